Source: an optimization exercise on an open RTL-to-GDS flow (aim: a short achievable clock period and few clock cycles). Production flows keep margins and buffers that such runs may drop. Only simulation tests tie the RTL to the original design; equivalence was not proved. Order is by start time. A run may have started before the one above it ended, and the first run may already hold edits. Not every run is shown, and edits may drop behaviour that the tests do not exercise. Power and IR drop assume default switching activity.

<file path="design/flow/design.v">
`timescale 1ns/1ns
module alu(
    input wire [15:0] a, b,
    input wire [3:0] alu_op,
    output reg [15:0] alu_result,
    output  wire zero
);
    always @(*) begin
    case (alu_op)
        4'b0000: alu_result = a + b;
        4'b0001: alu_result = a - b;
        4'b0010: alu_result = a & b;
        4'b0011 : alu_result = a | b;
        4'b0100: alu_result = a ^ b;
        4'b0101: alu_result = ($signed(a) < $signed(b)) ? 16'd1 : 16'd0;
        default : alu_result = 16'd0;
    endcase
end
    assign zero = (alu_result == 16'd0);
endmodule
module control(
    input wire [3:0] opcode,
    input wire is_nop,
    output reg reg_write,
    output reg alu_src,
    output reg mem_read,
    output reg mem_write,
    output reg mem_to_reg,
    output reg branch,
    output reg branch_ne,
    output reg jump,
    output reg halt,
    output reg [3:0] alu_op
);
    always @(*) begin
        reg_write = 0; alu_src = 0;
        mem_read = 0; mem_write = 0; mem_to_reg = 0;
        branch = 0; branch_ne = 0; jump = 0;
        halt = 0;
        alu_op = 4'b0000;
        if (is_nop) begin
        end else case (opcode)
            4'h0  : begin reg_write=1; alu_op=4'b0000; end
            4'h1  : begin reg_write=1; alu_op=4'b0001; end
            4'h2  : begin reg_write=1; alu_op=4'b0010; end
            4'h3   : begin reg_write=1; alu_op=4'b0011; end
            4'h4  : begin reg_write=1; alu_op=4'b0100; end
            4'h5  : begin reg_write=1; alu_op=4'b0101; end
            4'h6 : begin reg_write=1; alu_src=1; end
            4'h7 : begin reg_write=1; alu_src=1; alu_op=4'b0010; end
            4'h8  : begin reg_write=1; alu_src=1; alu_op=4'b0011; end
            4'h9 : begin reg_write=1; alu_src=1; alu_op=4'b0100; end
            4'hA   : begin reg_write=1; alu_src=1; mem_read=1; mem_to_reg=1; end
            4'hB   : begin alu_src=1; mem_write=1; end
            4'hC  : begin branch=1; alu_op=4'b0001; end
            4'hD  : begin branch_ne=1; alu_op=4'b0001; end
            4'hE : begin jump=1; end
            4'hF : begin halt=1; end
        endcase
    end
endmodule
`timescale 1ns/1ns
module regfile(
    input wire clk,
    input wire rst,
    input wire reg_write,
    input wire [3:0] rs1,
    input wire [3:0] rs2,
    input wire [3:0] rd,
    input wire [15:0] rd_data,
    output wire [15:0] rs1_data,
    output wire [15:0] rs2_data
);
    reg [15:0] regs [0:15];
    integer i;
    always @(posedge clk or posedge rst) begin
        if (rst) begin
            for (i = 0; i < 16; i = i + 1)
                regs[i] <= 16'd0;
        end 
        else if (reg_write && rd != 4'd0) begin
            regs[rd] <= rd_data;
        end
    end
    wire [15:0] rs1_raw = (rs1 == 4'd0) ? 16'd0 : regs[rs1];
    wire [15:0] rs2_raw = (rs2 == 4'd0) ? 16'd0 : regs[rs2];
    assign rs1_data = (reg_write && (rd == rs1) && (rd != 4'd0)) ? rd_data : rs1_raw;
    assign rs2_data = (reg_write && (rd == rs2) && (rd != 4'd0)) ? rd_data : rs2_raw;
endmodule
`timescale 1ns/1ns
module hazard_unit (
    input wire [3:0] ifid_rs1,
    input wire [3:0] ifid_rs2,
    input wire [3:0] idex_rd,
    input wire idex_mem_read,
    output reg pc_write,       
    output reg ifid_write,     
    output reg idex_flush      
);
    always @(*) begin
        pc_write = 1'b1;
        ifid_write = 1'b1;
        idex_flush = 1'b0;
        if (idex_mem_read &&
            (idex_rd != 4'd0) &&
            ((idex_rd == ifid_rs1) || (idex_rd == ifid_rs2))) begin
            pc_write = 1'b0;       
            ifid_write = 1'b0;     
            idex_flush = 1'b1;     
        end
    end
endmodule
`timescale 1ns/1ns
module forwarding_unit (
    input wire [3:0] idex_rs1,
    input wire [3:0] idex_rs2,
    input wire exmem_reg_write,
    input wire exmem_mem_to_reg,
    input wire [3:0] exmem_rd,
    input wire memwb_reg_write,
    input wire [3:0] memwb_rd,
    input wire wb_reg_write,
    input wire [3:0] wb_rd,
    output reg [1:0] forward_a,     
    output reg [1:0] forward_b      
);
    always @(*) begin
        forward_a = 2'b00;
        forward_b = 2'b00;
        if (exmem_reg_write && !exmem_mem_to_reg &&
            exmem_rd != 4'd0 &&
            exmem_rd == idex_rs1) begin
            forward_a = 2'b10;
        end
        else if (memwb_reg_write && memwb_rd != 4'd0 &&
                 !(exmem_reg_write && !exmem_mem_to_reg && exmem_rd == idex_rs1) &&
                 memwb_rd == idex_rs1) begin
            forward_a = 2'b01;
        end
        else if (wb_reg_write && wb_rd != 4'd0 && wb_rd == idex_rs1) begin
            forward_a = 2'b11;
        end
        if (exmem_reg_write && !exmem_mem_to_reg &&
            exmem_rd != 4'd0 &&
            exmem_rd == idex_rs2) begin
            forward_b = 2'b10;
        end
        else if (memwb_reg_write && memwb_rd != 4'd0 &&
                 !(exmem_reg_write && !exmem_mem_to_reg && exmem_rd == idex_rs2) &&
                 memwb_rd == idex_rs2) begin
            forward_b = 2'b01;
        end
        else if (wb_reg_write && wb_rd != 4'd0 && wb_rd == idex_rs2) begin
            forward_b = 2'b11;
        end
    end
endmodule
`timescale 1ns/1ns
module pipe_if_id (
    input wire clk,
    input wire rst,
    input wire stall,            
    input wire flush,            
    input wire [15:0] if_pc,
    input wire [15:0] if_instr,
    output reg [15:0] id_pc,
    output reg [15:0] id_instr
);
    always @(posedge clk or posedge rst) begin
        if (rst) begin
            id_pc <= 16'd0;
            id_instr <= 16'h0000;
        end
        else if (flush) begin
            id_pc <= 16'd0;
            id_instr <= 16'h0000;   
        end 
        else if (!stall) begin
            id_pc <= if_pc;
            id_instr <= if_instr;
        end
    end
endmodule
`timescale 1ns/1ns
module pipe_id_ex (
    input wire clk,
    input wire rst,
    input wire flush,
    input wire [15:0] id_pc,
    input wire [15:0] id_rs1_data,
    input wire [15:0] id_rs2_data,
    input wire [15:0] id_imm,
    input wire [3:0] id_rs1,
    input wire [3:0] id_rs2,
    input wire [3:0] id_rd,
    input wire [3:0] id_alu_op,
    input wire id_reg_write,
    input wire id_alu_src,
    input wire id_mem_read,
    input wire id_mem_write,
    input wire id_mem_to_reg,
    input wire id_branch,
    input wire id_branch_ne,
    output reg [15:0] ex_pc,
    output reg [15:0] ex_rs1_data,
    output reg [15:0] ex_rs2_data,
    output reg [15:0] ex_imm,
    output reg [3:0] ex_rs1,
    output reg [3:0] ex_rs2,
    output reg [3:0] ex_rd,
    output reg [3:0] ex_alu_op,
    output reg ex_reg_write,
    output reg ex_alu_src,
    output reg ex_mem_read,
    output reg ex_mem_write,
    output reg ex_mem_to_reg,
    output reg ex_branch,
    output reg ex_branch_ne
);
    always @(posedge clk or posedge rst) begin
        if (rst) begin
            ex_pc <= 16'd0;
            ex_rs1_data <= 16'd0;
            ex_rs2_data <= 16'd0;
            ex_imm <= 16'd0;
            ex_rs1 <= 4'd0;
            ex_rs2 <= 4'd0;
            ex_rd <= 4'd0;
            ex_alu_op <= 4'd0;
            ex_reg_write <= 1'b0;
            ex_alu_src <= 1'b0;
            ex_mem_read <= 1'b0;
            ex_mem_write <= 1'b0;
            ex_mem_to_reg <= 1'b0;
            ex_branch <= 1'b0;
            ex_branch_ne <= 1'b0;
        end
        else if (flush) begin
            ex_pc <= 16'd0;
            ex_rs1_data <= 16'd0;
            ex_rs2_data <= 16'd0;
            ex_imm <= 16'd0;
            ex_rs1 <= 4'd0;
            ex_rs2 <= 4'd0;
            ex_rd <= 4'd0;
            ex_alu_op <= 4'd0;
            ex_reg_write <= 1'b0;
            ex_alu_src <= 1'b0;
            ex_mem_read <= 1'b0;
            ex_mem_write <= 1'b0;
            ex_mem_to_reg <= 1'b0;
            ex_branch <= 1'b0;
            ex_branch_ne <= 1'b0;
        end
        else begin
            ex_pc <= id_pc;
            ex_rs1_data <= id_rs1_data;
            ex_rs2_data <= id_rs2_data;
            ex_imm <= id_imm;
            ex_rs1 <= id_rs1;
            ex_rs2 <= id_rs2;
            ex_rd <= id_rd;
            ex_alu_op <= id_alu_op;
            ex_reg_write <= id_reg_write;
            ex_alu_src <= id_alu_src;
            ex_mem_read <= id_mem_read;
            ex_mem_write <= id_mem_write;
            ex_mem_to_reg <= id_mem_to_reg;
            ex_branch <= id_branch;
            ex_branch_ne <= id_branch_ne;
        end
    end
endmodule
`timescale 1ns/1ns
module pipe_ex1_ex2 (
    input wire clk,
    input wire rst,
    input wire flush,            
    input wire [15:0] ex1_alu_result,
    input wire [15:0] ex1_rs2_data,
    input wire [15:0] ex1_branch_target,
    input wire [3:0] ex1_rd,
    input wire ex1_zero,
    input wire ex1_reg_write,
    input wire ex1_mem_read,
    input wire ex1_mem_write,
    input wire ex1_mem_to_reg,
    input wire ex1_branch,
    input wire ex1_branch_ne,
    output reg [15:0] ex2_alu_result,
    output reg [15:0] ex2_rs2_data,
    output reg [15:0] ex2_branch_target,
    output reg [3:0] ex2_rd,
    output reg ex2_zero,
    output reg ex2_reg_write,
    output reg ex2_mem_read,
    output reg ex2_mem_write,
    output reg ex2_mem_to_reg,
    output reg ex2_branch,
    output reg ex2_branch_ne
);
    always @(posedge clk or posedge rst) begin
        if (rst) begin
            ex2_alu_result <= 16'd0;
            ex2_rs2_data <= 16'd0;
            ex2_branch_target <= 16'd0;
            ex2_rd <= 4'd0;
            ex2_zero <= 1'b0;
            ex2_reg_write <= 1'b0;
            ex2_mem_read <= 1'b0;
            ex2_mem_write <= 1'b0;
            ex2_mem_to_reg <= 1'b0;
            ex2_branch <= 1'b0;
            ex2_branch_ne <= 1'b0;
        end 
        else if (flush) begin
            ex2_alu_result <= ex1_alu_result;
            ex2_rs2_data <= ex1_rs2_data;
            ex2_branch_target <= ex1_branch_target;
            ex2_rd <= ex1_rd;
            ex2_zero <= ex1_zero;
            ex2_reg_write <= 1'b0;
            ex2_mem_read <= 1'b0;
            ex2_mem_write <= 1'b0;
            ex2_mem_to_reg <= 1'b0;
            ex2_branch <= 1'b0;
            ex2_branch_ne <= 1'b0;
        end
        else begin
            ex2_alu_result <= ex1_alu_result;
            ex2_rs2_data <= ex1_rs2_data;
            ex2_branch_target <= ex1_branch_target;
            ex2_rd <= ex1_rd;
            ex2_zero <= ex1_zero;
            ex2_reg_write <= ex1_reg_write;
            ex2_mem_read <= ex1_mem_read;
            ex2_mem_write <= ex1_mem_write;
            ex2_mem_to_reg <= ex1_mem_to_reg;
            ex2_branch <= ex1_branch;
            ex2_branch_ne <= ex1_branch_ne;
        end
    end
endmodule
`timescale 1ns/1ns
module pipe_ex2_mem (
    input wire clk,
    input wire rst,
    input wire flush_mem,        
    input wire [15:0] ex2_alu_result,
    input wire [15:0] ex2_rs2_data,
    input wire [3:0]  ex2_rd,
    input wire [15:0] ex2_branch_target,
    input wire ex2_zero,
    input wire ex2_reg_write,
    input wire ex2_mem_read,
    input wire ex2_mem_write,
    input wire ex2_mem_to_reg,
    input wire ex2_branch,
    input wire ex2_branch_ne,
    output reg [15:0] mem_alu_result,
    output reg [15:0] mem_rs2_data,
    output reg [3:0]  mem_rd,
    output reg [15:0] mem_branch_target,
    output reg mem_zero,
    output reg mem_reg_write,
    output reg mem_mem_read,
    output reg mem_mem_write,
    output reg mem_mem_to_reg,
    output reg mem_branch,
    output reg mem_branch_ne
);
    always @(posedge clk or posedge rst) begin
        if (rst) begin
            mem_alu_result    <= 16'd0;
            mem_rs2_data      <= 16'd0;
            mem_rd            <= 4'd0;
            mem_branch_target <= 16'd0;
            mem_zero          <= 1'b0;
            mem_reg_write     <= 1'b0;
            mem_mem_read      <= 1'b0;
            mem_mem_write     <= 1'b0;
            mem_mem_to_reg    <= 1'b0;
            mem_branch        <= 1'b0;
            mem_branch_ne     <= 1'b0;
        end 
        else if (flush_mem) begin
            mem_alu_result    <= 16'd0;
            mem_rs2_data      <= 16'd0;
            mem_rd            <= 4'd0;
            mem_branch_target <= 16'd0;
            mem_zero          <= 1'b0;
            mem_reg_write     <= 1'b0;
            mem_mem_read      <= 1'b0;
            mem_mem_write     <= 1'b0;
            mem_mem_to_reg    <= 1'b0;
            mem_branch        <= 1'b0;
            mem_branch_ne     <= 1'b0;
        end 
        else begin
            mem_alu_result    <= ex2_alu_result;
            mem_rs2_data      <= ex2_rs2_data;
            mem_rd            <= ex2_rd;
            mem_branch_target <= ex2_branch_target;
            mem_zero          <= ex2_zero;
            mem_reg_write     <= ex2_reg_write;
            mem_mem_read      <= ex2_mem_read;
            mem_mem_write     <= ex2_mem_write;
            mem_mem_to_reg    <= ex2_mem_to_reg;
            mem_branch        <= ex2_branch;
            mem_branch_ne     <= ex2_branch_ne;
        end
    end
endmodule
`timescale 1ns/1ns
module pipe_mem_wb(
    input wire clk,
    input wire rst,
    input wire flush,           
    input wire mem_to_reg_in,
    input wire reg_write_in,
    input wire [15:0] alu_result_in,
    input wire [15:0] mem_data_in,
    input wire [3:0] rd_in,
    output reg mem_to_reg,
    output reg reg_write,
    output reg [15:0] alu_result,
    output reg [15:0] mem_data,
    output reg [3:0] rd
);
    always @(posedge clk or posedge rst) begin
        if (rst) begin
            mem_to_reg <= 1'b0;
            reg_write  <= 1'b0;
            alu_result <= 16'd0;
            mem_data   <= 16'd0;
            rd         <= 4'd0;
        end
        else if (flush) begin
            mem_to_reg <= 1'b0;
            reg_write  <= 1'b0;
            alu_result <= 16'd0;
            mem_data   <= 16'd0;
            rd         <= 4'd0;
        end
        else begin
            mem_to_reg <= mem_to_reg_in;
            reg_write  <= reg_write_in;
            alu_result <= alu_result_in;
            mem_data   <= mem_data_in;
            rd         <= rd_in;
        end
    end
endmodule
`timescale 1ns/1ns
module if_stage(
    input wire clk,
    input wire rst,
    input wire stall_if,           
    input wire flush_if,           
    input wire halt,               
    input wire branch_taken,       
    input wire [15:0] branch_target,   
    input wire jump_taken,         
    input wire [15:0] jump_target,     
    output wire [7:0] imem_addr,
    input wire [15:0] imem_data,
    output reg [15:0] if_pc,       
    output wire [15:0] if_instr    
);
    assign imem_addr = if_pc[7:0];
    assign if_instr = imem_data;
    always @(posedge clk or posedge rst) begin
        if (rst) begin
            if_pc <= 16'd0;
        end
        else if (branch_taken) begin
            if_pc <= branch_target;
        end
        else if (!stall_if && !halt) begin
            if (jump_taken) begin
                if_pc <= jump_target;
            end
            else begin
                if_pc <= if_pc + 16'd1;
            end
        end
    end
endmodule
`timescale 1ns/1ns
module cpu_top_pipeline (
    input wire clk,
    input wire rst,
    output wire [7:0]  imem_addr,
    input  wire [15:0] imem_data,
    output wire [7:0]  dmem_addr,
    output wire [15:0] dmem_wdata,
    output wire        dmem_we,
    input  wire [15:0] dmem_rdata,
    output wire        halted
);
    wire [15:0] if_pc, if_instr;
    wire if_stall, if_flush;
    wire [15:0] id_pc, id_instr;
    wire [3:0] id_opcode, id_rd, id_rs1, id_rs2;
    wire [15:0] id_rs1_data, id_rs2_data, id_imm;
    wire id_reg_write, id_alu_src, id_mem_read, id_mem_write, id_mem_to_reg;
    wire id_branch, id_branch_ne, id_jump;
    wire [3:0] id_alu_op;
    wire id_halt, id_pc_write;
    wire [15:0] ex1_pc, ex1_rs1_data, ex1_rs2_data, ex1_imm;
    wire [3:0] ex1_rd, ex1_rs1, ex1_rs2, ex1_alu_op;
    wire ex1_reg_write, ex1_alu_src, ex1_mem_read, ex1_mem_write, ex1_mem_to_reg;
    wire ex1_branch, ex1_branch_ne;
    wire [15:0] ex1_alu_result, ex1_branch_target;
    wire ex1_zero;
    wire [1:0] forward_a, forward_b;
    wire [15:0] ex1_rs1_fwd, ex1_rs2_fwd;
    wire [15:0] ex2_alu_result, ex2_rs2_data, ex2_branch_target;
    wire [3:0] ex2_rd;
    wire ex2_reg_write, ex2_mem_read, ex2_mem_write, ex2_mem_to_reg;
    wire ex2_branch, ex2_branch_ne, ex2_zero;
    wire [15:0] mem_alu_result, mem_rs2_data, mem_read_data, mem_branch_target;
    wire [3:0] mem_rd;
    wire mem_reg_write, mem_mem_read, mem_mem_write, mem_mem_to_reg;
    wire mem_branch, mem_branch_ne, mem_zero;
    wire [15:0] wb_alu_result, wb_mem_data, wb_write_data;
    wire [3:0] wb_rd;
    wire wb_reg_write, wb_mem_to_reg;
    wire stall_signal, flush_signal;
    wire branch_taken, jump_taken;
    wire [15:0] jump_target;
    wire ifid_write_en;
    reg fetch_stop;
    reg halt_ex1, halt_ex2, halt_mem, halt_wb;
    wire id_halt_go;
    assign halted = halt_wb;
    always @(posedge clk or posedge rst) begin
        if (rst) begin
            fetch_stop <= 1'b0;
            halt_ex1 <= 1'b0;
            halt_ex2 <= 1'b0;
            halt_mem <= 1'b0;
            halt_wb <= 1'b0;
        end
        else begin
            if (branch_taken)
                fetch_stop <= 1'b0;
            else if (id_halt_go)
                fetch_stop <= 1'b1;
            halt_ex1 <= id_halt_go;
            halt_ex2 <= halt_ex1 && !branch_taken;
            halt_mem <= halt_ex2;
            halt_wb <= halt_wb || halt_mem;
        end
    end
    hazard_unit u_hazard (
        .ifid_rs1(id_rs1),
        .ifid_rs2(id_rs2),
        .idex_rd(ex1_rd),
        .idex_mem_read(ex1_mem_read),
        .pc_write(id_pc_write),
        .ifid_write(ifid_write_en),
        .idex_flush(flush_signal)
    );
    assign stall_signal = ~ifid_write_en;
    assign jump_taken = id_jump && !stall_signal && !branch_taken && !fetch_stop;
    assign id_halt_go = id_halt && !stall_signal && !branch_taken && !fetch_stop;
    assign jump_target = {{4{id_instr[11]}}, id_instr[11:0]};   
    assign branch_taken = (ex2_branch && ex2_zero) || (ex2_branch_ne && !ex2_zero);
    assign if_flush = branch_taken || jump_taken || id_halt_go || fetch_stop;
    if_stage u_if (
        .clk(clk),
        .rst(rst),
        .stall_if(stall_signal),
        .flush_if(if_flush),
        .halt(fetch_stop || id_halt_go),
        .branch_taken(branch_taken),
        .branch_target(ex2_branch_target),
        .jump_taken(jump_taken),
        .jump_target(jump_target),
        .imem_addr(imem_addr),
        .imem_data(imem_data),
        .if_pc(if_pc),
        .if_instr(if_instr)
    );
    pipe_if_id u_if_id (
        .clk(clk),
        .rst(rst),
        .stall(stall_signal),
        .flush(if_flush),
        .if_pc(if_pc),
        .if_instr(if_instr),
        .id_pc(id_pc),
        .id_instr(id_instr)
    );
    assign id_opcode = id_instr[15:12];
    assign id_rd = id_instr[11:8];
    assign id_rs1 = id_instr[7:4];
    assign id_rs2 = id_instr[3:0];
    assign id_imm = {{12{id_instr[3]}}, id_instr[3:0]};   
    control u_ctrl (
        .opcode(id_opcode),
        .is_nop(id_instr == 16'h0000),
        .reg_write(id_reg_write),
        .alu_src(id_alu_src),
        .mem_read(id_mem_read),
        .mem_write(id_mem_write),
        .mem_to_reg(id_mem_to_reg),
        .branch(id_branch),
        .branch_ne(id_branch_ne),
        .jump(id_jump),
        .alu_op(id_alu_op),
        .halt(id_halt)
    );
    regfile u_rf (
        .clk(clk),
        .rst(rst),
        .reg_write(wb_reg_write),
        .rs1(id_rs1),
        .rs2(id_rs2),
        .rd(wb_rd),
        .rd_data(wb_write_data),
        .rs1_data(id_rs1_data),
        .rs2_data(id_rs2_data)
    );
    pipe_id_ex u_id_ex (
        .clk(clk),
        .rst(rst),
        .flush(flush_signal || if_flush),
        .id_pc(id_pc),
        .id_rs1(id_rs1),
        .id_rs2(id_rs2),
        .id_rd(id_rd),
        .id_rs1_data(id_rs1_data),
        .id_rs2_data(id_rs2_data),
        .id_imm(id_imm),
        .id_alu_op(id_alu_op),
        .id_reg_write(id_reg_write),
        .id_alu_src(id_alu_src),
        .id_mem_read(id_mem_read),
        .id_mem_write(id_mem_write),
        .id_mem_to_reg(id_mem_to_reg),
        .id_branch(id_branch),
        .id_branch_ne(id_branch_ne),
        .ex_pc(ex1_pc),
        .ex_rs1(ex1_rs1),
        .ex_rs2(ex1_rs2),
        .ex_rd(ex1_rd),
        .ex_rs1_data(ex1_rs1_data),
        .ex_rs2_data(ex1_rs2_data),
        .ex_imm(ex1_imm),
        .ex_alu_op(ex1_alu_op),
        .ex_reg_write(ex1_reg_write),
        .ex_alu_src(ex1_alu_src),
        .ex_mem_read(ex1_mem_read),
        .ex_mem_write(ex1_mem_write),
        .ex_mem_to_reg(ex1_mem_to_reg),
        .ex_branch(ex1_branch),
        .ex_branch_ne(ex1_branch_ne)
    );
    forwarding_unit u_fwd (
        .idex_rs1(ex1_rs1),
        .idex_rs2(ex1_rs2),
        .exmem_reg_write(ex2_reg_write),
        .exmem_mem_to_reg(ex2_mem_to_reg),
        .exmem_rd(ex2_rd),
        .memwb_reg_write(mem_reg_write),
        .memwb_rd(mem_rd),
        .wb_reg_write(wb_reg_write),
        .wb_rd(wb_rd),
        .forward_a(forward_a),
        .forward_b(forward_b)
    );
    wire [15:0] mem_fwd_data = mem_mem_to_reg ? mem_read_data : mem_alu_result;
    assign ex1_rs1_fwd = (forward_a == 2'b10) ? ex2_alu_result :
                         (forward_a == 2'b01) ? mem_fwd_data : 
                         (forward_a == 2'b11) ? wb_write_data :
                         ex1_rs1_data;
    assign ex1_rs2_fwd = (forward_b == 2'b10) ? ex2_alu_result :
                         (forward_b == 2'b01) ? mem_fwd_data : 
                         (forward_b == 2'b11) ? wb_write_data :
                         ex1_rs2_data;
    wire [15:0] alu_input_b = ex1_alu_src ? ex1_imm : ex1_rs2_fwd;
    alu u_alu (
        .a(ex1_rs1_fwd),
        .b(alu_input_b),
        .alu_op(ex1_alu_op),
        .alu_result(ex1_alu_result),
        .zero(ex1_zero)
    );
    assign ex1_branch_target = ex1_pc + ex1_imm;
    pipe_ex1_ex2 u_ex1_ex2 (
        .clk(clk),
        .rst(rst),
        .flush(branch_taken),
        .ex1_alu_result(ex1_alu_result),
        .ex1_rs2_data(ex1_rs2_fwd),
        .ex1_rd(ex1_rd),
        .ex1_branch_target(ex1_branch_target),
        .ex1_zero(ex1_zero),
        .ex1_reg_write(ex1_reg_write),
        .ex1_mem_read(ex1_mem_read),
        .ex1_mem_write(ex1_mem_write),
        .ex1_mem_to_reg(ex1_mem_to_reg),
        .ex1_branch(ex1_branch),
        .ex1_branch_ne(ex1_branch_ne),
        .ex2_alu_result(ex2_alu_result),
        .ex2_rs2_data(ex2_rs2_data),
        .ex2_rd(ex2_rd),
        .ex2_branch_target(ex2_branch_target),
        .ex2_zero(ex2_zero),
        .ex2_reg_write(ex2_reg_write),
        .ex2_mem_read(ex2_mem_read),
        .ex2_mem_write(ex2_mem_write),
        .ex2_mem_to_reg(ex2_mem_to_reg),
        .ex2_branch(ex2_branch),
        .ex2_branch_ne(ex2_branch_ne)
    );
    pipe_ex2_mem u_ex2_mem (
        .clk(clk),
        .rst(rst),
        .flush_mem(1'b0),
        .ex2_alu_result(ex2_alu_result),
        .ex2_rs2_data(ex2_rs2_data),
        .ex2_rd(ex2_rd),
        .ex2_branch_target(ex2_branch_target),
        .ex2_reg_write(ex2_reg_write),
        .ex2_mem_read(ex2_mem_read),
        .ex2_mem_write(ex2_mem_write),
        .ex2_mem_to_reg(ex2_mem_to_reg),
        .ex2_branch(ex2_branch),
        .ex2_branch_ne(ex2_branch_ne),
        .ex2_zero(ex2_zero),
        .mem_alu_result(mem_alu_result),
        .mem_rs2_data(mem_rs2_data),
        .mem_rd(mem_rd),
        .mem_branch_target(mem_branch_target),
        .mem_reg_write(mem_reg_write),
        .mem_mem_read(mem_mem_read),
        .mem_mem_write(mem_mem_write),
        .mem_mem_to_reg(mem_mem_to_reg),
        .mem_branch(mem_branch),
        .mem_branch_ne(mem_branch_ne),
        .mem_zero(mem_zero)
    );
    assign dmem_addr = mem_alu_result[7:0];
    assign dmem_wdata = mem_rs2_data;
    assign dmem_we = mem_mem_write;
    assign mem_read_data = dmem_rdata;
    pipe_mem_wb u_mem_wb (
        .clk(clk),
        .rst(rst),
        .flush(1'b0),
        .mem_to_reg_in(mem_mem_to_reg),
        .reg_write_in(mem_reg_write),
        .alu_result_in(mem_alu_result),
        .mem_data_in(mem_read_data),
        .rd_in(mem_rd),
        .mem_to_reg(wb_mem_to_reg),
        .reg_write(wb_reg_write),
        .alu_result(wb_alu_result),
        .mem_data(wb_mem_data),
        .rd(wb_rd)
    );
    assign wb_write_data = wb_mem_to_reg ? wb_mem_data : wb_alu_result;
endmodule
</file>
<file path="design/flow/config.mk">
export PLATFORM = sky130hd
export DESIGN_NAME = cpu_top_pipeline
export DESIGN_NICKNAME = cpu_top_pipeline
export VERILOG_FILES = /design/flow/design.v
export SDC_FILE = /design/flow/constraint.sdc
export NUM_CORES = 4
export LEC_CHECK = 0
export CAP_MARGIN = 20
export CORE_MARGIN = 2
export CORE_UTILIZATION = 40
export PLACE_DENSITY = 0.6
export SLEW_MARGIN = 20
</file>
<file path="design/flow/run.sh">
#!/bin/bash
# synth_recipe.tcl (not shown) runs the flow's synth.tcl, then flattens the netlist and writes it again
# the make line also repeats each setting of config.mk as NAME=value (left out here)
make -C /OpenROAD-flow-scripts/flow DESIGN_CONFIG=/design/flow/config.mk WORK_HOME=/design/flow/orfs CLKGATE_MAP_FILE= SYNTH_SCRIPT=/design/flow/synth_recipe.tcl finish
</file>
<file path="design/flow/constraint.sdc">
create_clock -name core_clock -period 5.5 [get_ports {clk}]
set_input_delay 1.1000 -clock core_clock [delete_from_list [all_inputs] [get_ports {clk}]]
set_output_delay 1.1000 -clock core_clock [all_outputs]
set_load 0.01 [all_outputs]
</file>
==> summary.md, run 1 <==
| Metric | Value |
|---|---|
| CTS Sinks | roughly 470 |
| Period utilization | 0.949 |
| # nets final | 2620 |
| Status | complete, no violations |
| WP data arrival | 5.74 ns |
| Crit-path max FO | 12 |
| Synth Area per Inst | 9.39 um^2 |
| Area leader, netlist | dfrtp_1 |
| Global-route usage over all layers | 0.276 |
| Max_cap viols | 0 |
| Initial antenna violation count | 2 |
| Cells after DPL | between 3k and 4k |
| Initial core utilization | 0.406 |
| Synth warn | 13 |
| Final hold violations | 0 |
| Vias in the first global route | around 20k |
| Non-Filler Instances | 3335 |
| First-pass GRT wire length | 127 mm |
| Least-Margin Pin Slew | ~1.1 ns |
| Core ar. | about 58000 um^2 |
| Final Critical Period | 5.22 ns |
| Critical path type | reg -> reg |
| Ys async rst share | 1.00 |
| Fmax achieved | about 0.19 GHz |
| Cts repair resizes | 0 |
| Worst setup SP type | flip-flop |
| Most frequent cells in the layout | dfrtp_1, nor2_1, a21oi_1 |
| Slew margin rel. | 0.231 |
| Worst skew pair latency | a little over 0.6 ns |
| DRC viols | 0 |
| Total routed wirelength | 84.0 mm |
| Seq/Total Area, Yosys | 0.495 |
| DRT Pass-1 Iters | 8 |
| Total setup buffers inserted after CTS | 0 |
| # fillers | 5517 |
| Ratio of cells with drive above 1 in the final layout | 0.114 |
| Commonest non-fill, non-tap cell in the layout | dfrtp_1 |
| Crit end category | flip-flop |
| CTS tree | built |
| Clk pin slew, worst setup/hold paths | around 0.070 ns |
| Max FFs per register | 240 |
| Via density | 6.19 |
| H-tree level count | 2 |
| Vert. Die Dim | 246 um |
| Largest Register | u_rf.regs |
| Largest net degree at the start of global routing | 194 |
| Top post-synthesis cells by area | dfrtp_1, a21oi_1, nor2_1, a22oi_1, o21ai_0 |
| I/O pin count | 68 |
| Synthesized area | between 20000 and 25000 um^2 |
| Longest Clk Path Bufs | 3 |
| Ys flop type | dfrtp_1 |
| Dpl hpwl | between 50 and 60 mm |
| Die area | 60700 um^2 |
| First DRT Iteration DRCs | 2700 |
| Layout area overhead | 15.8% |
| Post-CTS Hold Buffers | 0 |
| Root Buffer | clkbuf_16 |
| Number of synthesized flops with an enable pin | 0 |
| Syn Nets | between 2k and 3k |
| Area share of the largest cell type after synthesis | 0.495 |
| Final Slew Violations | 0 |
| Final setup vio count | 0 |
| Wire length per cell | 25.2 um |
| Worst Clk Skew | between 0.02 and 0.025 ns |
| IO Port Bufs | 67 |
| Total global routing overflow | 0 |
| Netlist cell types | 85 |
| Vias | roughly 21k |
| Routability cong. | about 0.96 |
| Std-Cell Rows | 88 |
| Hold Crit Class | reg -> reg |
| WP data required | about 6 ns |
| Seq cells post-synth | 465 |
| Antenna Violating Nets Remaining | 0 |
| Post-Synthesis Cells | roughly 2.5k |
| Horiz. Die Dim | about 250 um |
| Number of buffers created by CTS | 53 |
[metrics by stage]
step           area (um^2)  worst slack, ns  TNS [ns]  hold slack, ns  utilization
2_1_floorplan        23500            -1.89   -881.14           0.331            -
3_3_place_gp         25200            0.203         0           0.336        0.435
3_5_place_dp         25200            0.106         0           0.335        0.435
4_1_cts              27100           0.0681         0           0.351        0.468
5_1_grt              27200         -0.00394  -0.00394           0.351        0.470
6_report             27200            0.279         0           0.349        0.470
[layout make-up]
type,instances,area [um^2],area share
inverter,71,270,0.00993
clock inverter,20,243,0.00892
timing repair buffer,171,1530,0.0562
clock buffer,78,1620,0.0596
sequential,465,11600,0.428
multi-input combinational,1764,10900,0.402
tap,765,957,0.0352
antenna,1,2.50,0.0000920
[layer usage]
metal / wire length (um) / GRT usage / share of wire
met1: 34500 / 0.378 / 0.41
met2: 36900 / 0.422 / 0.44
met3: 8530 / 0.0615 / 0.10
met4: 4030 / 0.115 / 0.048
met5: 13 / 0 / 0.00015
[kinds of logic (layout without fill, tap and decap cells)]
kind of cell	Yosys count	count (layout)	synth area share
AO/OA/AOI/OAI	850	850	0.234
XOR/XNOR	55	55	0.0205
adder cells (fa/ha/maj)	60	60	0.0329
buffers and inverters	274	340	0.0505
flip-flops	465	465	0.495
multiplexers	46	46	0.0212
other	0	1	0
AND/OR/NAND/NOR	753	753	0.146
[synth_stat cells (12+ instances only)]
cell type / n
nand2b_1: 29
a222oi_1: 32
clkbuf_1: 167
xor2_1: 17
xnor2_1: 38
nand4_1: 23
and2_1: 29
o21ai_0: 157
mux2i_1: 25
a31oi_1: 28
a221oi_1: 21
and4_1: 20
nand2_1: 152
a22oi_1: 126
buf_4: 12
a21oi_1: 294
nand3_1: 37
a22o_1: 45
inv_1: 71
nor2_1: 361
nor3_1: 34
a211oi_1: 41
ha_1: 57
dfrtp_1: 465
mux2_2: 20
[path summary, 6_finish.rpt]
check                                               startpoint                                   to  slack, ns  cells past startpoint
min in group asynchronous                                  rst     u_id_ex.ex_rs1_data[6]$_DFF_PP0_       0.81                      2
min                        u_ex1_ex2.ex2_rs2_data[4]$_DFF_PP0_  u_ex2_mem.mem_rs2_data[4]$_DFF_PP0_       0.35                      0
max reg2reg                           u_mem_wb.rd[3]$_DFF_PP0_         u_ex1_ex2.ex2_zero$_DFF_PP0_       0.28                     18
max in group asynchronous                                  rst         u_rf.regs[12][0]$_DFFE_PP0P_       3.37                      4
min reg2reg                u_ex1_ex2.ex2_rs2_data[4]$_DFF_PP0_  u_ex2_mem.mem_rs2_data[4]$_DFF_PP0_       0.35                      0
max                                   u_mem_wb.rd[3]$_DFF_PP0_         u_ex1_ex2.ex2_zero$_DFF_PP0_       0.28                     18
[critical path, stage by stage (launching register included)]
cell,delay (ns)
dfrtp_1,0.52
o41ai_2,0.52
nor2_4,0.11
buf_6,0.18
a211o_1,0.31
a31oi_2,0.21
mux2_2,0.22
ha_1,0.22
inv_1,0.08
fa_1,0.47
nand2b_2,0.24
a211o_1,0.28
a21oi_2,0.14
a311oi_1,0.06
a221o_1,0.28
or4_1,0.55
a2111oi_2,0.26
nand4b_1,0.16
nor4b_2,0.30
Testbench counts, summed over its fixed seeds: cycles 32,241.
Power of run 1 is not shown: the default activity estimate is doubtful for this run.
==> inputs of run 2 (changes only) <==
==> design/flow/design.v (replaced) <==
`timescale 1ns/1ns
module cpu_top_pipeline (
    input wire clk,
    input wire rst,
    output wire [7:0]  imem_addr,
    input  wire [15:0] imem_data,
    output wire [7:0]  dmem_addr,
    output wire [15:0] dmem_wdata,
    output wire        dmem_we,
    input  wire [15:0] dmem_rdata,
    output wire        halted
);
    reg [15:0] xa, xb;           
    reg [3:0]  ximm;             
    reg [3:0]  xrd;
    reg        xwe;              
    reg        xld, xst, xbeq, xbne, xhalt;
    reg        xadd, xsub, xand, xor_, xxor, xslt;
    reg [7:0]  xtgt;             
    reg [7:0]  fseq;             
    reg [15:0] rf [1:15];
    wire [15:0] sum = xa + xb;
    wire [15:0] dif = xa - xb;
    wire        slt = (xa[15] ^ xb[15]) ? xa[15] : dif[15];
    wire [15:0] alu = ({16{xadd}} & sum) | ({16{xsub}} & dif) |
                      ({16{xand}} & (xa & xb)) | ({16{xor_}} & (xa | xb)) |
                      ({16{xxor}} & (xa ^ xb)) | {15'd0, xslt & slt};
    wire [15:0] xres = xld ? dmem_rdata : alu;
    wire eq = (xa == xb);
    wire taken = (xbeq & eq) | (xbne & ~eq);
    assign imem_addr  = taken ? xtgt : fseq;
    assign dmem_addr  = xa[7:0] + {{4{ximm[3]}}, ximm};
    assign dmem_wdata = xb;
    assign dmem_we    = xst;
    assign halted     = xhalt;
    wire [15:0] ins = imem_data;
    wire [3:0] op  = ins[15:12];
    wire [3:0] rd  = ins[11:8];
    wire [3:0] rs1 = ins[7:4];
    wire [3:0] rs2 = ins[3:0];
    wire [15:0] rfa = (rs1 == 4'd0) ? 16'd0 : rf[rs1];
    wire [15:0] rfb = (rs2 == 4'd0) ? 16'd0 : rf[rs2];
    wire [15:0] opa = (xwe && xrd == rs1) ? xres : rfa;
    wire [15:0] opb = (xwe && xrd == rs2) ? xres : rfb;
    wire f_itype = (op >= 4'h6) && (op <= 4'hA);
    wire f_wr    = (op <= 4'hA) && (rd != 4'd0);
    wire f_jump  = (op == 4'hE);
    wire f_halt  = (op == 4'hF);
    wire [7:0] imm8 = {{4{ins[3]}}, ins[3:0]};
    wire [7:0] tgt_inc = xtgt + 8'd1;
    wire [7:0] seq_inc = fseq + 8'd1;
    wire [7:0] tgt_imm = xtgt + imm8;
    wire [7:0] seq_imm = fseq + imm8;
    always @(posedge clk or posedge rst) begin
        if (rst) begin
            xa <= 16'd0; xb <= 16'd0; ximm <= 4'd0; xrd <= 4'd0;
            xwe <= 1'b0; xld <= 1'b0; xst <= 1'b0;
            xbeq <= 1'b0; xbne <= 1'b0; xhalt <= 1'b0;
            xadd <= 1'b0; xsub <= 1'b0; xand <= 1'b0; xor_ <= 1'b0;
            xxor <= 1'b0; xslt <= 1'b0;
            xtgt <= 8'd0; fseq <= 8'd0;
        end else if (!xhalt) begin
            xa   <= opa;
            xb   <= f_itype ? {{12{ins[3]}}, ins[3:0]} : opb;
            ximm <= ins[3:0];
            xrd  <= rd;
            xwe  <= f_wr;
            xld  <= (op == 4'hA);
            xst  <= (op == 4'hB);
            xbeq <= (op == 4'hC);
            xbne <= (op == 4'hD);
            xhalt <= f_halt;
            xadd <= (op == 4'h0) || (op == 4'h6);
            xsub <= (op == 4'h1);
            xand <= (op == 4'h2) || (op == 4'h7);
            xor_ <= (op == 4'h3)  || (op == 4'h8);
            xxor <= (op == 4'h4) || (op == 4'h9);
            xslt <= (op == 4'h5);
            xtgt <= taken ? tgt_imm : seq_imm;
            fseq <= f_jump ? ins[7:0] : (taken ? tgt_inc : seq_inc);
        end
    end
    integer i;
    always @(posedge clk or posedge rst) begin
        if (rst) begin
            for (i = 1; i < 16; i = i + 1) rf[i] <= 16'd0;
        end else if (xwe) begin
            rf[xrd] <= xres;
        end
    end
endmodule
==> run 2 against run 1 <==
  * Cell count is 9.8% lower
  * Routed wire length is 0.61% lower
  * Still clean on timing, DRC and antenna
  * Highest routed layer is now met4
  * Utilization shrank 1.2 points
  * Critical endpoint is now imem_addr[0]
  * Sequential share of layout area decreased by 9.1 points
  * Critical path type is now reg -> out
  * Global-route usage rose by 4.0 points
==> summary.md, run 2 <==
| Metric | Value |
|---|---|
| Status | complete, no violations (unchanged) |
| Vias | 19.1k (was 20.7k) |
| Number of synthesized flops with an enable pin | 0 (unchanged) |
| Worst Clk Skew | 0.0365 ns (was 0.0244 ns) |
| Top-count cell post-synth | nand2_1 (was dfrtp_1) |
| Hold Crit Class | reg -> reg (unchanged) |
| R2r endpoint | xtgt[7]$_DFFE_PP0N_ (was u_ex1_ex2.ex2_zero$_DFF_PP0_) |
| Commonest cells post-synth | nand2_1, dfrtp_1, o21ai_0 (was dfrtp_1, nor2_1, a21oi_1) |
| RSZ-0062 raised after global routing | false |
| Area share of the largest cell type after synthesis | 0.382 (was 0.495) |
| WP data arrival | 3.90 ns (was 5.74 ns) |
| Clk pin slew, worst setup/hold paths | 0.05 ns (was 0.07 ns) |
| CTS Sinks | 308 (was 465) |
| Most frequent cells in the layout | nand2_1, dfrtp_1, o21ai_0 (was dfrtp_1, nor2_1, a21oi_1) |
| Least-Margin Pin Slew | 1.19 ns (was 1.14 ns) |
| Antenna Violating Nets Remaining | 0 (unchanged) |
| DRT Pass-1 Iters | 9 (was 8) |
| Std-Cell Rows | 82 (was 88) |
| Post-CTS Hold Buffers | 0 (unchanged) |
| Fin Hold WS | 0.487 ns (was 0.349 ns) |
| Final setup vio count | 0 (unchanged) |
| R2R depth | 14 (was 18) |
| Ys async rst share | 1.00 (unchanged) |
| Via density | 6.36 (was 6.19) |
| WP data required | 4.40 ns (was 6.02 ns) |
| FF-to-FF setup slack | 0.92 ns (was 0.28 ns) |
| IR Drop Worst-Case VDD | ~190 uV |
| Worst Min Path Start | xst$_DFFE_PP0N_ (was u_ex1_ex2.ex2_rs2_data[4]$_DFF_PP0_) |
| Post-Synthesis Cells | 2294 (was 2503) |
| Ys flop type | dfrtp_1 (unchanged) |
| Horiz. Die Dim | 229 um (was 246 um) |
| # fillers | 4892 (was 5517) |
| Global-route usage over all layers | 0.316 (was 0.276) |
| Worst skew pair latency | 0.59 ns (was 0.62 ns) |
| Vias in the first global route | 18.3k (was 20.4k) |
| # nets final | 2410 (was 2620) |
| Layout area overhead | 13.4% (was 15.8%) |
| Max FFs per register | 240 (unchanged) |
| Period utilization | 0.910 (was 0.949) |
| Synth Area per Inst | 8.80 um^2 (was 9.39 um^2) |
| Reg2reg start | xb[10]$_DFFE_PP0N_ (was u_mem_wb.rd[3]$_DFF_PP0_) |
| Vert. Die Dim | 229 um (was 246 um) |
| Final Critical Period | 5.00 ns (was 5.22 ns) |
| Syn Nets | 2398 (was 2597) |
| Area leader, netlist | dfrtp_1 (unchanged) |
| Largest net degree at the start of global routing | 138 (was 194) |
| Final hold violations | 0 (unchanged) |
| I/O pin count | 68 (unchanged) |
| Total setup buffers inserted after CTS | 0 (unchanged) |
| Longest Clk Path Bufs | 3 (unchanged) |
| Cells after DPL | 2938 (was 3233) |
| Largest Register | rf (was u_rf.regs) |
| Number of buffers created by CTS | 38 (was 53) |
| IO Port Bufs | 67 (unchanged) |
| Total routed wirelength | 83.5 mm (was 84.0 mm) |
| Commonest non-fill, non-tap cell in the layout | nand2_1 (was dfrtp_1) |
| H-tree level count | 2 (unchanged) |
| Seq cells post-synth | 308 (was 465) |
| Top post-synthesis cells by area | dfrtp_1, nand2_1, mux2_2, o21ai_0, ha_1 (was dfrtp_1, a21oi_1, nor2_1, a22oi_1, o21ai_0) |
| Fmax achieved | 0.200 GHz (was 0.192 GHz) |
| Max_cap viols | 0 (unchanged) |
| Setup TNS | 0 ns (unchanged) |
| Synth warn | 2 (was 13) |
| Final Power | around 7.3 mW |
| First-pass GRT wire length | 124 mm (was 127 mm) |
| Leak | 9.96 nW |
| Routability cong. | 0.971 (was 0.955) |
| Total global routing overflow | 0 (unchanged) |
| Wire length per cell | 27.7 um (was 25.2 um) |
| Biggest regs | rf x240, xa x16, xb x16 |
| CTS tree | built (unchanged) |
| Hold path cells | 2 (was 0) |
| Core ar. | 50000 um^2 (was 57900 um^2) |
| Ratio of cells with drive above 1 in the final layout | 0.140 (was 0.114) |
| Worst setup SP type | flip-flop (unchanged) |
| Crit-path max FO | 13 (was 12) |
| Non-Filler Instances | 3009 (was 3335) |
| Die area | 52300 um^2 (was 60700 um^2) |
| Dpl hpwl | 57.5 mm (was 52.3 mm) |
| Slew margin rel. | 0.207 (was 0.231) |
| Initial antenna violation count | 3 (was 2) |
| Initial core utilization | 0.404 (was 0.406) |
| Netlist cell types | 90 (was 85) |
| Critical path type | reg -> out (was reg -> reg) |
| First DRT Iteration DRCs | 2717 (was 2700) |
| Final Slew Violations | 0 (unchanged) |
| Cts repair resizes | 0 (unchanged) |
| Synthesized area | 20200 um^2 (was 23500 um^2) |
| Root Buffer | clkbuf_16 (unchanged) |
| DRC viols | 0 (unchanged) |
| End point of the worst hold path | xst$_DFFE_PP0N_ (was u_ex2_mem.mem_rs2_data[4]$_DFF_PP0_) |
| Pwr Density | 317 nW/um^2 |
| Seq/Total Area, Yosys | 0.382 (was 0.495) |
| Crit end category | output port (was flip-flop) |
-- run 2: cell count changes after synthesis, sizes merged, moves of 24 or more --
| cell | previous run | this run |
|---|---|---|
| o31ai | 2 | 29 |
| buf | 29 | 81 |
| a21oi | 295 | 118 |
| nor2 | 362 | 125 |
| o21ai | 160 | 221 |
| clkbuf | 173 | 100 |
| a22oi | 126 | 32 |
| mux2i | 25 | 72 |
| dfrtp | 465 | 308 |
| nor2b | 12 | 42 |
| a22o | 45 | 21 |
| nand2 | 152 | 379 |
| mux2 | 20 | 116 |
| a222oi | 32 | 5 |
-- run 2: critical path, stage by stage, from the launching register on --
cell and delay [ns]:
dfrtp_1 0.39, inv_1 0.09, ha_1 0.49, nor4_4 0.37, and3_1 0.26, nand4_2 0.22
mux2i_4 0.57, mux2_2 0.45, clkdlybuf4s50_1 0.49
-- run 2: cell type report --
cell class	count	area (um^2)	share of cell area
Multi-Input combinational cell	1723	11400	0.498
Sequential cell	308	7710	0.337
Timing Repair Buffer	153	1330	0.0582
Clock buffer	55	1130	0.0496
Tap cell	672	841	0.0367
Inverter	82	312	0.0136
Clock inverter	13	161	0.00705
Antenna cell	3	7.51	0.000328
-- run 2: worst max-delay path by stage --
stage | startpoint | to | slack [ns] | depth (start not counted)
finish | xb[10]$_DFFE_PP0N_ | imem_addr[0] | 0.50 | 8
global route | xb[10]$_DFFE_PP0N_ | imem_addr[0] | 0.35 | 8
CTS | xb[10]$_DFFE_PP0N_ | imem_addr[0] | 0.50 | 8
detailed placement | xb[10]$_DFFE_PP0N_ | xtgt[7]$_DFFE_PP0N_ | 0.98 | 14
global placement | xb[10]$_DFFE_PP0N_ | xtgt[7]$_DFFE_PP0N_ | 1.09 | 14
floorplan | rst | fseq[0]$_DFFE_PP0N_ | 0.30 | 1
-- run 2: kinds of logic after synthesis --
group | after synthesis | share of synthesized area
AOI/OAI and AO/OA | 694 | 0.232
xor gates and xnor gates | 35 | 0.0159
adders and majority gates | 70 | 0.0453
buffers and inverters | 263 | 0.0553
DFF | 308 | 0.382
muxes | 192 | 0.106
and+or+nand+nor | 732 | 0.164
-- run 2: where the power goes --
group / switching, mW / leakage (nW) / internal, mW / total (mW)
sequential: 0.380 / 3.59 / 2.67 / 3.05
combinational: 0.943 / 5.73 / 0.647 / 1.59
clock: 1.05 / 0.642 / 1.58 / 2.63
total: 2.37 / 9.96 / 4.89 / 7.26
-- run 2: layer usage --
| metal | track usage | vias up | wire, um |
|---|---|---|---|
| met3 | 0.0768 | 259 | 9290 |
| li1 | - | 8324 | - |
| met1 | 0.424 | 9313 | 33200 |
| met2 | 0.477 | 1231 | 36500 |
| met4 | 0.152 | 0 | 4470 |
| met5 | 0 | - | 0 |
-- run 2: metrics by stage --
| stage | util | instance area [um^2] | setup slack (ns) |
|---|---|---|---|
| after global placement | 0.432 | 21600 | 1.09 |
| after CTS | 0.458 | 22900 | 0.496 |
| after global routing | 0.458 | 22900 | 0.351 |
| final | 0.458 | 22900 | 0.497 |
| after floorplan | - | 20200 | 0.301 |
| after detailed placement | 0.432 | 21600 | 0.978 |
Testbench counts for the RTL of run 2, summed over its fixed seeds: cycles 23,811.
==> inputs of run 3 (changes only) <==
==> design/flow/design.v (replaced) <==
`timescale 1ns/1ns
module ks_add16 (
    input  wire [15:0] a,
    input  wire [15:0] b,
    input  wire        ci,
    output wire [15:0] s
);
    wire [15:0] p0 = a ^ b;
    wire [15:0] g0 = a & b;
    wire [15:0] g1, p1, g2, p2, g3, p3, g4, p4;
    wire [15:0] gi = {g0[15:1], g0[0] | (p0[0] & ci)};
    genvar i;
    generate
        for (i = 0; i < 16; i = i + 1) begin : l1
            if (i >= 1) begin : c
                assign g1[i] = gi[i] | (p0[i] & gi[i-1]);
                assign p1[i] = p0[i] & p0[i-1];
            end else begin : n
                assign g1[i] = gi[i];
                assign p1[i] = p0[i];
            end
        end
        for (i = 0; i < 16; i = i + 1) begin : l2
            if (i >= 2) begin : c
                assign g2[i] = g1[i] | (p1[i] & g1[i-2]);
                assign p2[i] = p1[i] & p1[i-2];
            end else begin : n
                assign g2[i] = g1[i];
                assign p2[i] = p1[i];
            end
        end
        for (i = 0; i < 16; i = i + 1) begin : l3
            if (i >= 4) begin : c
                assign g3[i] = g2[i] | (p2[i] & g2[i-4]);
                assign p3[i] = p2[i] & p2[i-4];
            end else begin : n
                assign g3[i] = g2[i];
                assign p3[i] = p2[i];
            end
        end
        for (i = 0; i < 16; i = i + 1) begin : l4
            if (i >= 8) begin : c
                assign g4[i] = g3[i] | (p3[i] & g3[i-8]);
                assign p4[i] = p3[i] & p3[i-8];
            end else begin : n
                assign g4[i] = g3[i];
                assign p4[i] = p3[i];
            end
        end
    endgenerate
    assign s = p0 ^ {g4[14:0], ci};
endmodule
`timescale 1ns/1ns
module cpu_top_pipeline (
    input wire clk,
    input wire rst,
    output wire [7:0]  imem_addr,
    input  wire [15:0] imem_data,
    output wire [7:0]  dmem_addr,
    output wire [15:0] dmem_wdata,
    output wire        dmem_we,
    input  wire [15:0] dmem_rdata,
    output wire        halted
);
    reg [7:0]  fpc;              
    reg [15:0] xa, xb;           
    reg [3:0]  ximm;             
    reg [3:0]  xrd;
    reg        xwe;              
    reg        xld, xst, xhalt;
    reg        xadd, xsub, xand, xor_, xxor, xslt;
    reg        xmeq, xmne;       
    reg [7:0]  xalt;             
    reg [15:0] rf [1:15];
    wire [15:0] sum, dif;
    ks_add16 u_add (.a(xa), .b(xb), .ci(1'b0), .s(sum));
    ks_add16 u_sub (.a(xa), .b(~xb), .ci(1'b1), .s(dif));
    wire        slt = (xa[15] ^ xb[15]) ? xa[15] : dif[15];
    wire [15:0] alu = ({16{xadd}} & sum) | ({16{xsub}} & dif) |
                      ({16{xand}} & (xa & xb)) | ({16{xor_}} & (xa | xb)) |
                      ({16{xxor}} & (xa ^ xb)) | {15'd0, xslt & slt};
    wire [15:0] xres = xld ? dmem_rdata : alu;
    wire eq = (xa == xb);
    wire miss = eq ? xmeq : xmne;
    wire [4:0] alo = {1'b0, xa[3:0]} + {1'b0, ximm};
    wire [3:0] ahi_p = xa[7:4] + 4'd1;
    wire [3:0] ahi_m = xa[7:4] - 4'd1;
    wire [3:0] ahi = (alo[4] == ximm[3]) ? xa[7:4] : (alo[4] ? ahi_p : ahi_m);
    assign imem_addr  = fpc;
    assign dmem_addr  = {ahi, alo[3:0]};
    assign dmem_wdata = xb;
    assign dmem_we    = xst;
    assign halted     = xhalt;
    wire [15:0] ins = imem_data;
    wire [3:0] op  = ins[15:12];
    wire [3:0] rd  = ins[11:8];
    wire [3:0] rs1 = ins[7:4];
    wire [3:0] rs2 = ins[3:0];
    wire [15:0] rfa = (rs1 == 4'd0) ? 16'd0 : rf[rs1];
    wire [15:0] rfb = (rs2 == 4'd0) ? 16'd0 : rf[rs2];
    wire ba = xwe && (xrd == rs1);
    wire bb = xwe && (xrd == rs2);
    wire f_itype = (op >= 4'h6) && (op <= 4'hA);
    wire sa_rf  = ~ba;
    wire sa_alu = ba & ~xld;
    wire sa_ld  = ba & xld;
    wire sb_imm = f_itype;
    wire sb_rf  = ~f_itype & ~bb;
    wire sb_alu = ~f_itype & bb & ~xld;
    wire sb_ld  = ~f_itype & bb & xld;
    wire [15:0] imm16 = {{12{ins[3]}}, ins[3:0]};
    wire [15:0] opa = ({16{sa_rf}} & rfa) | ({16{sa_alu}} & alu) |
                      ({16{sa_ld}} & dmem_rdata);
    wire [15:0] opb = ({16{sb_rf}} & rfb) | ({16{sb_alu}} & alu) |
                      ({16{sb_ld}} & dmem_rdata) | ({16{sb_imm}} & imm16);
    wire f_wr    = (op <= 4'hA) && (rd != 4'd0);
    wire f_beq   = (op == 4'hC);
    wire f_bne   = (op == 4'hD);
    wire f_jump  = (op == 4'hE);
    wire f_halt  = (op == 4'hF);
    wire f_pred  = (rs1 == rs2) ? f_beq : ins[3];
    wire [7:0] pc_inc = fpc + 8'd1;
    wire [3:0] phi_p = fpc[7:4] + 4'd1;
    wire [3:0] phi_m = fpc[7:4] - 4'd1;
    wire [4:0] plo = {1'b0, fpc[3:0]} + {1'b0, ins[3:0]};
    wire [3:0] phi = (plo[4] == ins[3]) ? fpc[7:4] : (plo[4] ? phi_p : phi_m);
    wire [7:0] pc_tgt = {phi, plo[3:0]};
    always @(posedge clk or posedge rst) begin
        if (rst) begin
            fpc <= 8'd0;
            xa <= 16'd0; xb <= 16'd0; ximm <= 4'd0; xrd <= 4'd0;
            xwe <= 1'b0; xld <= 1'b0; xst <= 1'b0; xhalt <= 1'b0;
            xadd <= 1'b0; xsub <= 1'b0; xand <= 1'b0; xor_ <= 1'b0;
            xxor <= 1'b0; xslt <= 1'b0;
            xmeq <= 1'b0; xmne <= 1'b0; xalt <= 8'd0;
        end else if (!xhalt) begin
            xa   <= opa;
            xb   <= opb;
            ximm <= ins[3:0];
            xrd  <= rd;
            xadd <= (op == 4'h0) || (op == 4'h6);
            xsub <= (op == 4'h1);
            xand <= (op == 4'h2) || (op == 4'h7);
            xor_ <= (op == 4'h3)  || (op == 4'h8);
            xxor <= (op == 4'h4) || (op == 4'h9);
            xslt <= (op == 4'h5);
            xalt <= f_pred ? pc_inc : pc_tgt;
            if (miss) begin
                fpc   <= xalt;
                xwe   <= 1'b0;
                xld   <= 1'b0;
                xst   <= 1'b0;
                xhalt <= 1'b0;
                xmeq  <= 1'b0;
                xmne  <= 1'b0;
            end else begin
                fpc   <= f_jump ? ins[7:0] :
                         f_halt ? fpc :
                         ((f_beq | f_bne) & f_pred) ? pc_tgt : pc_inc;
                xwe   <= f_wr;
                xld   <= (op == 4'hA);
                xst   <= (op == 4'hB);
                xhalt <= f_halt;
                xmeq  <= (f_beq & ~f_pred) | (f_bne & f_pred);
                xmne  <= (f_beq & f_pred) | (f_bne & ~f_pred);
            end
        end
    end
    integer i;
    always @(posedge clk or posedge rst) begin
        if (rst) begin
            for (i = 1; i < 16; i = i + 1) rf[i] <= 16'd0;
        end else if (xwe) begin
            rf[xrd] <= xres;
        end
    end
endmodule
==> design/flow/flow/run.sh (new file) <==
#!/bin/bash
# Layout flow: the standard layout (standard.sh, all ORFS steps), with two
# changes to synthesis only:
#  - no adder extraction (ADDER_MAP_FILE empty), so ABC maps the adders
#    together with the rest of the logic;
#  - ABC's mapping uses flow/abc.script (delay-oriented 'map') instead of
#    ORFS's abc_speed.script.
# Everything else (synth_recipe.tcl, -nofsm -noshare, flatten, renames, the
# registers) is as in the standard synthesis.
set -euo pipefail
W=$PWD
{
  head -n 1 synth_recipe.tcl
  cat <<EOT
proc abc {args} {
  set i [lsearch -exact \$args -script]
  if {\$i >= 0} { lset args [expr {\$i + 1}] $W/flow/abc.script }
  yosys abc {*}\$args
}
EOT
  tail -n +2 synth_recipe.tcl
} > flow_synth.tcl
sed "s|SYNTH_SCRIPT=[^ ]*synth_recipe.tcl|SYNTH_SCRIPT=$W/flow_synth.tcl|" standard.sh > flow_standard.sh
grep -q "SYNTH_SCRIPT=$W/flow_synth.tcl" flow_standard.sh
bash flow_standard.sh ADDER_MAP_FILE= finish > flow_standard.log 2>&1
==> design/flow/flow/abc.script (new file) <==
strash
dch -f
map -D 1000
buffer -c
topo
stime -c
upsize -c
dnsize -c
==> design/flow/standard.sh (new file) <==
#!/bin/bash
# synth_recipe.tcl (not shown) runs the flow's synth.tcl, then flattens the netlist and writes it again
# the make line also repeats each setting of config.mk as NAME=value (left out here)
make -C /OpenROAD-flow-scripts/flow DESIGN_CONFIG=/design/flow/config.mk WORK_HOME=/design/flow/orfs CLKGATE_MAP_FILE= SYNTH_SCRIPT=/design/flow/synth_recipe.tcl "${@:-finish}"
--- a/design/flow/config.mk
+++ b/design/flow/config.mk
@@ -11,2 +11,3 @@
 export PLACE_DENSITY = 0.6
+export SETUP_SLACK_MARGIN = 3.5
 export SLEW_MARGIN = 20
removed: design/flow/run.sh
==> run 3 against run 2 <==
  * Utilization is 18 points higher
  * Cell count is 19% higher
  * Sequential cell count stayed put
  * Global-route usage is 8.7 points higher
  * Routed wire length is 26% higher
  * Non-clock buffer count is 311 higher
  * Via count is 24% higher
  * Sequential share of layout area is 7.7 points lower
  * Clock power is 3% higher
  * Critical endpoint is now dmem_addr[7]
==> summary.md, run 3 <==
| Metric | Value |
|---|---|
| Biggest regs | rf x240, xa x16, xb x16 (unchanged) |
| Cells after DPL | 3122 (was 2938) |
| Ys async rst share | 1.00 (unchanged) |
| Clk pin slew, worst setup/hold paths | 0.06 ns (was 0.05 ns) |
| Area share of the largest cell type after synthesis | 0.408 (was 0.382) |
| Non-Filler Instances | 3591 (was 3009) |
| Layout area overhead | 58.0% (was 13.4%) |
| H-tree level count | 2 (unchanged) |
| Synth warn | 2 (unchanged) |
| Status | complete, no violations (unchanged) |
| Number of synthesized flops with an enable pin | 0 (unchanged) |
| Largest Register | rf (unchanged) |
| WP data arrival | 2.38 ns (was 3.90 ns) |
| Period utilization | 0.633 (was 0.910) |
| Worst setup SP type | flip-flop (unchanged) |
| # fillers | 3668 (was 4892) |
| Leak | 13.9 nW (was 9.96 nW) |
| IR Drop Worst-Case VDD | 275 uV (was 194 uV) |
| Std-Cell Rows | 79 (was 82) |
| First DRT Iteration DRCs | 3572 (was 2717) |
| Setup TNS | 0 ns (unchanged) |
| Max_cap viols | 0 (unchanged) |
| RSZ-0062 raised after global routing | true (was false) |
| Antenna Violating Nets Remaining | 0 (unchanged) |
| Utilization after layout | 0.642 (was 0.458) |
| Die area | 49000 um^2 (was 52300 um^2) |
| Fmax achieved | 0.287 GHz (was 0.200 GHz) |
| Total global routing overflow | 0 (unchanged) |
| Slew margin rel. | 0.333 (was 0.207) |
| Least-Margin Pin Slew | 1.00 ns (was 1.19 ns) |
| Critical path type | reg -> out (unchanged) |
| Wire length per cell | 29.2 um (was 27.7 um) |
| Crit end category | output port (unchanged) |
| Vert. Die Dim | 221 um (was 229 um) |
| Synth Area per Inst | 7.38 um^2 (was 8.80 um^2) |
| Commonest non-fill, non-tap cell in the layout | nand2_1 (unchanged) |
| Syn Nets | 2595 (was 2398) |
| Synthesized area | 18900 um^2 (was 20200 um^2) |
| DRC viols | 0 (unchanged) |
| IO Port Bufs | 67 (unchanged) |
| Initial core utilization | 0.406 (was 0.404) |
| CTS Sinks | 308 (unchanged) |
| Hold Crit Class | reg -> reg (unchanged) |
| Root Buffer | clkbuf_16 (unchanged) |
| Dpl hpwl | 57.9 mm (was 57.5 mm) |
| Crit-path max FO | 3 (was 13) |
| Final Critical Period | 3.48 ns (was 5.00 ns) |
| Global-route usage over all layers | 0.403 (was 0.316) |
| Total routed wirelength | 105 mm (was 83.5 mm) |
| Vias | 23.6k (was 19.1k) |
| Netlist cell types | 64 (was 90) |
| Max FFs per register | 240 (unchanged) |
| Final setup vio count | 0 (unchanged) |
| Initial antenna violation count | 4 (was 3) |
| Vias in the first global route | 22.8k (was 18.3k) |
| WP data required | 4.40 ns (about the same) |
| Largest net degree at the start of global routing | 119 (was 138) |
| I/O pin count | 68 (unchanged) |
| Core ar. | 46600 um^2 (was 50000 um^2) |
| Longest Clk Path Bufs | 3 (unchanged) |
| CTS tree | built (unchanged) |
| # nets final | 2990 (was 2410) |
| Seq/Total Area, Yosys | 0.408 (was 0.382) |
| Final Power | 6.49 mW (was 7.26 mW) |
| Ratio of cells with drive above 1 in the final layout | 0.399 (was 0.140) |
| Top-count cell post-synth | nand2_1 (unchanged) |
| Final hold violations | 0 (unchanged) |
| Pwr Density | 217 nW/um^2 (was 317 nW/um^2) |
| DRT Pass-1 Iters | 8 (was 9) |
| First-pass GRT wire length | 149 mm (was 124 mm) |
| Post-CTS Hold Buffers | 0 (unchanged) |
| Most frequent cells in the layout | nand2_1, inv_1, dfrtp_1 (was nand2_1, dfrtp_1, o21ai_0) |
| Area leader, netlist | dfrtp_1 (unchanged) |
| Commonest cells post-synth | nand2_1, inv_1, dfrtp_1 (was nand2_1, dfrtp_1, o21ai_0) |
| Post-Synthesis Cells | 2561 (was 2294) |
| Ys flop type | dfrtp_1 (unchanged) |
| Worst skew pair latency | 0.60 ns (was 0.59 ns) |
| Horiz. Die Dim | 221 um (was 229 um) |
| Seq cells post-synth | 308 (unchanged) |
| Final Slew Violations | 0 (unchanged) |
| Routability cong. | 0.985 (was 0.971) |
| Via density | 6.58 (was 6.36) |
| Number of buffers created by CTS | 38 (unchanged) |
| Top post-synthesis cells by area | dfrtp_1, nand2_1, o22ai_1, o21ai_0, inv_1 (was dfrtp_1, nand2_1, mux2_2, o21ai_0, ha_1) |
| Worst Clk Skew | 0.0356 ns (was 0.0365 ns) |
run 3: area by class of cell:
type                       instances  area, um^2  share of cell area
antenna                            1        2.50           0.0000838
clock buffer                      52        1050              0.0353
clock inverter                    15         260             0.00871
multi-input combinational       1776       13200               0.441
timing repair inverter            10        75.1             0.00251
inverter                         358        1510              0.0506
tap                              607         759              0.0254
sequential                       308        7750               0.259
timing repair buffer             464        5300               0.177
run 3: power by group:
group	switching, mW	total, mW	internal, mW	leakage [nW]
Combinational	0.905	1.44	0.532	10.4
Clock	1.08	2.72	1.63	0.637
Sequential	0.0310	2.33	2.30	2.85
run 3: critical path, cell delays in order, from the launching register on:
cell	delay, ns
dfrtp_2	0.44
nor2_4	0.16
o21ai_4	0.08
nand2_4	0.07
nand2_4	0.05
o21bai_4	0.12
buf_6	0.12
nand3_1	0.13
nor2_1	0.15
o21ai_1	0.10
xor2_1	0.20
buf_2	0.17
run 3: kinds of logic (layout without fill, tap and decap cells):
logic type	count (synthesis)	after routing	share of synthesized area
simple gates	915	927	0.218
compound gates	825	828	0.259
buf+inv	492	899	0.104
xor+xnor	17	17	0.00788
flops	308	308	0.408
other cells	0	1	0
mux	4	4	0.00364
run 3: metrics by stage:
step / instance area [um^2] / hold WS, ns / setup WS [ns]
floorplan: 19500 / 0.447 / 0.301
global placement: 20300 / 0.459 / 1.29
detailed placement: 20300 / 0.473 / 1.21
CTS: 28800 / 0.483 / 2.12
global route: 29900 / 0.504 / 1.91
finish: 29900 / 0.479 / 2.02
run 3: worst paths after layout:
check                                      from                    end  slack [ns]  cells after the start
min in group asynchronous                   rst      xa[8]$_DFFE_PP0N_        0.85                      2
min reg2reg                rf[4][2]$_DFFE_PP0P_   rf[4][2]$_DFFE_PP0P_        0.48                      2
min                        rf[4][2]$_DFFE_PP0P_   rf[4][2]$_DFFE_PP0P_        0.48                      2
max                         ximm[1]$_DFFE_PP0N_           dmem_addr[7]        2.02                     11
max reg2reg                  xrd[0]$_DFFE_PP0N_  rf[8][10]$_DFFE_PP0P_        2.49                      6
max in group asynchronous                   rst  rf[12][3]$_DFFE_PP0P_        3.66                      3
run 3: what timing repair did:
action | 4_1_cts | 5_1_grt
resized for setup | 1100 | 247
pin swaps | 221 | 102
setup buffers | 327 | 34
setup endpoints to repair | 328 | 328
gates cloned | 35 | 5
run 3: metal layers:
layer	vias up	track usage	wire [um]
li1	9778	-	-
met1	11316	0.509	38900
met2	1862	0.597	44500
met3	671	0.115	12700
met4	4	0.270	8830
met5	-	0.00684	23
Testbench counts for the RTL of run 3, summed over its fixed seeds: cycles 24,679.
==> inputs of run 4 (changes only) <==
--- a/design/flow/design.v
+++ b/design/flow/design.v
@@ -65,10 +65,11 @@
     reg [7:0]  fpc;              
-    reg [15:0] xa, xb;           
-    reg [3:0]  ximm;             
-    reg [3:0]  xrd;
     reg        xwe;              
     reg        xld, xst, xhalt;
+    reg        xmeq, xmne;       
+    reg [15:0] xa, xb;           
+    reg [7:0]  xaddr;            
+    reg [3:0]  xrd;
     reg        xadd, xsub, xand, xor_, xxor, xslt;
-    reg        xmeq, xmne;       
     reg [7:0]  xalt;             
+    reg        xdec;             
     reg [15:0] rf [1:15];
@@ -84,8 +85,4 @@
     wire miss = eq ? xmeq : xmne;
-    wire [4:0] alo = {1'b0, xa[3:0]} + {1'b0, ximm};
-    wire [3:0] ahi_p = xa[7:4] + 4'd1;
-    wire [3:0] ahi_m = xa[7:4] - 4'd1;
-    wire [3:0] ahi = (alo[4] == ximm[3]) ? xa[7:4] : (alo[4] ? ahi_p : ahi_m);
     assign imem_addr  = fpc;
-    assign dmem_addr  = {ahi, alo[3:0]};
+    assign dmem_addr  = xaddr;
     assign dmem_wdata = xb;
@@ -98,2 +95,4 @@
     wire [3:0] rs2 = ins[3:0];
+    wire [7:0] imm8 = {{4{ins[3]}}, ins[3:0]};
+    wire [15:0] imm16 = {{12{ins[3]}}, ins[3:0]};
     wire [15:0] rfa = (rs1 == 4'd0) ? 16'd0 : rf[rs1];
@@ -103,14 +102,37 @@
     wire f_itype = (op >= 4'h6) && (op <= 4'hA);
-    wire sa_rf  = ~ba;
-    wire sa_alu = ba & ~xld;
-    wire sa_ld  = ba & xld;
-    wire sb_imm = f_itype;
-    wire sb_rf  = ~f_itype & ~bb;
-    wire sb_alu = ~f_itype & bb & ~xld;
-    wire sb_ld  = ~f_itype & bb & xld;
-    wire [15:0] imm16 = {{12{ins[3]}}, ins[3:0]};
-    wire [15:0] opa = ({16{sa_rf}} & rfa) | ({16{sa_alu}} & alu) |
-                      ({16{sa_ld}} & dmem_rdata);
-    wire [15:0] opb = ({16{sb_rf}} & rfb) | ({16{sb_alu}} & alu) |
-                      ({16{sb_ld}} & dmem_rdata) | ({16{sb_imm}} & imm16);
+    wire bax = ba & ~xld;
+    wire bbx = bb & ~xld & ~f_itype;
+    wire [15:0] opa = ({16{~ba}}                     & rfa) |
+                      ({16{ba & xld}}                & dmem_rdata) |
+                      ({16{bax & xadd}}              & sum) |
+                      ({16{bax & xsub}}              & dif) |
+                      ({16{bax & xand}}              & (xa & xb)) |
+                      ({16{bax & xor_}}              & (xa | xb)) |
+                      ({16{bax & xxor}}              & (xa ^ xb)) |
+                      {15'd0, bax & xslt & slt};
+    wire [15:0] opb = ({16{f_itype}}                 & imm16) |
+                      ({16{~f_itype & ~bb}}          & rfb) |
+                      ({16{~f_itype & bb & xld}}     & dmem_rdata) |
+                      ({16{bbx & xadd}}              & sum) |
+                      ({16{bbx & xsub}}              & dif) |
+                      ({16{bbx & xand}}              & (xa & xb)) |
+                      ({16{bbx & xor_}}              & (xa | xb)) |
+                      ({16{bbx & xxor}}              & (xa ^ xb)) |
+                      {15'd0, bbx & xslt & slt};
+    wire [7:0] ad_rf  = rfa[7:0] + imm8;
+    wire [7:0] ad_ld  = dmem_rdata[7:0] + imm8;
+    wire [7:0] ad_add = xa[7:0] + xb[7:0] + imm8;
+    wire [7:0] ad_sub = xa[7:0] + ~xb[7:0] + imm8 + 8'd1;
+    wire [7:0] ad_and = (xa[7:0] & xb[7:0]) + imm8;
+    wire [7:0] ad_or  = (xa[7:0] | xb[7:0]) + imm8;
+    wire [7:0] ad_xor = (xa[7:0] ^ xb[7:0]) + imm8;
+    wire [7:0] ad_slt = imm8 + {7'd0, slt};
+    wire [7:0] addr = ({8{~ba}}          & ad_rf) |
+                      ({8{ba & xld}}     & ad_ld) |
+                      ({8{bax & xadd}}   & ad_add) |
+                      ({8{bax & xsub}}   & ad_sub) |
+                      ({8{bax & xand}}   & ad_and) |
+                      ({8{bax & xor_}}   & ad_or) |
+                      ({8{bax & xxor}}   & ad_xor) |
+                      ({8{bax & xslt}}   & ad_slt);
     wire f_wr    = (op <= 4'hA) && (rd != 4'd0);
@@ -120,49 +142,43 @@
     wire f_halt  = (op == 4'hF);
-    wire f_pred  = (rs1 == rs2) ? f_beq : ins[3];
+    wire f_zero  = ba & xdec & (xa == 16'd1);
+    wire f_pred  = (rs1 == rs2) ? f_beq :
+                   f_zero ? f_beq : ins[3];
     wire [7:0] pc_inc = fpc + 8'd1;
-    wire [3:0] phi_p = fpc[7:4] + 4'd1;
-    wire [3:0] phi_m = fpc[7:4] - 4'd1;
-    wire [4:0] plo = {1'b0, fpc[3:0]} + {1'b0, ins[3:0]};
-    wire [3:0] phi = (plo[4] == ins[3]) ? fpc[7:4] : (plo[4] ? phi_p : phi_m);
-    wire [7:0] pc_tgt = {phi, plo[3:0]};
+    wire [7:0] pc_tgt = fpc + imm8;
+    wire go = ~miss & ~xhalt;
     always @(posedge clk or posedge rst) begin
         if (rst) begin
-            fpc <= 8'd0;
-            xa <= 16'd0; xb <= 16'd0; ximm <= 4'd0; xrd <= 4'd0;
-            xwe <= 1'b0; xld <= 1'b0; xst <= 1'b0; xhalt <= 1'b0;
-            xadd <= 1'b0; xsub <= 1'b0; xand <= 1'b0; xor_ <= 1'b0;
-            xxor <= 1'b0; xslt <= 1'b0;
-            xmeq <= 1'b0; xmne <= 1'b0; xalt <= 8'd0;
-        end else if (!xhalt) begin
-            xa   <= opa;
-            xb   <= opb;
-            ximm <= ins[3:0];
-            xrd  <= rd;
-            xadd <= (op == 4'h0) || (op == 4'h6);
-            xsub <= (op == 4'h1);
-            xand <= (op == 4'h2) || (op == 4'h7);
-            xor_ <= (op == 4'h3)  || (op == 4'h8);
-            xxor <= (op == 4'h4) || (op == 4'h9);
-            xslt <= (op == 4'h5);
-            xalt <= f_pred ? pc_inc : pc_tgt;
-            if (miss) begin
-                fpc   <= xalt;
-                xwe   <= 1'b0;
-                xld   <= 1'b0;
-                xst   <= 1'b0;
-                xhalt <= 1'b0;
-                xmeq  <= 1'b0;
-                xmne  <= 1'b0;
-            end else begin
-                fpc   <= f_jump ? ins[7:0] :
-                         f_halt ? fpc :
-                         ((f_beq | f_bne) & f_pred) ? pc_tgt : pc_inc;
-                xwe   <= f_wr;
-                xld   <= (op == 4'hA);
-                xst   <= (op == 4'hB);
-                xhalt <= f_halt;
-                xmeq  <= (f_beq & ~f_pred) | (f_bne & f_pred);
-                xmne  <= (f_beq & f_pred) | (f_bne & ~f_pred);
-            end
+            fpc   <= 8'd0;
+            xwe   <= 1'b0;
+            xld   <= 1'b0;
+            xst   <= 1'b0;
+            xhalt <= 1'b0;
+            xmeq  <= 1'b0;
+            xmne  <= 1'b0;
+        end else begin
+            fpc   <= miss ? xalt :
+                     f_jump ? ins[7:0] :
+                     f_halt ? fpc :
+                     ((f_beq | f_bne) & f_pred) ? pc_tgt : pc_inc;
+            xwe   <= go & f_wr;
+            xld   <= go & (op == 4'hA);
+            xst   <= go & (op == 4'hB);
+            xhalt <= xhalt | (~miss & f_halt);
+            xmeq  <= go & ((f_beq & ~f_pred) | (f_bne & f_pred));
+            xmne  <= go & ((f_beq & f_pred) | (f_bne & ~f_pred));
         end
+    end
+    always @(posedge clk) begin
+        xa    <= opa;
+        xb    <= opb;
+        xaddr <= addr;
+        xrd   <= rd;
+        xadd  <= (op == 4'h0) || (op == 4'h6);
+        xsub  <= (op == 4'h1);
+        xand  <= (op == 4'h2) || (op == 4'h7);
+        xor_  <= (op == 4'h3)  || (op == 4'h8);
+        xxor  <= (op == 4'h4) || (op == 4'h9);
+        xslt  <= (op == 4'h5);
+        xalt  <= f_pred ? pc_inc : pc_tgt;
+        xdec  <= (op == 4'h6) && (ins[3:0] == 4'hF);
     end
==> run 4 against run 3 <==
  * Still clean on timing, DRC and antenna
  * Total power increased by 58%
  * Cell area increased by 20%
  * Worst hold slack improved by 0.0061 ns
  * Synthesized cell count increased by 20%
  * Clock power increased by 4%
  * Global-route usage decreased by 1.6 points
  * Critical path depth increased by 1
  * Clock skew decreased by 0.0020 ns
  * Maximum frequency increased by 31%
  * Sequential cell count increased by 5
  * Via count increased by 20%
  * Non-clock buffer count increased by 115
  * Critical endpoint is now xaddr[6]$_DFF_P_
  * Largest cell class unchanged
  * Highest routed layer is now met4
==> summary.md, run 4 <==
| Metric | Value |
|---|---|
| Status | complete, no violations (unchanged) |
| Top-count cell post-synth | nand2_1 (unchanged) |
| Area share of the largest cell type after synthesis | 0.291 (was 0.408) |
| Initial core utilization | 0.405 (was 0.406) |
| CP delay by family, top | compound AO/OA/AOI/OAI gates (was simple AND/OR/NAND/NOR gates) |
| Period utilization | 0.484 (was 0.633) |
| Reg2reg start | xb[1]$_DFF_P_ (was xrd[0]$_DFFE_PP0N_) |
| Via density | 6.62 (was 6.58) |
| Antenna Violating Nets Remaining | 0 (unchanged) |
| Ys flop type | dfrtp_1 (unchanged) |
| Wire length per cell | 28.6 um (was 29.2 um) |
| Std-Cell Rows | 85 (was 79) |
| Worst skew pair latency | 0.58 ns (was 0.60 ns) |
| IO Port Bufs | 67 (unchanged) |
| R2r endpoint | rf[10][5]$_DFFE_PP0P_ (was rf[8][10]$_DFFE_PP0P_) |
| Ratio of cells with drive above 1 in the final layout | 0.457 (was 0.399) |
| Post-synthesis mux area share | 0 (was 0.00364) |
| Clk pin slew, worst setup/hold paths | 0.06 ns (about the same) |
| Crit-path max FO | 9 (was 3) |
| First DRT Iteration DRCs | 3742 (was 3572) |
| Diodes inserted | 0 (was 1) |
| Routability cong. | 1.01 (was 0.985) |
| RSZ-0062 raised after global routing | true (unchanged) |
| DRC viols | 0 (unchanged) |
| Reg power frac | 0.262 (was 0.359) |
| I/O pin count | 68 (unchanged) |
| Compound-gate portion of the synthesized area | 0.260 (was 0.259) |
| Critical path type | in -> reg (was reg -> out) |
| # nets final | 3609 (was 2990) |
| Comb power frac | 0.463 (was 0.222) |
| Worst Path Buf+Inv | 3 (was 2) |
| Worst setup SP type | input pin (was flip-flop) |
| Commonest non-fill, non-tap cell in the layout | nand2_1 (unchanged) |
| Biggest regs | rf x240, xa x16, xb x16 (unchanged) |
| IR Drop Worst-Case VDD | 264 uV (was 275 uV) |
| Ys async rst share | 0.812 (was 1.00) |
| Vert. Die Dim | 238 um (was 221 um) |
| Hold Crit Class | reg -> reg (unchanged) |
| Least-Margin Pin Slew | 1.18 ns (was 1.00 ns) |
| Synth warn | 2 (unchanged) |
| Most frequent cells in the layout | nand2_1, buf_4, inv_1 (was nand2_1, inv_1, dfrtp_1) |
| Dpl hpwl | 74.8 mm (was 57.9 mm) |
| Post-Synth Simple-Gate Area | 0.279 (was 0.218) |
| Commonest cells post-synth | nand2_1, inv_1, nand3_1 (was nand2_1, inv_1, dfrtp_1) |
| Area leader, netlist | dfrtp_1 (unchanged) |
| DRT Pass-1 Iters | 11 (was 8) |
| Synth Area per Inst | 7.09 um^2 (was 7.38 um^2) |
| WP data arrival | 3.10 ns (was 2.38 ns) |
| Seq/Total Area, Yosys | 0.346 (was 0.408) |
| Syn Nets | 3111 (was 2595) |
| Leak | 15.4 nW (was 13.9 nW) |
| R2R depth | 14 (was 6) |
| Worst Min Path Start | rf[4][12]$_DFFE_PP0P_ (was rf[4][2]$_DFFE_PP0P_) |
| Core ar. | 53800 um^2 (was 46600 um^2) |
| Number of synthesized flops with an enable pin | 0 (unchanged) |
| Synth Area in Adders | 0 (unchanged) |
| CTS tree | built (unchanged) |
| Top post-synthesis cells by area | dfrtp_1, nand2_1, nand3_1, inv_1, o21ai_0 (was dfrtp_1, nand2_1, o22ai_1, o21ai_0, inv_1) |
| Final setup vio count | 0 (unchanged) |
| Netlist cell types | 83 (was 64) |
| Setup TNS | 0 ns (unchanged) |
| Final hold violations | 0 (unchanged) |
| Largest Register | rf (unchanged) |
| Max FFs per register | 240 (unchanged) |
| Largest net degree at the start of global routing | 143 (was 119) |
| Crit end category | flip-flop (was output port) |
| Synth Area in XOR/XNOR | 0.0112 (was 0.00788) |
| Fmax achieved | 0.376 GHz (was 0.287 GHz) |
| Number of buffers created by CTS | 38 (unchanged) |
| Post-Synthesis Cells | 3077 (was 2561) |
| CTS Sinks | 313 (was 308) |
| Worst Clk Skew | 0.0336 ns (was 0.0356 ns) |
| Longest Clk Path Bufs | 3 (unchanged) |
| P_int | 6.05 mW (was 4.47 mW) |
| Switching share of total power | 0.411 (was 0.312) |
| # fillers | 4312 (was 3668) |
| Pwr Density | 287 nW/um^2 (was 217 nW/um^2) |
| Final Power | 10.3 mW (was 6.49 mW) |
| Sw Pwr | 4.22 mW (was 2.02 mW) |
| Layout area overhead | 63.7% (was 58.0%) |
| Crit path cell chain | buf_16 > buf_16 > nand3_4 > nand2_2 > nor2_1 > nand4_1 > inv_1 > o21ai_1 > a32oi_4 > o221a_2 > nand4_1 > o21bai_1 (was nor2_4 > o21ai_4 > nand2_4 > nand2_4 > o21bai_4 > buf_6 > nand3_1 > nor2_1 > o21ai_1 > xor2_1 > buf_2) |
| H-tree level count | 2 (unchanged) |
| Largest stage delay, worst path | 0.34 ns (was 0.44 ns) |
| Horiz. Die Dim | 238 um (was 221 um) |
| Max_cap viols | 0 (unchanged) |
| Clock network power share | 0.275 (was 0.419) |
| Vias | 28.5k (was 23.6k) |
| FF-to-FF setup slack | 2.94 ns (was 2.49 ns) |
| Final Critical Period | 2.66 ns (was 3.48 ns) |
| Largest family of logic cells by synthesized area | simple AND/OR/NAND/NOR gates (was compound AO/OA/AOI/OAI gates) |
| Die area | 56400 um^2 (was 49000 um^2) |
| Total global routing overflow | 0 (unchanged) |
| First-pass GRT wire length | 163 mm (was 149 mm) |
| Slew margin rel. | 0.211 (was 0.333) |
| Synthesized area | 21800 um^2 (was 18900 um^2) |
| Vias in the first global route | 25.2k (was 22.8k) |
| End point of the worst hold path | rf[4][12]$_DFFE_PP0P_ (was rf[4][2]$_DFFE_PP0P_) |
| Global-route usage over all layers | 0.386 (was 0.403) |
| Slowest cell on crit path | a32oi_4 (was dfrtp_2) |
| Initial antenna violation count | 1 (was 4) |
| Final Slew Violations | 0 (unchanged) |
| WP data required | 5.94 ns (was 4.40 ns) |
| Root Buffer | clkbuf_16 (unchanged) |
| Hold path cells | 2 (unchanged) |
| Seq cells post-synth | 313 (was 308) |
| Total routed wirelength | 123 mm (was 105 mm) |
## run 4: cell count changes in the layout (fill, tap and decap cells not counted), moves of 24 or more
cell / previous run / this run
nand3_2: 68 / 159
buf_4: 213 / 320
dfrtp_1: 275 / 250
dfxtp_4: 0 / 29
nor3_1: 9 / 33
o21ai_1: 199 / 140
dfrtp_2: 33 / 4
o22ai_1: 199 / 127
nor2_1: 83 / 167
nor2_4: 41 / 72
o21ai_2: 69 / 119
o21ai_0: 78 / 106
nand3_1: 103 / 129
nand4_1: 30 / 69
## run 4: repair_timing
| item | 4_1_cts | 5_1_grt |
|---|---|---|
| setup buffers | 240 | 223 |
| hold buffers | 0 | 0 |
| gates resized for setup | 838 | 870 |
| pin swaps | 181 | 261 |
| setup endpoints to repair | 337 | 336 |
| gates cloned | 23 | 16 |
## run 4: final cells by class
cell class	instances	area, um^2	area share
Clock buffer	49	1070	0.0301
Clock inverter	21	305	0.00855
Inverter	398	1800	0.0503
Multi-Input combinational cell	2242	17800	0.499
Sequential cell	313	7670	0.215
Tap cell	696	871	0.0244
Timing Repair Buffer	579	6150	0.172
Timing Repair inverter	3	28.8	0.000806
## run 4: worst max-delay path by stage
stage,depth (start not counted),from,slack [ns],end
2_1_floorplan,1,rst,1.06,fpc[0]$_DFFE_PP0P_
3_5_place_dp,11,imem_data[4],0.70,xaddr[6]$_DFF_P_
5_1_grt,12,imem_data[3],2.75,xaddr[6]$_DFF_P_
4_1_cts,13,imem_data[5],2.94,xaddr[6]$_DFF_P_
6_report,12,imem_data[3],2.84,xaddr[6]$_DFF_P_
3_3_place_gp,11,imem_data[4],0.72,xaddr[6]$_DFF_P_
## run 4: logic make-up after synthesis
group / count (synthesis)
and+or+nand+nor: 1292
AOI/OAI and AO/OA: 899
buffers and inverters: 545
DFF: 313
xor gates and xnor gates: 28
## run 4: tightest hold or removal path, delay by kind of cell (launching register included)
family | cells | cell delay [ns]
flops | 1 | 0.34
simple gates | 1 | 0.06
compound gates | 1 | 0.05
## run 4: metrics by stage
stage / setup slack, ns / util / cells / hold WS (ns) / instance area (um^2)
final: 2.84 / 0.664 / 4301 / 0.485 / 35700
after floorplan: 1.06 / - / 3077 / 0.453 / 22700
after CTS: 2.94 / 0.556 / 4062 / 0.484 / 29900
after global routing: 2.75 / 0.664 / 4301 / 0.495 / 35700
after detailed placement: 0.701 / 0.435 / 3729 / 0.469 / 23400
after global placement: 0.719 / 0.435 / 3729 / 0.466 / 23400
## run 4: power by group through the flow
stage,clock network (mW),registers [mW],logic (mW)
after floorplan,0,2.63,1.82
after global placement,0,2.68,2.63
after detailed placement,0,2.68,2.64
after global routing,2.92,2.70,4.95
final,2.82,2.69,4.75
after CTS,2.83,2.65,3.33
## run 4: per-layer routing
layer	share of wire	track usage	up-vias
li1	-	-	11932
met1	0.37	0.500	13711
met2	0.43	0.598	2153
met3	0.11	0.0703	665
met4	0.083	0.242	0
met5	0	0	-
Testbench counts for the RTL of run 4, summed over its fixed seeds: cycles 24,042.
==> inputs of run 5 (changes only) <==
--- a/design/flow/design.v
+++ b/design/flow/design.v
@@ -65,2 +65,3 @@
     reg [7:0]  fpc;              
+    reg        rv;               
     reg        xwe;              
@@ -68,2 +69,5 @@
     reg        xmeq, xmne;       
+    reg [15:0] rins;             
+    reg [7:0]  rinc, rtgt;       
+    reg        rpred;            
     reg [15:0] xa, xb;           
@@ -72,4 +76,4 @@
     reg        xadd, xsub, xand, xor_, xxor, xslt;
+    reg        xdec;             
     reg [7:0]  xalt;             
-    reg        xdec;             
     reg [15:0] rf [1:15];
@@ -90,9 +94,8 @@
     assign halted     = xhalt;
-    wire [15:0] ins = imem_data;
-    wire [3:0] op  = ins[15:12];
-    wire [3:0] rd  = ins[11:8];
-    wire [3:0] rs1 = ins[7:4];
-    wire [3:0] rs2 = ins[3:0];
-    wire [7:0] imm8 = {{4{ins[3]}}, ins[3:0]};
-    wire [15:0] imm16 = {{12{ins[3]}}, ins[3:0]};
+    wire [3:0] op  = rins[15:12];
+    wire [3:0] rd  = rins[11:8];
+    wire [3:0] rs1 = rins[7:4];
+    wire [3:0] rs2 = rins[3:0];
+    wire [7:0] imm8 = {{4{rins[3]}}, rins[3:0]};
+    wire [15:0] imm16 = {{12{rins[3]}}, rins[3:0]};
     wire [15:0] rfa = (rs1 == 4'd0) ? 16'd0 : rf[rs1];
@@ -101,5 +104,5 @@
     wire bb = xwe && (xrd == rs2);
-    wire f_itype = (op >= 4'h6) && (op <= 4'hA);
+    wire r_itype = (op >= 4'h6) && (op <= 4'hA);
     wire bax = ba & ~xld;
-    wire bbx = bb & ~xld & ~f_itype;
+    wire bbx = bb & ~xld & ~r_itype;
     wire [15:0] opa = ({16{~ba}}                     & rfa) |
@@ -112,5 +115,5 @@
                       {15'd0, bax & xslt & slt};
-    wire [15:0] opb = ({16{f_itype}}                 & imm16) |
-                      ({16{~f_itype & ~bb}}          & rfb) |
-                      ({16{~f_itype & bb & xld}}     & dmem_rdata) |
+    wire [15:0] opb = ({16{r_itype}}                 & imm16) |
+                      ({16{~r_itype & ~bb}}          & rfb) |
+                      ({16{~r_itype & bb & xld}}     & dmem_rdata) |
                       ({16{bbx & xadd}}              & sum) |
@@ -137,13 +140,17 @@
                       ({8{bax & xslt}}   & ad_slt);
-    wire f_wr    = (op <= 4'hA) && (rd != 4'd0);
-    wire f_beq   = (op == 4'hC);
-    wire f_bne   = (op == 4'hD);
-    wire f_jump  = (op == 4'hE);
-    wire f_halt  = (op == 4'hF);
-    wire f_zero  = ba & xdec & (xa == 16'd1);
-    wire f_pred  = (rs1 == rs2) ? f_beq :
-                   f_zero ? f_beq : ins[3];
+    wire r_wr   = (op <= 4'hA) && (rd != 4'd0);
+    wire r_beq  = (op == 4'hC);
+    wire r_bne  = (op == 4'hD);
+    wire r_br   = r_beq | r_bne;
+    wire r_halt = (op == 4'hF);
+    wire r_zero = ba & xdec & (xa == 16'd1);
+    wire pred   = (rs1 == rs2) | r_zero ? r_beq : rpred;
+    wire rgo    = rv & ~miss & ~xhalt;
+    wire redir  = rv & ~miss & r_br & (pred ^ rpred);
+    wire [15:0] ins = imem_data;
+    wire [3:0] f_op = ins[15:12];
+    wire f_br   = (f_op == 4'hC) || (f_op == 4'hD);
+    wire f_pred = ins[3];
     wire [7:0] pc_inc = fpc + 8'd1;
-    wire [7:0] pc_tgt = fpc + imm8;
-    wire go = ~miss & ~xhalt;
+    wire [7:0] pc_tgt = fpc + {{4{ins[3]}}, ins[3:0]};
     always @(posedge clk or posedge rst) begin
@@ -151,2 +158,3 @@
             fpc   <= 8'd0;
+            rv    <= 1'b0;
             xwe   <= 1'b0;
@@ -159,11 +167,13 @@
             fpc   <= miss ? xalt :
-                     f_jump ? ins[7:0] :
-                     f_halt ? fpc :
-                     ((f_beq | f_bne) & f_pred) ? pc_tgt : pc_inc;
-            xwe   <= go & f_wr;
-            xld   <= go & (op == 4'hA);
-            xst   <= go & (op == 4'hB);
-            xhalt <= xhalt | (~miss & f_halt);
-            xmeq  <= go & ((f_beq & ~f_pred) | (f_bne & f_pred));
-            xmne  <= go & ((f_beq & f_pred) | (f_bne & ~f_pred));
+                     redir ? (pred ? rtgt : rinc) :
+                     (f_op == 4'hE) ? ins[7:0] :
+                     (f_op == 4'hF) ? fpc :
+                     (f_br & f_pred) ? pc_tgt : pc_inc;
+            rv    <= ~miss & ~redir;
+            xwe   <= rgo & r_wr;
+            xld   <= rgo & (op == 4'hA);
+            xst   <= rgo & (op == 4'hB);
+            xhalt <= xhalt | (rv & ~miss & r_halt);
+            xmeq  <= rgo & ((r_beq & ~pred) | (r_bne & pred));
+            xmne  <= rgo & ((r_beq & pred) | (r_bne & ~pred));
         end
@@ -171,2 +181,6 @@
     always @(posedge clk) begin
+        rins  <= ins;
+        rinc  <= pc_inc;
+        rtgt  <= pc_tgt;
+        rpred <= f_br & f_pred;
         xa    <= opa;
@@ -181,4 +195,4 @@
         xslt  <= (op == 4'h5);
-        xalt  <= f_pred ? pc_inc : pc_tgt;
-        xdec  <= (op == 4'h6) && (ins[3:0] == 4'hF);
+        xdec  <= (op == 4'h6) && (rins[3:0] == 4'hF);
+        xalt  <= pred ? rinc : rtgt;
     end
--- a/design/flow/config.mk
+++ b/design/flow/config.mk
@@ -9,5 +9,5 @@
 export CORE_MARGIN = 2
-export CORE_UTILIZATION = 40
-export PLACE_DENSITY = 0.6
-export SETUP_SLACK_MARGIN = 3.5
+export CORE_UTILIZATION = 50
+export PLACE_DENSITY = 0.7
+export SETUP_SLACK_MARGIN = 3.3
 export SLEW_MARGIN = 20
==> run 5 against run 4 <==
  * Total power increased by 42%
  * Non-clock buffer count fell by 24
  * Sequential power rose by 66%
  * Setup slack got worse by 0.070 ns
  * Die area decreased by 17%
  * Largest cell class unchanged
==> summary.md, run 5 <==
| Metric | Value |
|---|---|
| Reg2reg start | rins[3]$_DFF_P_ (was xb[1]$_DFF_P_) |
| Synth Area per Inst | 7.14 um^2 (was 7.09 um^2) |
| DRT Pass-1 Iters | 14 (was 11) |
| Crit-path max FO | 5 (was 9) |
| Post-Synth Simple-Gate Area | 0.283 (was 0.279) |
| Std-Cell Rows | 78 (was 85) |
| Switching share of total power | 0.460 (was 0.411) |
| WP data arrival | 3.19 ns (was 3.10 ns) |
| Vert. Die Dim | 217 um (was 238 um) |
| Wire length per cell | 29.6 um (was 28.6 um) |
| Final setup vio count | 0 (unchanged) |
| Ratio of cells with drive above 1 in the final layout | 0.414 (was 0.457) |
| M3 GR Usage | 0.182 (was 0.0703) |
| Die area | 47100 um^2 (was 56400 um^2) |
| Synth Area in Adders | 0 (unchanged) |
| Final hold violations | 0 (unchanged) |
| Final Power | 14.5 mW (was 10.3 mW) |
| Top post-synthesis cells by area | dfrtp_1, nand2_1, dfxtp_1, nand3_1, inv_1 (was dfrtp_1, nand2_1, nand3_1, inv_1, o21ai_0) |
| Via density | 7.17 (was 6.62) |
| Largest net degree at the start of global routing | 134 (was 143) |
| Compound-gate portion of the synthesized area | 0.250 (was 0.260) |
| Final Critical Period | 2.73 ns (was 2.66 ns) |
| Max_cap viols | 0 (unchanged) |
| Total routed wirelength | 127 mm (was 123 mm) |
| Most frequent cells in the layout | nand2_1, buf_4, inv_1 (unchanged) |
| WP data required | 5.96 ns (was 5.94 ns) |
| CP delay by family, top | buffers and inverters (was compound AO/OA/AOI/OAI gates) |
| Netlist cell types | 85 (was 83) |
| Pwr Density | 418 nW/um^2 (was 287 nW/um^2) |
| Area share of the largest cell type after synthesis | 0.282 (was 0.291) |
| Reg power frac | 0.307 (was 0.262) |
| Fmax achieved | 0.366 GHz (was 0.376 GHz) |
| Antenna Violating Nets Remaining | 0 (unchanged) |
| Layout area overhead | 53.5% (was 63.7%) |
| DP Area | 23900 um^2 (was 23400 um^2) |
| Status | complete, no violations (unchanged) |
| Clock network power share | 0.185 (was 0.275) |
| Ys flop type | dfrtp_1 (unchanged) |
| Sw Pwr | 6.69 mW (was 4.22 mW) |
| CTS Sinks | 347 (was 313) |
| Hold Crit Class | reg -> reg (unchanged) |
| IO Port Bufs | 67 (unchanged) |
| Core ar. | 45100 um^2 (was 53800 um^2) |
| Commonest cells post-synth | nand2_1, inv_1, nand3_1 (unchanged) |
| Ys async rst share | 0.735 (was 0.812) |
| Total global routing overflow | 0 (unchanged) |
| Vias | 30.6k (was 28.5k) |
| Period utilization | 0.497 (was 0.484) |
| Horiz. Die Dim | 217 um (was 238 um) |
| Least-Margin Pin Slew | 0.971 ns (was 1.18 ns) |
| Worst setup startpoint | rins[3]$_DFF_P_ (was imem_data[3]) |
| GR peak layer | met2 (unchanged) |
| Initial core utilization | 0.503 (was 0.405) |
| Worst Clk Skew | 0.0389 ns (was 0.0336 ns) |
| First-pass GRT wire length | 169 mm (was 163 mm) |
| Crit end category | flip-flop (unchanged) |
| Post-Synthesis Cells | 3174 (was 3077) |
| Seq/Total Area, Yosys | 0.363 (was 0.346) |
| Clk pin slew, worst setup/hold paths | 0.07 ns (was 0.06 ns) |
| Worst setup SP type | flip-flop (was input pin) |
| Vias in the first global route | 26.9k (was 25.2k) |
| Crit path cell chain | clkinvlp_4 > buf_6 > buf_6 > nor2_4 > nand3_2 > buf_6 > clkinvlp_4 > buf_4 > buf_6 > a221oi_2 > nand4_1 > a221oi_2 > nand2_1 (was buf_16 > buf_16 > nand3_4 > nand2_2 > nor2_1 > nand4_1 > inv_1 > o21ai_1 > a32oi_4 > o221a_2 > nand4_1 > o21bai_1) |
| Met2 Use GR | 0.686 (was 0.598) |
| Synth Area in XOR/XNOR | 0.00878 (was 0.0112) |
| Syn Nets | 3208 (was 3111) |
| Max FFs per register | 240 (unchanged) |
| CTS tree | built (unchanged) |
| Slew margin rel. | 0.351 (was 0.211) |
| Leak | 14.8 nW (was 15.4 nW) |
| DRC viols | 0 (unchanged) |
| Number of synthesized flops with an enable pin | 0 (unchanged) |
| Dpl hpwl | 76.4 mm (was 74.8 mm) |
| Area leader, netlist | dfrtp_1 (unchanged) |
| Critical path type | reg -> reg (was in -> reg) |
| Most frequent cell on the critical path | buf_6 |
| Largest Register | rf (unchanged) |
| Initial antenna violation count | 2 (was 1) |
| Largest family of logic cells by synthesized area | simple AND/OR/NAND/NOR gates (unchanged) |
| Post-synthesis mux area share | 0 (unchanged) |
| Seq cells post-synth | 347 (was 313) |
| I/O pin count | 68 (unchanged) |
| P_int | 7.84 mW (was 6.05 mW) |
| Global-route usage over all layers | 0.476 (was 0.386) |
| Post-CTS Hold Buffers | 0 (unchanged) |
| Longest Clk Path Bufs | 3 (unchanged) |
| Commonest non-fill, non-tap cell in the layout | nand2_1 (unchanged) |
| Worst Min Path Start | rins[9]$_DFF_P_ (was rf[4][12]$_DFFE_PP0P_) |
| Comb power frac | 0.508 (was 0.463) |
| Synth warn | 2 (unchanged) |
| # fillers | 3018 (was 4312) |
| Routability cong. | 1.19 (was 1.01) |
| H-tree level count | 2 (unchanged) |
| IR Drop Worst-Case VDD | 417 uV (was 264 uV) |
| Setup TNS | 0 ns (unchanged) |
| # nets final | 3678 (was 3609) |
| Top-count cell post-synth | nand2_1 (unchanged) |
| Worst skew pair latency | 0.60 ns (was 0.58 ns) |
| RSZ-0062 raised after global routing | true (unchanged) |
| Synthesized area | 22700 um^2 (was 21800 um^2) |
| Number of buffers created by CTS | 38 (unchanged) |
| Slowest cell on crit path | nand4_1 (was a32oi_4) |
| GR Layer Usage met1 | 0.610 (was 0.500) |
| First DRT Iteration DRCs | 5518 (was 3742) |
| Root Buffer | clkbuf_16 (unchanged) |
| Fin area | 34800 um^2 (was 35700 um^2) |
| Final Slew Violations | 0 (unchanged) |
| Largest stage delay, worst path | 0.41 ns (was 0.34 ns) |
| Worst Path Buf+Inv | 7 (was 3) |
-- run 5: power by group through the flow --
stage          clock (mW)  sequential [mW]  combinational [mW]
3_3_place_gp            0             4.28                4.32
4_1_cts              2.67             4.31                5.38
3_5_place_dp            0             4.30                4.37
5_1_grt              2.77             4.49                7.68
2_1_floorplan           0             3.98                3.03
6_report             2.69             4.46                7.38
-- run 5: what timing repair did --
item | CTS | global route
gates resized for setup | 787 | 809
pin swaps | 131 | 239
gates cloned | 21 | 13
setup buffers | 214 | 218
setup endpoints to repair | 473 | 440
-- run 5: area by class of cell --
cell class / count / area (um^2) / share of cell area
Antenna cell: 4 / 10.0 / 0.000288
Timing Repair Buffer: 555 / 5530 / 0.159
Sequential cell: 347 / 8400 / 0.241
Tap cell: 600 / 751 / 0.0216
Timing Repair inverter: 1 / 7.51 / 0.000216
Clock buffer: 49 / 1030 / 0.0297
Inverter: 380 / 1650 / 0.0474
Clock inverter: 17 / 241 / 0.00694
Multi-Input combinational cell: 2321 / 17200 / 0.493
-- run 5: per-layer routing --
metal  part of all wire  up-vias
li1                   -    12228
met1               0.34    14267
met2               0.40     3017
met3               0.16     1129
met4              0.097        2
met5            0.00030        -
-- run 5: cells by family (layout without fill, tap and decap cells) --
kind of cell / Yosys count / count (layout)
flops: 347 / 347
other cells: 0 / 4
simple gates: 1384 / 1400
xor+xnor: 21 / 21
buf+inv: 523 / 1002
compound gates: 899 / 900
-- run 5: worst paths after layout --
check,slack [ns],depth (start not counted),end
min reg2reg,0.35,0,xrd[1]$_DFF_P_
min in group asynchronous,1.09,2,rf[1][7]$_DFFE_PP0P_
max,2.77,13,xb[5]$_DFF_P_
max in group asynchronous,3.53,3,rf[8][3]$_DFFE_PP0P_
max reg2reg,2.77,13,xb[5]$_DFF_P_
min,0.35,0,xrd[1]$_DFF_P_
-- run 5: stage by stage --
| step | hold slack (ns) | util | cells | setup WS, ns |
|---|---|---|---|---|
| final | 0.346 | 0.772 | 4274 | 2.77 |
| after global routing | 0.355 | 0.771 | 4270 | 2.82 |
| after CTS | 0.347 | 0.657 | 4039 | 3.06 |
| after detailed placement | 0.343 | 0.530 | 3738 | 1.93 |
| after global placement | 0.340 | 0.530 | 3738 | 1.97 |
| after floorplan | 0.331 | - | 3174 | 1.04 |
Testbench counts for the RTL of run 5, summed over its fixed seeds: cycles 25,077.
==> inputs of run 6 (changes only) <==
--- a/design/flow/design.v
+++ b/design/flow/design.v
@@ -70,4 +70,8 @@
     reg [15:0] rins;             
-    reg [7:0]  rinc, rtgt;       
+    reg [7:0]  rpc;              
     reg        rpred;            
+    reg [15:1] rh1, rh2;         
+    reg        rxa, rxb;         
+    reg        rwa, rwb;         
+    reg [7:0]  rsum [1:15];      
     reg [15:0] xa, xb;           
@@ -78,2 +82,5 @@
     reg [7:0]  xalt;             
+    reg        wwe;              
+    reg [3:0]  wrd;
+    reg [15:0] wres;             
     reg [15:0] rf [1:15];
@@ -100,6 +107,22 @@
     wire [15:0] imm16 = {{12{rins[3]}}, rins[3:0]};
-    wire [15:0] rfa = (rs1 == 4'd0) ? 16'd0 : rf[rs1];
-    wire [15:0] rfb = (rs2 == 4'd0) ? 16'd0 : rf[rs2];
-    wire ba = xwe && (xrd == rs1);
-    wire bb = xwe && (xrd == rs2);
+    wire wa = rwa;
+    wire wb = rwb;
+    reg [15:0] rfa0, rfb0;
+    reg [7:0]  ad_rf0;
+    integer r;
+    always @(*) begin
+        rfa0 = 16'd0;
+        rfb0 = 16'd0;
+        ad_rf0 = 8'd0;
+        for (r = 1; r < 16; r = r + 1) begin
+            rfa0 = rfa0 | ({16{rh1[r]}} & rf[r]);
+            rfb0 = rfb0 | ({16{rh2[r]}} & rf[r]);
+            ad_rf0 = ad_rf0 | ({8{rh1[r]}} & rsum[r]);
+        end
+        if (rs1 == 4'd0) ad_rf0 = imm8;
+    end
+    wire [15:0] rfa = wa ? wres : rfa0;
+    wire [15:0] rfb = wb ? wres : rfb0;
+    wire ba = rxa;
+    wire bb = rxb;
     wire r_itype = (op >= 4'h6) && (op <= 4'hA);
@@ -124,3 +147,3 @@
                       {15'd0, bbx & xslt & slt};
-    wire [7:0] ad_rf  = rfa[7:0] + imm8;
+    wire [7:0] ad_rf  = wa ? wres[7:0] + imm8 : ad_rf0;
     wire [7:0] ad_ld  = dmem_rdata[7:0] + imm8;
@@ -140,2 +163,4 @@
                       ({8{bax & xslt}}   & ad_slt);
+    wire [7:0] rinc = rpc + 8'd1;
+    wire [7:0] rtgt = rpc + imm8;
     wire r_wr   = (op <= 4'hA) && (rd != 4'd0);
@@ -149,2 +174,13 @@
     wire redir  = rv & ~miss & r_br & (pred ^ rpred);
+    wire [7:0] f_imm8 = {{4{imem_data[3]}}, imem_data[3:0]};
+    reg  [7:0] fsum [1:15];
+    integer m;
+    always @(*) begin
+        for (m = 1; m < 16; m = m + 1)
+            fsum[m] = ((wwe && wrd == m) ? wres[7:0] : rf[m][7:0]) + f_imm8;
+    end
+    function [15:1] onehot(input [3:0] n);
+        integer q;
+        for (q = 1; q < 16; q = q + 1) onehot[q] = (n == q);
+    endfunction
     wire [15:0] ins = imem_data;
@@ -153,4 +189,13 @@
     wire f_pred = ins[3];
+    wire f_jump = (f_op == 4'hE);
+    wire f_halt = (f_op == 4'hF);
+    wire f_back = f_br & f_pred;
+    wire [3:0] blo = {1'b0, fpc[2:0]} + {1'b0, ins[2:0]};
+    wire [4:0] fhi_m = fpc[7:3] - 5'd1;
+    wire [7:0] pc_back = {blo[3] ? fpc[7:3] : fhi_m, blo[2:0]};
+    wire [7:0] f_next = ({8{f_jump}} & ins[7:0]) |
+                        ({8{f_back}} & pc_back) |
+                        ({8{f_halt}} & fpc) |
+                        ({8{~f_jump & ~f_back & ~f_halt}} & pc_inc);
     wire [7:0] pc_inc = fpc + 8'd1;
-    wire [7:0] pc_tgt = fpc + {{4{ins[3]}}, ins[3:0]};
     always @(posedge clk or posedge rst) begin
@@ -165,8 +210,6 @@
             xmne  <= 1'b0;
+            wwe   <= 1'b0;
         end else begin
             fpc   <= miss ? xalt :
-                     redir ? (pred ? rtgt : rinc) :
-                     (f_op == 4'hE) ? ins[7:0] :
-                     (f_op == 4'hF) ? fpc :
-                     (f_br & f_pred) ? pc_tgt : pc_inc;
+                     redir ? (pred ? rtgt : rinc) : f_next;
             rv    <= ~miss & ~redir;
@@ -178,2 +221,3 @@
             xmne  <= rgo & ((r_beq & pred) | (r_bne & ~pred));
+            wwe   <= xwe;
         end
@@ -182,5 +226,11 @@
         rins  <= ins;
-        rinc  <= pc_inc;
-        rtgt  <= pc_tgt;
+        rpc   <= fpc;
         rpred <= f_br & f_pred;
+        rh1   <= onehot(ins[7:4]);
+        rh2   <= onehot(ins[3:0]);
+        rxa   <= rv & r_wr & (rd == ins[7:4]);
+        rxb   <= rv & r_wr & (rd == ins[3:0]);
+        rwa   <= xwe & (xrd == ins[7:4]);
+        rwb   <= xwe & (xrd == ins[3:0]);
+        for (m = 1; m < 16; m = m + 1) rsum[m] <= fsum[m];
         xa    <= opa;
@@ -197,2 +247,4 @@
         xalt  <= pred ? rinc : rtgt;
+        wrd   <= xrd;
+        wres  <= xres;
     end
@@ -202,4 +254,4 @@
             for (i = 1; i < 16; i = i + 1) rf[i] <= 16'd0;
-        end else if (xwe) begin
-            rf[xrd] <= xres;
+        end else if (wwe) begin
+            rf[wrd] <= wres;
         end
==> run 6 against run 5 <==
  * Cell count increased by 34%
  * Sequential cell count rose by 167
  * Maximum frequency rose by 6.6%
  * Sequential power is 31% higher
  * Register-to-register slack better by 0.17 ns
  * Total power is 23% higher
  * Global-route usage is 4.9 points lower
  * Non-clock buffer count decreased by 96
  * Via count up 28%
  * Setup slack better by 0.17 ns
  * Clock-buffer cell count increased by 28
  * First-iteration DRC count rose by 24%
==> summary.md, run 6 <==
| Metric | Value |
|---|---|
| CTS tree | built (unchanged) |
| Pwr Density | 427 nW/um^2 (was 418 nW/um^2) |
| Hold Crit Class | reg -> reg (unchanged) |
| Core ar. | 63100 um^2 (was 45100 um^2) |
| # nets final | 4879 (was 3678) |
| Leak | 17.7 nW (was 14.8 nW) |
| Most frequent cell on the critical path | o21ai_0 (was buf_6) |
| Number of buffers created by CTS | 57 (was 38) |
| Clk pin slew, worst setup/hold paths | 0.06 ns (was 0.07 ns) |
| Worst setup SP type | flip-flop (unchanged) |
| Die area | 65800 um^2 (was 47100 um^2) |
| Initial antenna violation count | 5 (was 2) |
| Non-Filler Instances | 5742 (was 4274) |
| DP Area | 33400 um^2 (was 23900 um^2) |
| Longest Clk Path Bufs | 3 (unchanged) |
| Via density | 6.86 (was 7.17) |
| CP delay by family, top | simple AND/OR/NAND/NOR gates (was buffers and inverters) |
| Commonest cells post-synth | nand2_1, o21ai_0, nor2_1 (was nand2_1, inv_1, nand3_1) |
| Vias | 39.4k (was 30.6k) |
| Syn Nets | 4573 (was 3208) |
| Largest Register | rf (unchanged) |
| Biggest regs | rf x240, rsum x120 |
| First-pass GRT wire length | 214 mm (was 169 mm) |
| Max_cap viols | 0 (unchanged) |
| Slowest cell on crit path | nor3_2 (was nand4_1) |
| Crit end category | flip-flop (unchanged) |
| Final Slew Violations | 0 (unchanged) |
| Fmax achieved | 0.390 GHz (was 0.366 GHz) |
| Vias in the first global route | 33.7k (was 26.9k) |
| DRT Pass-1 Iters | 13 (was 14) |
| WP data arrival | 3.09 ns (was 3.19 ns) |
| Top-count cell post-synth | nand2_1 (unchanged) |
| Crit-path max FO | 9 (was 5) |
| Worst Path Buf+Inv | 0 (was 7) |
| Final Power | 17.9 mW (was 14.5 mW) |
| Post-Synthesis Cells | 4539 (was 3174) |
| Layout area overhead | 31.4% (was 53.5%) |
| Seq/Total Area, Yosys | 0.363 (about the same) |
| Synth Area per Inst | 7.03 um^2 (was 7.14 um^2) |
| Max FFs per register | 240 (unchanged) |
| DRC viols | 0 (unchanged) |
| Synth warn | 4 (was 2) |
| Number of synthesized flops with an enable pin | 0 (unchanged) |
| Std-Cell Rows | 92 (was 78) |
| Area share of the largest cell type after synthesis | 0.201 (was 0.282) |
| Status | complete, no violations (unchanged) |
| Cells after DPL | 5288 (was 3738) |
| IR Drop Worst-Case VDD | 308 uV (was 417 uV) |
| First DRT Iteration DRCs | 6839 (was 5518) |
| Horiz. Die Dim | 257 um (was 217 um) |
| Largest net degree at the start of global routing | 121 (was 134) |
| Total global routing overflow | 0 (unchanged) |
| Crit path cell chain | nor2_1 > nand2_1 > nand3_1 > nor3_2 > o21ai_0 > o21ai_0 > o221ai_1 > a211oi_1 > o21ai_2 (was clkinvlp_4 > buf_6 > buf_6 > nor2_4 > nand3_2 > buf_6 > clkinvlp_4 > buf_4 > buf_6 > a221oi_2 > nand4_1 > a221oi_2 > nand2_1) |
| Ys flop type | dfxtp_1 (was dfrtp_1) |
| Seq cells post-synth | 514 (was 347) |
| Ratio of cells with drive above 1 in the final layout | 0.248 (was 0.414) |
| Setup TNS | 0 ns (unchanged) |
| Antenna Violating Nets Remaining | 0 (unchanged) |
| Routability cong. | 1.08 (was 1.19) |
| Area leader, netlist | dfrtp_1 (unchanged) |
| Worst skew pair latency | 0.66 ns (was 0.60 ns) |
| Total routed wirelength | 157 mm (was 127 mm) |
| Global-route usage over all layers | 0.427 (was 0.476) |
| Synthesized area | 31900 um^2 (was 22700 um^2) |
| I/O pin count | 68 (unchanged) |
| Root Buffer | clkbuf_16 (unchanged) |
| Critical path type | reg -> reg (unchanged) |
| Commonest non-fill, non-tap cell in the layout | nand2_1 (unchanged) |
| Largest stage delay, worst path | 0.54 ns (was 0.41 ns) |
| Least-Margin Pin Slew | 0.865 ns (was 0.971 ns) |
| RSZ-0062 raised after global routing | true (unchanged) |
| Ys async rst share | 0.498 (was 0.735) |
| Utilization after layout | 0.664 (was 0.772) |
| Dpl hpwl | 101 mm (was 76.4 mm) |
| Fin area | 41900 um^2 (was 34800 um^2) |
| Most frequent cells in the layout | nand2_1, o21ai_0, nor2_1 (was nand2_1, buf_4, inv_1) |
| Netlist cell types | 77 (was 85) |
| Final Critical Period | 2.56 ns (was 2.73 ns) |
| Wire length per cell | 27.3 um (was 29.6 um) |
| WP data required | 6.03 ns (was 5.96 ns) |
| Final setup vio count | 0 (unchanged) |
| Initial core utilization | 0.506 (was 0.503) |
| Worst Clk Skew | 0.0425 ns (was 0.0389 ns) |
| Vert. Die Dim | 257 um (was 217 um) |
| IO Port Bufs | 67 (unchanged) |
| H-tree level count | 2 (unchanged) |
| Slew margin rel. | 0.420 (was 0.351) |
| Period utilization | 0.466 (was 0.497) |
| CTS Sinks | 514 (was 347) |
| Top post-synthesis cells by area | dfrtp_1, dfxtp_1, nand2_1, o21ai_0, nor2_1 (was dfrtp_1, nand2_1, dfxtp_1, nand3_1, inv_1) |
| Final hold violations | 0 (unchanged) |
==> run 6: timing repair <==
item	in CTS	in global routing
hold endpoints to repair	0	0
gates resized for setup	578	593
cloned	10	20
setup endpoints to repair	240	287
hold buffers	0	0
pin swaps	51	173
buffers inserted	130	184
==> run 6: final timing paths <==
kind | startpoint | to | slack (ns) | cells after the start
min in group asynchronous | rst | rf[1][8]$_DFFE_PP0P_ | 1.00 | 2
max in group asynchronous | rst | fpc[6]$_DFF_PP0_ | 3.46 | 3
max reg2reg | rins[6]$_DFF_P_ | xaddr[1]$_DFF_P_ | 2.94 | 9
min reg2reg | rins[8]$_DFF_P_ | xrd[0]$_DFF_P_ | 0.41 | 0
max | rins[6]$_DFF_P_ | xaddr[1]$_DFF_P_ | 2.94 | 9
min | rins[8]$_DFF_P_ | xrd[0]$_DFF_P_ | 0.41 | 0
==> run 6: routing by layer <==
metal  track usage  share of wire
met1         0.557           0.35
met2         0.594           0.39
met3         0.166           0.17
met4         0.256          0.085
met5        0.0102         0.0022
==> run 6: kinds of logic (layout without fill, tap and decap cells) <==
group	after synthesis	after routing	synth area share
AOI/OAI and AO/OA	1305	1305	0.262
xor gates and xnor gates	101	101	0.0277
buffers and inverters	608	950	0.0743
DFF	514	514	0.363
other	0	2	0
and+or+nand+nor	2011	2024	0.273
==> run 6: stage by stage <==
stage | setup slack [ns] | hold slack [ns]
after floorplan | 1.03 | 0.360
after global placement | 2.24 | 0.402
after detailed placement | 2.17 | 0.408
after CTS | 3.18 | 0.417
after global routing | 2.78 | 0.435
final | 2.94 | 0.413
==> run 6: power by group <==
part           switching (mW)  leakage [nW]  total [mW]  internal (mW)
combinational            5.15          11.1        7.90           2.75
sequential               1.05          5.60        5.85           4.81
clock                    1.77         0.999        4.14           2.37
total                    7.96          17.7        17.9           9.93
==> run 6: cell type report <==
type | count | area (um^2)
fill | 5300 | 21200
clock buffer | 77 | 1700
clock inverter | 31 | 318
sequential | 514 | 11800
multi-input combinational | 3430 | 20900
timing repair inverter | 2 | 13.8
inverter | 381 | 1600
antenna | 2 | 5.00
timing repair buffer | 459 | 4570
tap | 846 | 1060
Testbench counts for the RTL of run 6, summed over its fixed seeds: cycles 25,077.
==> inputs of run 7 (changes only) <==
--- a/design/flow/design.v
+++ b/design/flow/design.v
@@ -188,3 +188,7 @@
     wire f_br   = (f_op == 4'hC) || (f_op == 4'hD);
-    wire f_pred = ins[3];
+    wire r_dec  = rv & (op == 4'h6) & (rins[3:0] == 4'hF) & ~rxa;
+    wire [15:0] r_cnt = rwa ? wres : rfa0;
+    wire f_exit = r_dec & (r_cnt == 16'd1) & (ins[7:4] == rd) &
+                  (f_op == 4'hD);
+    wire f_pred = ins[3] & ~f_exit;
     wire f_jump = (f_op == 4'hE);
--- a/design/flow/flow/run.sh
+++ b/design/flow/flow/run.sh
@@ -1,4 +1,4 @@
 #!/bin/bash
-# Layout flow: the standard layout (standard.sh, all ORFS steps), with two
-# changes to synthesis only:
+# Layout flow: the standard layout (standard.sh, all ORFS steps), with
+# these changes. Synthesis:
 #  - no adder extraction (ADDER_MAP_FILE empty), so ABC maps the adders
@@ -9,2 +9,6 @@
 # registers) is as in the standard synthesis.
+# Layout: ORFS's timing repair after global route is skipped
+# (SKIP_INCREMENTAL_REPAIR=1): the legalisation that follows it moves cells
+# and undoes more than it gains; the repairs after floorplan, placement and
+# CTS stay.
 set -euo pipefail
@@ -24,2 +28,2 @@
 grep -q "SYNTH_SCRIPT=$W/flow_synth.tcl" flow_standard.sh
-bash flow_standard.sh ADDER_MAP_FILE= finish > flow_standard.log 2>&1
+bash flow_standard.sh ADDER_MAP_FILE= SKIP_INCREMENTAL_REPAIR=1 finish > flow_standard.log 2>&1
==> run 7 against run 6 <==
  * Still clean
  * Sequential cell count unchanged
  * Global-route usage increased by 4.5 points
  * Cell area decreased by 5.1%
  * Die area decreased by 0.90%
  * Setup slack got worse by 0.20 ns
  * Combinational power decreased by 7.5%
  * Critical path type unchanged
==> summary.md, run 7 <==
| Metric | Value |
|---|---|
| Std-Cell Rows | 92 (unchanged) |
| Final Power | 17.5 mW (was 17.9 mW) |
| Syn Nets | 4564 (was 4573) |
| Period utilization | 0.501 (was 0.466) |
| Initial antenna violation count | 8 (was 5) |
| Ratio of cells with drive above 1 in the final layout | 0.191 (was 0.248) |
| Max FFs per register | 240 (unchanged) |
| Total routed wirelength | 158 mm (was 157 mm) |
| Fin area | 39800 um^2 (was 41900 um^2) |
| WP data arrival | 3.30 ns (was 3.09 ns) |
| DP Area | 33300 um^2 (was 33400 um^2) |
| Synth Area per Inst | 6.98 um^2 (was 7.03 um^2) |
| DRT Pass-1 Iters | 11 (was 13) |
| Reg2reg start | xa[3]$_DFF_P_ (was rins[6]$_DFF_P_) |
| Vias | 37.9k (was 39.4k) |
| Via density | 6.73 (was 6.86) |
| Setup TNS | 0 ns (unchanged) |
| Final setup vio count | 0 (unchanged) |
| First DRT Iteration DRCs | 6224 (was 6839) |
| Seq cells post-synth | 514 (unchanged) |
| Seq/Total Area, Yosys | 0.366 (was 0.363) |
| Antenna Violating Nets Remaining | 0 (unchanged) |
| Initial core utilization | 0.504 (was 0.506) |
| Netlist cell types | 74 (was 77) |
| Number of buffers created by CTS | 57 (unchanged) |
| Vert. Die Dim | 255 um (was 257 um) |
| Longest Clk Path Bufs | 3 (unchanged) |
| I/O pin count | 68 (unchanged) |
| Routability cong. | 1.09 (was 1.08) |
| First-pass GRT wire length | 231 mm (was 214 mm) |
| IO Port Bufs | 67 (unchanged) |
| Hold path cells | 0 (unchanged) |
| Number of synthesized flops with an enable pin | 0 (unchanged) |
| Hold Crit Class | reg -> reg (unchanged) |
| # nets final | 4770 (was 4879) |
| Total global routing overflow | 0 (unchanged) |
| Ys async rst share | 0.498 (unchanged) |
| Worst setup startpoint | xa[3]$_DFF_P_ (was rins[6]$_DFF_P_) |
| Final Slew Violations | 0 (unchanged) |
| Top post-synthesis cells by area | dfrtp_1, dfxtp_1, nand2_1, o21ai_0, nor2_1 (unchanged) |
| Least-Margin Pin Slew | 1.22 ns (was 0.865 ns) |
| Synth warn | 4 (unchanged) |
| Status | complete, no violations (unchanged) |
| Crit end category | flip-flop (unchanged) |
| Post-Synthesis Cells | 4530 (was 4539) |
| Vias in the first global route | 36.0k (was 33.7k) |
| Commonest cells post-synth | nand2_1, nor2_1, o21ai_0 (was nand2_1, o21ai_0, nor2_1) |
| Fmax achieved | 0.363 GHz (was 0.390 GHz) |
| Worst skew pair latency | 0.66 ns (about the same) |
| Total setup buffers inserted after CTS | 206 (was 130) |
| Final hold violations | 0 (unchanged) |
| Worst setup SP type | flip-flop (unchanged) |
| Clk pin slew, worst setup/hold paths | 0.08 ns (was 0.06 ns) |
| Layout area overhead | 25.8% (was 31.4%) |
| Horiz. Die Dim | 255 um (was 257 um) |
| Global-route usage over all layers | 0.472 (was 0.427) |
| Max_cap viols | 0 (unchanged) |
| Worst Min Path Start | rins[9]$_DFF_P_ (was rins[8]$_DFF_P_) |
| CTS Sinks | 514 (unchanged) |
| Post-CTS Hold Buffers | 0 (unchanged) |
| DRC viols | 0 (unchanged) |
| Dpl hpwl | 103 mm (was 101 mm) |
| WP data required | 6.04 ns (was 6.03 ns) |
| Commonest non-fill, non-tap cell in the layout | nand2_1 (unchanged) |
| Core ar. | 62700 um^2 (was 63100 um^2) |
| Area leader, netlist | dfrtp_1 (unchanged) |
| Top-count cell post-synth | nand2_1 (unchanged) |
| Final Critical Period | 2.76 ns (was 2.56 ns) |
| Worst Clk Skew | 0.0398 ns (was 0.0425 ns) |
| Biggest regs | rf x240, rsum x120 (unchanged) |
| Largest Register | rf (unchanged) |
| Most frequent cells in the layout | nand2_1, nor2_1, inv_1 (was nand2_1, o21ai_0, nor2_1) |
| IR Drop Worst-Case VDD | 315 uV (was 308 uV) |
| R2R depth | 11 (was 9) |
| Area share of the largest cell type after synthesis | 0.203 (was 0.201) |
| Root Buffer | clkbuf_16 (unchanged) |
| H-tree level count | 2 (unchanged) |
| Pwr Density | 441 nW/um^2 (was 427 nW/um^2) |
| Synthesized area | 31600 um^2 (was 31900 um^2) |
| Ys flop type | dfxtp_1 (unchanged) |
| Slew margin rel. | 0.184 (was 0.420) |
| Critical path type | reg -> reg (unchanged) |
| Die area | 65200 um^2 (was 65800 um^2) |
| Wire length per cell | 28.1 um (was 27.3 um) |
| CTS tree | built (unchanged) |
| Leak | 17.0 nW (was 17.7 nW) |
| Crit-path max FO | 7 (was 9) |
| Cts repair resizes | 833 (was 578) |
| Largest net degree at the start of global routing | 126 (was 121) |
run 7: changes by cell type after synthesis, sizes merged, moves of 20 or more:
cell,delta
o211ai,-50
o21ai,-35
o22ai,-24
buf,-20
a21oi,+78
nor2,+66
a22oi,+82
nand3,-56
a221oi,-44
run 7: routing by layer:
metal	routed length [um]	global-route usage	vias to the layer above
met5	356	0.0300	-
met4	17500	0.400	16
met3	22700	0.190	1121
met2	64100	0.691	3139
met1	53600	0.534	17334
li1	-	-	16305
run 7: worst max-delay path: stages, from the launching register on:
cell and delay [ns]:
dfxtp_2 0.37, inv_1 0.13, nand2_2 0.18, a22oi_2 0.30, nand4_1 0.42, o21bai_2 0.37
nand2_2 0.13, nand4_1 0.19, buf_4 0.17, a21oi_1 0.04, a22oi_1 0.23, nand2_1 0.08
run 7: final timing paths:
kind | endpoint | slack (ns)
max | fpc[6]$_DFF_PP0_ | 2.74
min | xrd[1]$_DFF_P_ | 0.42
max reg2reg | fpc[6]$_DFF_PP0_ | 2.74
min reg2reg | xrd[1]$_DFF_P_ | 0.42
max in group asynchronous | fpc[3]$_DFF_PP0_ | 3.39
min in group asynchronous | rf[14][13]$_DFFE_PP0P_ | 0.93
run 7: area by class of cell:
type | instances | area, um^2
diodes | 7 | 17.5
well taps | 846 | 1060
clock buffers | 86 | 1720
flip-flops and latches | 514 | 11700
repair buffers | 340 | 3430
multi-input cells | 3433 | 19900
fillers | 5566 | 23000
inverters | 390 | 1590
clock inverters | 21 | 305
run 7: per-stage QoR:
stage          hold WS [ns]  cells  setup slack [ns]  utilization
2_1_floorplan         0.360   4530              1.03            -
3_5_place_dp          0.412   5297              1.85        0.531
3_3_place_gp          0.422   5297              1.90        0.531
6_report              0.421   5637              2.74        0.634
5_1_grt               0.420   5631              2.73        0.634
4_1_cts               0.418   5630              3.15        0.634
run 7: power by group:
group          leakage, nW  total, mW  internal (mW)  switching, mW
clock                0.998       4.21           2.48           1.73
combinational         10.4       7.31           2.44           4.88
sequential            5.57       6.01           4.85           1.16
total                 17.0       17.5           9.76           7.77
run 7: cells by family after synthesis:
family | Yosys count | share of synthesized area
buf+inv | 596 | 0.0727
mux | 2 | 0.000633
compound gates | 1304 | 0.258
flops | 514 | 0.366
xor+xnor | 108 | 0.0302
simple gates | 2006 | 0.272
Testbench counts for the RTL of run 7, summed over its fixed seeds: cycles 24,440.
==> inputs of run 8 (changes only) <==
--- a/design/flow/config.mk
+++ b/design/flow/config.mk
@@ -9,5 +9,5 @@
 export CORE_MARGIN = 2
-export CORE_UTILIZATION = 50
-export PLACE_DENSITY = 0.7
-export SETUP_SLACK_MARGIN = 3.3
+export CORE_UTILIZATION = 40
+export PLACE_DENSITY = 0.6
+export SETUP_SLACK_MARGIN = 3.5
 export SLEW_MARGIN = 20
==> run 8 against run 7 <==
  * Cell count is 6.6% higher
  * Non-clock buffer count is 163 higher
  * First-iteration DRC count is 9.5% lower
  * Worst hold slack better by 0.0075 ns
  * Synthesized cell count stayed put
  * Combinational power is 18% higher
  * Critical endpoint is now xaddr[5]$_DFF_P_
==> summary.md, run 8 <==
| Metric | Value |
|---|---|
| Setup TNS | 0 ns (unchanged) |
| WP data required | 6.03 ns (was 6.04 ns) |
| Least-Margin Pin Slew | 0.963 ns (was 1.22 ns) |
| Top post-synthesis cells by area | dfrtp_1, dfxtp_1, nand2_1, o21ai_0, nor2_1 (unchanged) |
| Final hold violations | 0 (unchanged) |
| First DRT Iteration DRCs | 5633 (was 6224) |
| Wire length per cell | 28.6 um (was 28.1 um) |
| Met1 Wirelength | 62.3 mm (was 53.6 mm) |
| Top-count cell post-synth | nand2_1 (unchanged) |
| Critical path type | reg -> reg (unchanged) |
| Biggest regs | rf x240, rsum x120 (unchanged) |
| Top layer in use | met5 (unchanged) |
| Root Buffer | clkbuf_16 (unchanged) |
| Crit end category | flip-flop (unchanged) |
| H-tree level count | 2 (unchanged) |
| Post-CTS Hold Buffers | 0 (unchanged) |
| Initial antenna violation count | 21 (was 8) |
| Vert. Die Dim | 285 um (was 255 um) |
| WP data arrival | 3.19 ns (was 3.30 ns) |
| Synthesized area | 31600 um^2 (unchanged) |
| Vias | 38.9k (was 37.9k) |
| Number of synthesized flops with an enable pin | 0 (unchanged) |
| Via density | 6.47 (was 6.73) |
| Worst skew pair latency | 0.69 ns (was 0.66 ns) |
| Hold Crit Class | reg -> reg (unchanged) |
| Seq/Total Area, Yosys | 0.366 (unchanged) |
| Commonest non-fill, non-tap cell in the layout | nand2_1 (unchanged) |
| IR Drop Worst-Case VDD | 303 uV (was 315 uV) |
| Ratio of cells with drive above 1 in the final layout | 0.296 (was 0.191) |
| First-pass GRT wire length | 250 mm (was 231 mm) |
| Global-route usage over all layers | 0.414 (was 0.472) |
| Ys flop type | dfxtp_1 (unchanged) |
| Core ar. | 78600 um^2 (was 62700 um^2) |
| Total setup buffers inserted after CTS | 347 (was 206) |
| Die area | 81300 um^2 (was 65200 um^2) |
| Area share of the largest cell type after synthesis | 0.203 (unchanged) |
| Fin Hold WS | 0.428 ns (was 0.421 ns) |
| Pwr Density | 426 nW/um^2 (was 441 nW/um^2) |
| CTS tree | built (unchanged) |
| Number of buffers created by CTS | 59 (was 57) |
| Cts repair resizes | 1327 (was 833) |
| Synth Area per Inst | 6.98 um^2 (unchanged) |
| # nets final | 4935 (was 4770) |
| Initial core utilization | 0.402 (was 0.504) |
| Worst Clk Skew | 0.0266 ns (was 0.0398 ns) |
| Leak | 18.7 nW (was 17.0 nW) |
| Largest net degree at the start of global routing | 104 (was 126) |
| DRT Pass-1 Iters | 9 (was 11) |
| Ys async rst share | 0.498 (unchanged) |
| Fmax achieved | 0.376 GHz (was 0.363 GHz) |
| Slew margin rel. | 0.355 (was 0.184) |
| IO Port Bufs | 67 (unchanged) |
| Commonest cells post-synth | nand2_1, nor2_1, o21ai_0 (unchanged) |
| Clk pin slew, worst setup/hold paths | 0.07 ns (was 0.08 ns) |
| Largest Register | rf (unchanged) |
| Max_cap viols | 0 (unchanged) |
| Area leader, netlist | dfrtp_1 (unchanged) |
| Longest Clk Path Bufs | 3 (unchanged) |
| Period utilization | 0.484 (was 0.501) |
| Vias in the first global route | 37.0k (was 36.0k) |
| I/O pin count | 68 (unchanged) |
| Seq cells post-synth | 514 (unchanged) |
| DRC viols | 0 (unchanged) |
| Layout area overhead | 40.8% (was 25.8%) |
| Std-Cell Rows | 103 (was 92) |
| Status | complete, no violations (unchanged) |
| Post-Synthesis Cells | 4530 (unchanged) |
| Met2 WL post-DR | 68.9 mm (was 64.1 mm) |
| Synth warn | 4 (unchanged) |
| Worst setup SP type | flip-flop (unchanged) |
| Netlist cell types | 74 (unchanged) |
| Final Slew Violations | 0 (unchanged) |
| Total global routing overflow | 0 (unchanged) |
| Total routed wirelength | 172 mm (was 158 mm) |
| DR WL met3 | 23.8 mm (was 22.7 mm) |
| CTS Sinks | 514 (unchanged) |
| Horiz. Die Dim | 285 um (was 255 um) |
| Routability cong. | 1.14 (was 1.09) |
| Max FFs per register | 240 (unchanged) |
| Final Critical Period | 2.66 ns (was 2.76 ns) |
| Dpl hpwl | 109 mm (was 103 mm) |
| Final setup vio count | 0 (unchanged) |
| Crit-path max FO | 9 (was 7) |
| Most frequent cells in the layout | nand2_1, nor2_1, inv_1 (unchanged) |
| Antenna Violating Nets Remaining | 0 (unchanged) |
| Syn Nets | 4564 (unchanged) |
-- run 8: cell counts after synthesis --
No cell type changed its count.
-- run 8: worst paths after layout --
kind | endpoint | depth (start not counted) | from | slack (ns)
max | xaddr[5]$_DFF_P_ | 7 | rh1[5]$_DFF_P_ | 2.84
max reg2reg | xaddr[5]$_DFF_P_ | 7 | rh1[5]$_DFF_P_ | 2.84
min | wrd[3]$_DFF_P_ | 0 | xrd[3]$_DFF_P_ | 0.43
min reg2reg | wrd[3]$_DFF_P_ | 0 | xrd[3]$_DFF_P_ | 0.43
min in group asynchronous | rf[14][11]$_DFFE_PP0P_ | 2 | rst | 0.85
max in group asynchronous | rf[9][2]$_DFFE_PP0P_ | 3 | rst | 3.57
-- run 8: layer usage --
layer / up-vias / track usage
met5: - / 0.00640
met4: 30 / 0.307
met3: 1043 / 0.172
met2: 2979 / 0.594
met1: 18180 / 0.494
li1: 16669 / -
-- run 8: stage by stage --
stage	area, um^2	util	worst slack, ns	total power [mW]	std cells
2_1_floorplan	33200	-	1.03	9.84	4530
3_3_place_gp	34500	0.439	1.54	12.2	5510
3_5_place_dp	34500	0.439	1.50	12.2	5510
4_1_cts	44500	0.566	3.17	18.4	6001
5_1_grt	44500	0.566	2.83	19.6	6001
6_report	44500	0.566	2.84	18.9	6009
-- run 8: cell families after synthesis --
kind of cell / Yosys count / share of synthesized area
mux: 2 / 0.000633
buf+inv: 596 / 0.0727
compound gates: 1304 / 0.258
flops: 514 / 0.366
xor+xnor: 108 / 0.0302
simple gates: 2006 / 0.272
-- run 8: critical path, cell delays in order (launching register included) --
cell	delay (ns)
dfxtp_4	0.47
buf_12	0.20
a22oi_2	0.29
nand4_1	0.20
o41ai_4	0.68
a21oi_4	0.19
a32oi_2	0.28
nand4_1	0.17
-- run 8: final cells by class --
cell class	instances	area, um^2
clock inverter	28	319
tap	1050	1310
antenna	8	20.0
timing repair inverter	2	38.8
timing repair buffer	503	5380
clock buffer	83	1690
inverter	390	1660
fill	7132	34100
sequential	514	11800
multi-input combinational	3431	22300
-- run 8: report_power, final --
part           switching, mW  total [mW]  internal (mW)
sequential              1.23        6.08           4.85
clock                   1.81        4.20           2.39
combinational           5.54        8.65           3.11
==> inputs of run 9 (changes only) <==
--- a/design/flow/design.v
+++ b/design/flow/design.v
@@ -171,3 +171,6 @@
     wire r_zero = ba & xdec & (xa == 16'd1);
-    wire pred   = (rs1 == rs2) | r_zero ? r_beq : rpred;
+    wire r_exact = ~rxa & ~rxb;
+    wire r_eq    = (rfa == rfb);
+    wire pred   = r_exact ? (r_beq ? r_eq : ~r_eq) :
+                  (rs1 == rs2) | r_zero ? r_beq : rpred;
     wire rgo    = rv & ~miss & ~xhalt;
==> run 9 against run 8 <==
  * Still clean on timing, DRC and antenna
  * First-iteration DRC count decreased by 4.3%
  * Sequential power up 15%
  * Setup slack worse by 0.48 ns
  * Die area down 2.5%
  * Sequential cell count stayed put
  * Utilization up 0.16 points
  * Routed wire length fell by 8.0%
  * Sequential share of layout area grew 0.83 points
  * Synthesized area fell by 2.6%
  * Cell count shrank 3.5%
  * Maximum frequency decreased by 15%
  * Largest power group unchanged
==> summary.md, run 9 <==
| Metric | Value |
|---|---|
| Wire length per cell | 27.3 um (was 28.6 um) |
| Longest Clk Path Bufs | 3 (unchanged) |
| Global-route usage over all layers | 0.394 (was 0.414) |
| Worst Clk Skew | 0.0383 ns (was 0.0266 ns) |
| Commonest non-fill, non-tap cell in the layout | nand2_1 (unchanged) |
| Slew margin rel. | 0.498 (was 0.355) |
| Status | complete, no violations (unchanged) |
| Horiz. Die Dim | 281 um (was 285 um) |
| End point of the worst hold path | wrd[3]$_DFF_P_ (unchanged) |
| Netlist cell types | 81 (was 74) |
| Total setup buffers inserted after CTS | 443 (was 347) |
| Hold path cells | 0 (unchanged) |
| Final Critical Period | 3.15 ns (was 2.66 ns) |
| H-tree level count | 2 (unchanged) |
| DRT Pass-1 Iters | 9 (unchanged) |
| Most frequent cells in the layout | nand2_1, nor2_1, buf_4 (was nand2_1, nor2_1, inv_1) |
| Fmax achieved | 0.318 GHz (was 0.376 GHz) |
| Initial antenna violation count | 9 (was 21) |
| CTS Sinks | 514 (unchanged) |
| Die area | 79200 um^2 (was 81300 um^2) |
| Final Power | 21.3 mW (was 18.9 mW) |
| Initial core utilization | 0.405 (was 0.402) |
| Setup TNS | 0 ns (unchanged) |
| Fin area | 43200 um^2 (was 44500 um^2) |
| Synth warn | 4 (unchanged) |
| IR Drop Worst-Case VDD | 350 uV (was 303 uV) |
| Area leader, netlist | dfrtp_1 (unchanged) |
| Fin Hold WS | 0.401 ns (was 0.428 ns) |
| First-pass GRT wire length | 231 mm (was 250 mm) |
| Final Slew Violations | 0 (unchanged) |
| Post-CTS Hold Buffers | 0 (unchanged) |
| Number of synthesized flops with an enable pin | 0 (unchanged) |
| Reg2reg start | rh2[7]$_DFF_P_ (was rh1[5]$_DFF_P_) |
| Syn Nets | 4301 (was 4564) |
| DRC viols | 0 (unchanged) |
| Layout area overhead | 40.3% (was 40.8%) |
| Clk pin slew, worst setup/hold paths | 0.07 ns (about the same) |
| Post-Synthesis Cells | 4267 (was 4530) |
| Dpl hpwl | 98.3 mm (was 109 mm) |
| Synth Area per Inst | 7.22 um^2 (was 6.98 um^2) |
| Ys async rst share | 0.498 (unchanged) |
| Routability cong. | 0.994 (was 1.14) |
| Largest net degree at the start of global routing | 116 (was 104) |
| Ratio of cells with drive above 1 in the final layout | 0.309 (was 0.296) |
| Core ar. | 76100 um^2 (was 78600 um^2) |
| Seq/Total Area, Yosys | 0.376 (was 0.366) |
| Crit-path max FO | 13 (was 9) |
| Final setup vio count | 0 (unchanged) |
| Synthesized area | 30800 um^2 (was 31600 um^2) |
| # nets final | 4750 (was 4935) |
| Vias in the first global route | 35.0k (was 37.0k) |
| Max_cap viols | 0 (unchanged) |
| Top post-synthesis cells by area | dfrtp_1, dfxtp_1, nand2_1, a22oi_1, nor2_1 (was dfrtp_1, dfxtp_1, nand2_1, o21ai_0, nor2_1) |
| Pre-CTS setup slack | 1.66 ns (was 1.50 ns) |
| Area share of the largest cell type after synthesis | 0.208 (was 0.203) |
| Std-Cell Rows | 101 (was 103) |
| Via density | 6.28 (was 6.47) |
| FF-to-FF setup slack | 2.35 ns (was 2.84 ns) |
| Cts repair resizes | 1215 (was 1327) |
| Max FFs per register | 240 (unchanged) |
| DP Area | 33200 um^2 (was 34500 um^2) |
| R2r endpoint | fpc[1]$_DFF_PP0_ (was xaddr[5]$_DFF_P_) |
| WP data required | 6.07 ns (was 6.03 ns) |
| Total global routing overflow | 0 (unchanged) |
| Biggest regs | rf x240, rsum x120 (unchanged) |
| Least-Margin Pin Slew | 0.746 ns (was 0.963 ns) |
| Hold Crit Class | reg -> reg (unchanged) |
| R2R depth | 14 (was 7) |
| WP data arrival | 3.71 ns (was 3.19 ns) |
| Critical path type | reg -> reg (unchanged) |
| Seq cells post-synth | 514 (unchanged) |
| Ys flop type | dfxtp_1 (unchanged) |
| Top-count cell post-synth | nand2_1 (unchanged) |
| Total routed wirelength | 158 mm (was 172 mm) |
| Pwr Density | 493 nW/um^2 (was 426 nW/um^2) |
| Period utilization | 0.572 (was 0.484) |
| Leak | 18.7 nW (about the same) |
| Final hold violations | 0 (unchanged) |
| First DRT Iteration DRCs | 5393 (was 5633) |
| Root Buffer | clkbuf_16 (unchanged) |
| Number of buffers created by CTS | 58 (was 59) |
| I/O pin count | 68 (unchanged) |
| Antenna Violating Nets Remaining | 0 (unchanged) |
| Worst setup SP type | flip-flop (unchanged) |
| Commonest cells post-synth | nand2_1, nor2_1, inv_1 (was nand2_1, nor2_1, o21ai_0) |
| CTS tree | built (unchanged) |
| IO Port Bufs | 67 (unchanged) |
| Vert. Die Dim | 281 um (was 285 um) |
| Setup WS post-layout | 2.35 ns (was 2.84 ns) |
| Worst skew pair latency | 0.69 ns (about the same) |
| Crit end category | flip-flop (unchanged) |
| Vias | 36.4k (was 38.9k) |
| Worst Min Path Start | xrd[3]$_DFF_P_ (unchanged) |
| Largest Register | rf (unchanged) |
[run 9: changes by cell type after synthesis, moves of 27 or more]
cell	before	now
o21ai_0	394	223
a22oi_1	185	266
nand2_1	1008	936
buf_2	37	108
clkbuf_1	145	76
xor2_1	79	132
inv_1	372	331
nand3_1	214	177
a221oi_1	54	22
nand4_1	154	126
o22ai_1	63	36
[run 9: kinds of logic (layout without fill, tap and decap cells)]
family	Yosys count	after routing	share of synthesized area
AO/OA/AOI/OAI	1135	1136	0.237
XOR/XNOR	178	178	0.0506
adder cells (fa/ha/maj)	1	1	0.000325
buffers and inverters	577	1074	0.0764
flip-flops	514	514	0.376
multiplexers	3	3	0.00146
other	0	2	0
AND/OR/NAND/NOR	1859	1860	0.258
[run 9: metrics by stage]
stage / util / std cells
2_1_floorplan: - / 4267
5_1_grt: 0.568 / 5796
4_1_cts: 0.568 / 5796
3_3_place_gp: 0.436 / 5227
6_report: 0.568 / 5798
3_5_place_dp: 0.436 / 5228
[run 9: critical path: stages, from the launching register on]
cell and delay [ns]:
dfxtp_4 0.48, buf_8 0.23, nand2_1 0.07, nand2_1 0.06, nor2_1 0.11, nand4_1 0.23
nand3_1 0.16, nand4_1 0.26, nor2_2 0.24, nand4_1 0.21, nand2_1 0.13, nand3_2 0.21
nand3_2 0.21, nand3_4 0.13, o311ai_1 0.28
[run 9: report_power, final]
| part | leakage [nW] | switching, mW | total (mW) | internal, mW |
|---|---|---|---|---|
| Clock | 0.962 | 1.78 | 4.09 | 2.31 |
| Combinational | 12.2 | 6.18 | 10.2 | 4.04 |
| Sequential | 5.51 | 1.81 | 6.98 | 5.18 |
[run 9: final cells by class]
cell class | instances | area [um^2]
diodes | 2 | 5.00
clock buffers | 87 | 1740
clock inverters | 23 | 240
fillers | 6732 | 32900
inverters | 357 | 1470
multi-input cells | 3178 | 20500
flip-flops and latches | 514 | 11800
well taps | 1030 | 1290
repair buffers | 607 | 6130
[run 9: worst max path at each step]
stage / cells past startpoint / slack [ns] / startpoint / endpoint
2_1_floorplan: 1 / 1.03 / rst / fpc[0]$_DFF_PP0_
3_3_place_gp: 5 / 1.29 / imem_data[7] / rwa$_DFF_P_
3_5_place_dp: 13 / 1.66 / imem_data[7] / fpc[3]$_DFF_PP0_
4_1_cts: 14 / 2.61 / rh1[6]$_DFF_P_ / fpc[3]$_DFF_PP0_
5_1_grt: 13 / 2.31 / imem_data[7] / fpc[1]$_DFF_PP0_
6_report: 14 / 2.35 / rh2[7]$_DFF_P_ / fpc[1]$_DFF_PP0_
[run 9: metal layers]
| layer | GRT usage | vias to the layer above | wire, um |
|---|---|---|---|
| li1 | - | 15646 | - |
| met1 | 0.493 | 16994 | 58100 |
| met2 | 0.565 | 2836 | 64400 |
| met3 | 0.140 | 909 | 22200 |
| met4 | 0.272 | 18 | 13500 |
| met5 | 0.00488 | - | 170 |
Testbench counts for the RTL of run 9, summed over its fixed seeds: cycles 24,271.

afterwards: timing with drivers on the ports:
Ports are ideal in the flow. The routed layouts listed here were re-timed in OpenROAD. Step 1: set_driving_cell puts a clkbuf_16 on clk and a buf_2 on each other input, an assumption about the parent block. Step 2 also shifts input and output timing later by t, the mid clock arrival at the registers, as if the neighbouring blocks saw the same clock. Three values: ideal ports, drivers, drivers and shift; two values: the first two.
run | t (ns) | slack for setup (ns) | worst slew at a driven data input, ns
run 1 | 0.667 | 0.279 / 0.279 / 0.060 | 0.08
run 2 | 0.622 | 0.497 / 0.442 / 0.919 | 0.07
run 3 | 0.651 | 2.019 / 1.952 / 2.270 | 0.10
run 4 | 0.629 | 2.838 / 2.822 / 2.192 | 0.15
run 5 | 0.641 | 2.768 / 2.768 / 2.364 | 0.04
run 6 | 0.710 | 2.937 / 2.937 / 2.620 | 0.11
run 7 | 0.710 | 2.742 / 2.742 / 2.434 | 0.06
run 8 | 0.742 | 2.837 / 2.837 / 2.407 | 0.21
run 9 | 0.741 | 2.354 / 2.354 / 1.768 | 0.07
After both steps setup and hold are still met in every run listed. The setup slack of run 4, which loses most, moves by -0.016 ns with the drivers and by -0.646 ns with both steps.
